This is an optimization exercise on Yosys and OpenROAD, whose aim is a short achievable clock period and few clock cycles, not a production implementation.
RTL that was checked went through simulation tests only; none was proved equivalent to the original.
Runs are listed by start time; runs that overlapped did not see each other's results, and the first one shown may already differ from the original design.
Some runs may be left out. An edit can pass the tests and still lose a function that they never use.
Function not checked in run 2: the RTL went through the layout flow alone.
No activity file was given, so power comes from the tool's default toggle rates.

### config.mk
export PLATFORM = sky130hd
export DESIGN_NAME = mips_single_cycle
export DESIGN_NICKNAME = mips_single_cycle
export VERILOG_FILES = /design/flow/design.v
export SDC_FILE = /design/flow/constraint.sdc
export NUM_CORES = 4
export LEC_CHECK = 0
export CAP_MARGIN = 20
export CORE_MARGIN = 2
export CORE_UTILIZATION = 40
export SLEW_MARGIN = 20
### constraint.sdc
create_clock -name core_clock -period 11.0 [get_ports {clk}]
set_input_delay 2.2000 -clock core_clock [delete_from_list [all_inputs] [get_ports {clk}]]
set_output_delay 2.2000 -clock core_clock [all_outputs]
set_load 0.01 [all_outputs]
### design.v
module adder_32b (a , b, cin, cout, sum);
  input [31:0] a, b;
  input cin;
  output cout;
  output [31:0] sum;
  assign {cout, sum} = a + b + cin;
endmodule
module alu (a, b, ctrl, y, zero);
  input signed [31:0] a, b;
  input [2:0] ctrl;
  output [31:0] y;
  output zero;
  assign y =  (ctrl == 3'b000) ? (a & b) :
              (ctrl == 3'b001) ? (a | b) : 
              (ctrl == 3'b010) ? (a + b) :
              (ctrl == 3'b110) ? (a - b) : ((a<b) ? 32'd1: 32'd0);
  assign zero = (y == 32'd0) ? 1'b1 : 1'b0;
endmodule
module alu_controller (alu_op, func, operation);
  input [1:0] alu_op;
  input [5:0] func;
  output [2:0] operation;
  reg [2:0] operation;
  always @(alu_op, func)
  begin
    operation = 3'b000;
    if (alu_op == 2'b00)         
      operation = 3'b010;
    else if (alu_op == 2'b01)    
      operation = 3'b110;
    else if (alu_op == 2'b10)
      begin
        case (func)
          6'b100000: operation = 3'b010;   
          6'b100011: operation = 3'b110;   
          6'b100100: operation = 3'b000;   
          6'b100101: operation = 3'b001;   
          6'b101010: operation = 3'b111;   
          default:   operation = 3'b000;
        endcase
      end
      else 
          operation = 3'b111;  
  end
endmodule
module controller 
( opcode, func, zero, reg_dst, mem_to_reg,
 reg_write, alu_src, mem_read, mem_write, pc_src,
  operation, jSel, wRsel, jalSel, pcSel
                  );
    input [5:0] opcode;
    input [5:0] func;
    input zero;
    output  reg_dst, mem_to_reg, reg_write, alu_src, 
            mem_read, mem_write, pc_src ,jSel,wRsel,jalSel,pcSel ;
    reg     reg_dst, mem_to_reg, reg_write, 
            alu_src, mem_read, mem_write, jSel,
            wRsel, jalSel, pcSel, temp; 
    output [2:0] operation;
    reg [1:0] alu_op;     
    reg branch;   
    alu_controller ALU_CTRL(alu_op, func, operation);
    always @(opcode)
    begin
      {reg_dst, alu_src, mem_to_reg, reg_write, mem_read, mem_write, branch, alu_op,jSel,wRsel,jalSel,pcSel} = 13'b0;
      case (opcode)
        6'b000000 : {reg_dst, reg_write, alu_op ,jSel,wRsel} = 6'b111011;   
        6'b100011 : {alu_src, mem_to_reg, reg_write, mem_read,jSel,wRsel} = 6'b111111; 
        6'b101011 : {alu_src, mem_write,jSel} = 3'b111;                                 
        6'b000100 : {branch, alu_op,jSel} = 4'b1011; 
        6'b001001: {reg_write, alu_src,jSel,wRsel} = 4'b1111; 
        6'b000010:  ; 
        6'b000011: {reg_write,jalSel} = 2'b11 ; 
        6'b000110: {jSel,pcSel} = 2'b11 ; 
        6'b001010: {reg_write,wRsel,alu_src,alu_op,jSel} = 6'b111111; 
      endcase
    end
    assign pc_src = branch & zero;
endmodule
module mux2to1_32b (i0, i1, sel, y);
  input [31:0] i0, i1;
  input sel;
  output [31:0] y;
  assign y = (sel==1'b1) ? i1 : i0;
endmodule
module mux2to1_5b (i0, i1, sel, y);
  input [4:0] i0, i1;
  input sel;
  output [4:0] y;
  assign y = (sel==1'b1) ? i1 : i0;
endmodule
module reg_32b (d_in, sclr, ld, clk, d_out);
  input [31:0] d_in;
  input sclr, ld, clk;
  output [31:0] d_out;
  reg [31:0] d_out;
  always @(posedge clk)
  begin
    if (sclr==1'b1)
      d_out <= 32'd0;
    else if (ld)
      d_out <= d_in;
  end
endmodule
module reg_file (wr_data, rd_reg1, rd_reg2, wr_reg, reg_write, rst, clk, rd_data1, rd_data2);
  input [31:0] wr_data;
  input [4:0] rd_reg1, rd_reg2, wr_reg;
  input reg_write, rst, clk;
  output [31:0] rd_data1, rd_data2;
  reg [31:0] register_file [0:31];
  integer i;
  assign rd_data1 = (rd_reg1 == 5'b0) ? 32'd0 : register_file[rd_reg1];
  assign rd_data2 = (rd_reg2 == 5'b0) ? 32'd0 : register_file[rd_reg2];
  always @(posedge clk)
    if (rst == 1'b1)
      for (i=0; i<32 ; i=i+1 )
        register_file[i] <= 32'd0;
    else if (reg_write == 1'b1)
      if(wr_reg != 5'd0)
        register_file[wr_reg] <= wr_data;
endmodule
module shl2 (d_in, d_out);
  input [31:0] d_in;
  output [31:0] d_out;
  assign d_out = d_in << 2;
endmodule
module shl2_26bit (d_in, d_out);
  input [25:0] d_in;
  output [27:0] d_out;
  assign d_out = {d_in  , 2'b0};
endmodule
module sign_ext (d_in, d_out);
  input [15:0] d_in;
  output [31:0] d_out;
  assign d_out = {{16{d_in[15]}}, d_in};
endmodule
module datapath ( clk, rst, inst_adr, inst, data_adr,
data_out, data_in ,regDst, mem_to_reg, alu_src,
 pc_src, alu_ctrl, reg_write,zero, jalSel, wRsel, jSel, pcSel
                 );
  input  clk, rst;
  input jalSel,wRsel,jSel,pcSel;
  output [31:0] inst_adr;
  input  [31:0] inst;
  output [31:0] data_adr;
  output [31:0] data_out;
  input  [31:0] data_in;
  input  regDst, mem_to_reg, alu_src, pc_src, reg_write;
  input  [2:0] alu_ctrl;
  output zero;
  wire [31:0] pc_out;
  wire cout_pc_adder;
  wire [31:0] pc_plus4;
  wire cout_pc_adder2;
  wire [31:0] read_data1, read_data2;
  wire [31:0] sgn_ext_out;
  wire [31:0] mux2_out;
  wire [31:0] alu_out;
  wire [31:0] adder2_out;
  wire [31:0] shl2_out;
  wire [31:0] mux3_out;
  wire [31:0] mux4_out;
  wire [4:0]  mux1_out;
  wire [4:0] mux5_out;
  wire [31:0] mux6_out;
  wire [31:0] mux7_out;
  wire [31:0] mux8_out;
  wire [27:0] outShl ;
  wire [31:0] jAdr ;
  reg_32b PC(mux8_out, rst, 1'b1, clk, pc_out);
  adder_32b ADDER_PC (pc_out , 32'd4, 1'b0, cout_pc_adder, pc_plus4);
  adder_32b ADDER2_PC(pc_plus4, shl2_out, 1'b0, cout_pc_adder2, adder2_out);
  mux2to1_32b MUX_6(pc_plus4, adder2_out, pc_src, mux3_out);
  shl2 SHL2(sgn_ext_out, shl2_out);
  mux2to1_32b MUX_7(mux3_out,read_data1, pcSel , mux7_out);
  shl2_26bit SHL2_26to28(inst[25:0], outShl);
  mux2to1_32b MUX_8(jAdr,mux7_out, jSel , mux8_out);
  mux2to1_5b MUX_1(inst[20:16], inst[15:11], regDst, mux1_out);
  mux2to1_5b MUX_2(mux1_out, 5'd31 , jalSel, mux5_out);
  mux2to1_32b MUX_3(pc_plus4, mux4_out, wRsel, mux6_out);
  reg_file  RF(mux6_out, inst[25:21], inst[20:16], mux5_out, reg_write, rst, clk, read_data1, read_data2);
  sign_ext SGN_EXT(inst[15:0], sgn_ext_out);
  mux2to1_32b MUX_5(read_data2, sgn_ext_out, alu_src, mux2_out);
  alu ALU(read_data1, mux2_out, alu_ctrl, alu_out, zero);
  mux2to1_32b MUX_4(alu_out, data_in, mem_to_reg, mux4_out);
  assign inst_adr = pc_out;
  assign data_adr = alu_out;
  assign data_out = read_data2;
  assign jAdr = {pc_plus4[31:28],outShl};
endmodule
module mips_single_cycle 
(rst, clk, inst_adr, inst, data_adr, data_in,
 data_out, mem_read, mem_write);
  input rst, clk;
  output [31:0] inst_adr;
  input  [31:0] inst;
  output [31:0] data_adr;
  input  [31:0] data_in;
  output [31:0] data_out;
  output mem_read, mem_write;
  wire reg_dst, mem_to_reg, alu_src,
   pc_src, reg_write, zero,jalSel,wRsel,jSel,pcSel;
  wire [2:0] alu_ctrl;
  datapath DP(  
    clk, rst, inst_adr, inst, data_adr,
    data_out, data_in ,reg_dst, mem_to_reg, alu_src, 
    pc_src, alu_ctrl, reg_write,
    zero, jalSel, wRsel, jSel, pcSel
            );
  controller CU(  
    inst[31:26], inst[5:0], zero, reg_dst,
     mem_to_reg, reg_write, alu_src,
      mem_read, mem_write, pc_src, alu_ctrl,
       jSel, wRsel, jalSel, pcSel
                );
endmodule
### run.sh
#!/bin/bash
# synth_recipe.tcl (not shown) runs the flow's synth.tcl, then flattens the netlist and writes it again
# the make line also repeats each setting of config.mk as NAME=value (left out here)
make -C /OpenROAD-flow-scripts/flow DESIGN_CONFIG=/design/flow/config.mk WORK_HOME=/design/flow/orfs CLKGATE_MAP_FILE= SYNTH_SCRIPT=/design/flow/synth_recipe.tcl finish
==> results.cfg, run 1 <==
[status]
outcome = complete, no violations

[cts]
worstSkewPairLatency_ps = 750
cts.path.max_buffers = 3
hold_buffer_count_at_cts = 0
clk_transition_reported_paths_ps = 70
cts_inserted_buffers = 112
clk_root_buffer_cell = clkbuf_16
cts_sinks = 1056
cts_tree = done
ctsHtreeMaxLevel = 3

[synth]
synth_compound_area_share_pct = 7.05
synth.cell_area_um2 = 61500
area_share_of_xor_xnor_cells_in_the_synthesized_design_pct = 0.755
synth.distinct_cells = 91
synth.most_common_cell = nor2_1
netlist.top_cell.by_area = edfxtp_1
ys_ff_latch = 1056
yosys.area_share.adder_pct = 2.66
syn_avg_cell_area_um2 = 12.8
synthFlopType = edfxtp_1
ys.warnings.count = 4
synth_top_area_share_pct = 50.0
post_synth_and_or_nand_nor_area_fraction_pct = 10.9
synth_edf_count = 1024
post_synth_main_area_contributors = edfxtp_1 50%, mux4_2 21%, nor2_1 7.3%, ha_1 2.6%, mux2i_1 2.3%
async_sr_flop_fraction_pct = 0
synth_sequential_area_ratio_pct = 51.1
synth_cells = 4811
synth_top_family_by_area = multiplexers
post_synth_mux_area_share_pct = 23.9
ys_top_cells_by_count = 1,195 x nor2_1, 1,024 x edfxtp_1, 572 x mux4_2

[place]
place.port_buffers = 163
dp_hpwl_um = 147000
routability_congestion_estimate_from_global_placement = 0.965

[pwr]
vdd_drop_max_mv = 0.114
power-per-cell-area_nw_per_um2 = 157
power.leakage_nw = 24.5
finalPower_w = 0.0110

[critical_path]
crit_type = in -> out
timing.critical_path.from_type = input port
arrival_ps = 8460
cp_max_fo = 51
worstSetupEndpointType = output pin
cp.required_ps = 8800

[routing]
postRouteWirelength_um = 234000
wl_per_cell_um = 33.3
dr_vias_cell = 6.46
firstDrtPassIters = 6
dr.first_iter.drc_count = 7014
drc_violation_count_after_routing = 0
antenna_left = 0
vias = 45400

[grt]
grt-ovfl-total = 0
first_global_vias = 44700
grt_util_all_layers_pct = 29.5
grt_start_max_net_pins = 68
number_of_antenna_violations_at_the_first_check_in_global_routing = 8
global_route_wire_length_before_repair_um = 330000

[cells_and_area]
final_layout_size_suffix_gt1_share_pct = 23.2
seq_area_um2 = 31400
fillCellCount = 13500
nNetsFinal = 5094
area_of_the_multi_input_gates_um2 = 28400
syn_to_final_growth_pct = 14.1

[timing]
period_needed_ps = 10660
timing.max_slew.rel_slack_pct = 17.0
final_max_slew_viol_count = 0
final_hold_viol_count = 0
finalHoldWorstSlack_ps = 523
grt_setup_unrepaired = false
timing.clock.skew_ps = 47.5
tightestPinTransition_ps = 1230
fin_setup_tns_ps = 0
max_freq_mhz = 93.8
final_setup_viols = 0
finalCritPeriodShare_pct = 96.9

[min_path]
min_path_type = reg -> reg

[floorplanning]
core_um2 = 152000
effective_utilization_at_floorplan_pct = 40.4
dieArea_um2 = 157000
chipHeight_um = 396
io-pin-count = 164
die_width_um = 396
fp-row-count = 143

[flow_run]
maxcap_violations = 0
-- timing repair --
action                     in CTS  in global routing
setup buffers                   0                  0
setup endpoints to repair       0                  3
resized for setup               0                  1
hold endpoints to repair        0                  0
-- final cells by class --
class                           count  share of cell area [%]
Antenna cell                        1                 0.00357
Clock buffer                      141                    4.27
Clock inverter                     71                    1.01
Inverter                          117                   0.626
Multi-Input combinational cell   3212                    40.4
Sequential cell                  1056                    44.8
Tap cell                         2030                    3.62
Timing Repair Buffer              400                    5.28
-- report_power, final --
part / switching [W] / internal (W) / leakage, nW
Sequential: 0.0000851 / 0.00456 / 10.7
Combinational: 0.00151 / 0.000972 / 12.0
Clock: 0.00168 / 0.00221 / 1.80
-- per-layer routing --
metal  track usage, %  routed length (µm)  up-vias  part of all wire [%]
met3             5.96               27600      581                    12
met1             39.2               86100    23200                    37
met5                0                  64        -                 0.027
li1                 -                   -    18500                     -
met4             11.1                9480       10                   4.0
met2             48.0              111000     3060                    47
-- flip-flops by register name (all words and copies together), names as in the netlist, named ones only --
name	cells
DP.PC.d_out	30
DP.RF.register_file	1024
-- stage by stage --
stage | cells | setup WS, ps | area [µm²] | utilization [%]
finish | 7028 | 337 | 70100 | 46.1
global route | 7027 | 26.7 | 70100 | 46.1
CTS | 7026 | 171 | 70100 | 46.1
detailed placement | 6814 | 184 | 66400 | 43.6
global placement | 6813 | 304 | 66400 | 43.6
floorplan | 4842 | 937 | 61600 | -
-- path summary, 6_finish.rpt --
| check | from | to | slack (ps) | cells past startpoint |
|---|---|---|---|---|
| setup / recovery | inst[22] | data_adr[22] | 340 | 20 |
| hold / removal | flop | flop | 520 | 2 |
| setup reg to reg | DP.RF.register_file[12][0] | DP.PC.d_out[16] | 3500 | 20 |
| hold reg to reg | flop | flop | 520 | 2 |
-- cells by family after synthesis --
logic type,Yosys count
AO/OA/AOI/OAI,639
XOR/XNOR,53
adder cells (fa/ha/maj),129
buffers and inverters,574
flip-flops,1056
multiplexers,747
other,1
AND/OR/NAND/NOR,1612
-- worst max-delay path, cell delays in order --
cell and delay [ps]:
buf_8 250, buf_12 340, mux4_2 360, mux2_2 270
a221oi_1 550, o21ai_0 340, nand2b_1 460, inv_1 90
ha_1 250, fa_1 470, a21oi_1 270, o211ai_1 150
a21oi_1 310, a2111oi_2 180, buf_4 180, nor2_1 170
o31a_1 180, a221oi_1 80, o21ai_0 570, clkdlybuf4s50_1 660
-- placed cells by master (no fill, tap or decap), types with 32 or more instances in the layout --
cell type        netlist  routed
inv_1                117     117
nand2_1              148     116
mux2_2                34      34
clkbuf_16              0     114
nor2_1              1195    1193
edfxtp_1            1024    1024
mux2i_1              141     139
nand3_1               41      41
buf_4                  2     218
ha_1                 126     126
o211ai_1              33      33
mux4_2               572     572
o21ai_0              119      91
clkdlybuf4s50_1        0     152
dfxtp_1               32      32
nand2_2                1      33
a211oi_1              34      34
a21oi_1              147     146
nor3_1                38      36
o22ai_1               42      42
conb_1                 1      32
o21ai_2                3      32
Testbench counts, summed over its fixed seeds: cycles 259,282.
==> run 2, diff against run 1 <==
==> design.v (replaced) <==
module adder_32b (a , b, cin, cout, sum);
  input [31:0] a, b;
  input cin;
  output cout;
  output [31:0] sum;
  assign {cout, sum} = a + b + cin;
endmodule
module alu (a, b, op_add, op_sub, op_and, op_or, op_slt, y);
  input  [31:0] a, b;
  input  op_add, op_sub, op_and, op_or, op_slt;
  output [31:0] y;
  wire [31:0] sum  = a + b;
  wire [31:0] diff = a - b;
  wire lt = (a[31] ^ b[31]) ? a[31] : diff[31];
  assign y = ({32{op_add}} & sum)
           | ({32{op_sub}} & diff)
           | ({32{op_and}} & (a & b))
           | ({32{op_or}}  & (a | b))
           | {31'd0, op_slt & lt};
endmodule
module alu_controller (alu_op, func, operation);
  input [1:0] alu_op;
  input [5:0] func;
  output [2:0] operation;
  reg [2:0] operation;
  always @(alu_op, func)
  begin
    operation = 3'b000;
    if (alu_op == 2'b00)         
      operation = 3'b010;
    else if (alu_op == 2'b01)    
      operation = 3'b110;
    else if (alu_op == 2'b10)
      begin
        case (func)
          6'b100000: operation = 3'b010;   
          6'b100011: operation = 3'b110;   
          6'b100100: operation = 3'b000;   
          6'b100101: operation = 3'b001;   
          6'b101010: operation = 3'b111;   
          default:   operation = 3'b000;
        endcase
      end
      else 
          operation = 3'b111;  
  end
endmodule
module controller (inst, uses_rs, uses_rt, reg_write, dst_rd, dst_31,
                   alu_imm, is_load, is_store, is_beq, is_jr, is_jal,
                   op_add, op_sub, op_and, op_or, op_slt);
  input  [31:0] inst;
  output uses_rs, uses_rt, reg_write, dst_rd, dst_31, alu_imm,
         is_load, is_store, is_beq, is_jr, is_jal,
         op_add, op_sub, op_and, op_or, op_slt;
  wire [5:0] opcode = inst[31:26];
  wire [5:0] func   = inst[5:0];
  wire r_type = (opcode == 6'b000000);
  wire addi   = (opcode == 6'b001001);
  wire slti   = (opcode == 6'b001010);
  assign is_load  = (opcode == 6'b100011);
  assign is_store = (opcode == 6'b101011);
  assign is_beq   = (opcode == 6'b000100);
  assign is_jal   = (opcode == 6'b000011);
  assign is_jr    = (opcode == 6'b000110);
  wire f_add = (func == 6'b100000);
  wire f_sub = (func == 6'b100011);
  wire f_and = (func == 6'b100100);
  wire f_or  = (func == 6'b100101);
  wire f_slt = (func == 6'b101010);
  assign uses_rs   = r_type | addi | slti | is_load | is_store | is_beq | is_jr;
  assign uses_rt   = r_type | is_store | is_beq;
  assign reg_write = r_type | addi | slti | is_load | is_jal;
  assign dst_rd    = r_type;
  assign dst_31    = is_jal;
  assign alu_imm   = addi | slti | is_load | is_store;
  assign op_add = addi | is_load | is_store | is_jal | (r_type & f_add);
  assign op_sub = r_type & f_sub;
  assign op_and = r_type & (f_and | ~(f_add | f_sub | f_or | f_slt));
  assign op_or  = r_type & f_or;
  assign op_slt = slti | (r_type & f_slt);
endmodule
module mux2to1_32b (i0, i1, sel, y);
  input [31:0] i0, i1;
  input sel;
  output [31:0] y;
  assign y = (sel==1'b1) ? i1 : i0;
endmodule
module mux2to1_5b (i0, i1, sel, y);
  input [4:0] i0, i1;
  input sel;
  output [4:0] y;
  assign y = (sel==1'b1) ? i1 : i0;
endmodule
module reg_32b (d_in, sclr, ld, clk, d_out);
  input [31:0] d_in;
  input sclr, ld, clk;
  output [31:0] d_out;
  reg [31:0] d_out;
  always @(posedge clk)
  begin
    if (sclr==1'b1)
      d_out <= 32'd0;
    else if (ld)
      d_out <= d_in;
  end
endmodule
module reg_file (wr_data, rd_reg1, rd_reg2, wr_reg, reg_write, rst, clk, rd_data1, rd_data2);
  input [31:0] wr_data;
  input [4:0] rd_reg1, rd_reg2, wr_reg;
  input reg_write, rst, clk;
  output [31:0] rd_data1, rd_data2;
  reg [31:0] register_file [1:31];
  integer i;
  assign rd_data1 = (rd_reg1 == 5'b0) ? 32'd0 : register_file[rd_reg1];
  assign rd_data2 = (rd_reg2 == 5'b0) ? 32'd0 : register_file[rd_reg2];
  always @(posedge clk)
    if (rst == 1'b1)
      for (i = 1; i < 32; i = i + 1)
        register_file[i] <= 32'd0;
    else if (reg_write == 1'b1 && wr_reg != 5'd0)
      register_file[wr_reg] <= wr_data;
endmodule
module shl2 (d_in, d_out);
  input [31:0] d_in;
  output [31:0] d_out;
  assign d_out = d_in << 2;
endmodule
module shl2_26bit (d_in, d_out);
  input [25:0] d_in;
  output [27:0] d_out;
  assign d_out = {d_in  , 2'b0};
endmodule
module sign_ext (d_in, d_out);
  input [15:0] d_in;
  output [31:0] d_out;
  assign d_out = {{16{d_in[15]}}, d_in};
endmodule
module datapath (clk, rst, inst_adr, inst, data_adr, data_in, data_out,
                 mem_read, mem_write);
  input  clk, rst;
  output [31:0] inst_adr;
  input  [31:0] inst;
  output [31:0] data_adr;
  input  [31:0] data_in;
  output [31:0] data_out;
  output mem_read, mem_write;
  reg  [31:0] pc;
  reg         d_valid;
  reg  [31:0] d_ir;
  reg  [31:0] d_pc4;
  reg         d_fredir;      
  reg         e_valid;       
  reg  [31:0] e_a, e_b, e_sd;
  reg         e_add, e_sub, e_and, e_or, e_slt;
  reg         e_we, e_load, e_store, e_beqc;
  reg  [4:0]  e_wr;
  reg  [31:0] e_btarget;
  reg  [31:0] m_res, m_sd;
  reg         m_we, m_load, m_store;
  reg  [4:0]  m_wr;
  wire [31:0] pc4 = pc + 32'd4;
  wire [5:0]  f_op = inst[31:26];
  wire        f_j  = (f_op == 6'b000010) | (f_op == 6'b000011);
  wire        f_beq_u = (f_op == 6'b000100) & (inst[25:21] == inst[20:16]);
  wire [10:0] f_lo = {1'b0, pc4[11:2]} + {1'b0, inst[9:0]};
  wire        f_sgn = inst[15];
  wire        f_hi_ok = (inst[15:10] == {6{f_sgn}}) & (f_lo[10] == f_sgn);
  wire        f_bfast = f_beq_u & f_hi_ok;
  wire [31:0] f_jtarget = {pc4[31:28], inst[25:0], 2'b00};
  wire [31:0] f_btarget = {pc4[31:12], f_lo[9:0], pc4[1:0]};
  wire uses_rs, uses_rt, dec_we, dst_rd, dst_31, alu_imm,
       is_load, is_store, is_beq, is_jr, is_jal,
       op_add, op_sub, op_and, op_or, op_slt;
  controller CU(d_ir, uses_rs, uses_rt, dec_we, dst_rd, dst_31, alu_imm,
                is_load, is_store, is_beq, is_jr, is_jal,
                op_add, op_sub, op_and, op_or, op_slt);
  wire [4:0] rs = d_ir[25:21];
  wire [4:0] rt = d_ir[20:16];
  wire [4:0] wr = dst_31 ? 5'd31 : (dst_rd ? d_ir[15:11] : rt);
  wire [31:0] imm = {{16{d_ir[15]}}, d_ir[15:0]};
  wire [31:0] m_wdata = m_load ? data_in : m_res;
  wire [31:0] rf_a, rf_b;
  reg_file RF(m_wdata, rs, rt, m_wr, m_we, rst, clk, rf_a, rf_b);
  wire [31:0] e_res;
  alu ALU(e_a, e_b, e_add, e_sub, e_and, e_or, e_slt, e_res);
  wire fe_a = e_we & (e_wr == rs);
  wire fm_a = m_we & (m_wr == rs);
  wire fe_b = e_we & (e_wr == rt);
  wire fm_b = m_we & (m_wr == rt);
  wire [31:0] fwd_a = fe_a ? e_res : fm_a ? m_wdata : rf_a;
  wire [31:0] fwd_b = fe_b ? e_res : fm_b ? m_wdata : rf_b;
  wire rs_eq_rt = (rs == rt);
  wire stall = d_valid & e_load & ((uses_rs & fe_a) | (uses_rt & fe_b));
  wire e_redir = e_valid & e_beqc & (e_a == e_sd);
  wire [31:0] d_btarget = d_pc4 + {imm[29:0], 2'b00};
  wire d_redir = d_valid & ~stall & ~d_fredir & ((is_beq & rs_eq_rt) | is_jr);
  wire [31:0] d_target = is_jr ? fwd_a : d_btarget;
  wire d_go = d_valid & ~stall & ~e_redir;    
  always @(posedge clk) begin
    if (rst) begin
      pc <= 32'd0;
      d_valid <= 1'b0;
    end else if (e_redir) begin
      pc <= e_btarget;
      d_valid <= 1'b0;
    end else if (stall) begin
      pc <= pc;
    end else if (d_redir) begin
      pc <= d_target;
      d_valid <= 1'b0;
    end else begin
      pc <= f_j ? f_jtarget : (f_bfast ? f_btarget : pc4);
      d_valid <= 1'b1;
      d_ir <= inst;
      d_pc4 <= pc4;
      d_fredir <= f_j | f_bfast;
    end
  end
  always @(posedge clk) begin
    if (rst | ~d_go) begin
      e_valid <= 1'b0;
      e_we <= 1'b0; e_load <= 1'b0; e_store <= 1'b0; e_beqc <= 1'b0;
    end else begin
      e_valid <= 1'b1;
      e_we <= dec_we & (wr != 5'd0);
      e_load <= is_load;
      e_store <= is_store;
      e_beqc <= is_beq & ~rs_eq_rt;
    end
    e_a  <= is_jal ? d_pc4 : fwd_a;
    e_b  <= alu_imm ? imm : (is_jal ? 32'd0 : fwd_b);
    e_sd <= fwd_b;
    e_add <= op_add; e_sub <= op_sub; e_and <= op_and; e_or <= op_or; e_slt <= op_slt;
    e_wr <= wr;
    e_btarget <= d_btarget;
  end
  always @(posedge clk) begin
    if (rst) begin
      m_we <= 1'b0; m_load <= 1'b0; m_store <= 1'b0;
    end else begin
      m_we <= e_we; m_load <= e_load; m_store <= e_store;
    end
    m_res <= e_res;
    m_sd  <= e_sd;
    m_wr  <= e_wr;
  end
  assign inst_adr  = pc;
  assign data_adr  = m_res;
  assign data_out  = m_sd;
  assign mem_read  = m_load;
  assign mem_write = m_store;
endmodule
module mips_single_cycle
(rst, clk, inst_adr, inst, data_adr, data_in,
 data_out, mem_read, mem_write);
  input rst, clk;
  output [31:0] inst_adr;
  input  [31:0] inst;
  output [31:0] data_adr;
  input  [31:0] data_in;
  output [31:0] data_out;
  output mem_read, mem_write;
  datapath DP(clk, rst, inst_adr, inst, data_adr, data_in, data_out,
              mem_read, mem_write);
endmodule
--- a/config.mk
+++ b/config.mk
@@ -5,6 +5,7 @@
 export SDC_FILE = /design/flow/constraint.sdc
 export NUM_CORES = 4
 export LEC_CHECK = 0
+export ABC_CLOCK_PERIOD_IN_PS = 3000
 export CAP_MARGIN = 20
 export CORE_MARGIN = 2
 export CORE_UTILIZATION = 40
==> run 2 against run 1 <==
  * Still clean on timing, DRC and antenna
  * Die area rose by 17%
  * Count of clock-buffer cells in the layout rose by 54
  * Cell count rose by 15%
  * Utilization fell by 0.71 points
  * Clock power rose by 25%
  * Critical path depth fell by 10
  * Highest routed layer unchanged
==> results.cfg, run 2 <==
[grt]
first_global_vias = 49600
number_of_antenna_violations_at_the_first_check_in_global_routing = 11
grt_start_max_net_pins = 114
grt_util_all_layers_pct = 28.8
global_route_wire_length_before_repair_um = 373000
grt-ovfl-total = 0

[status]
outcome = complete, no violations

[cells_and_area]
layout.cells.most_common_list = 1,168 x nor2_1, 1,089 x edfxtp_1, 638 x mux4_2
max_ffs_per_register = 1024
syn_to_final_growth_pct = 12.7
nNetsFinal = 5808
largest_register_by_flop_count = DP.RF.register_file
mostFrequentLayoutCell = nor2_1
fillCellCount = 16000
post-route-cell-area_um2 = 80900
final_layout_size_suffix_gt1_share_pct = 19.9
final_util_pct = 45.3

[floorplanning]
die_width_um = 428
dieArea_um2 = 183000
core_um2 = 178000
fp-row-count = 155
effective_utilization_at_floorplan_pct = 40.2
chipHeight_um = 428
io-pin-count = 164

[synth]
ys_ff_latch = 1347
synth_cells = 5617
synth.cell_area_um2 = 71800
synth_top_area_share_pct = 45.5
synth.most_common_cell = nor2_1
netlist.top_cell.by_area = edfxtp_1
synth_edf_count = 1089
synth_sequential_area_ratio_pct = 52.7
synthFlopType = edfxtp_1
async_sr_flop_fraction_pct = 0
ys.warnings.count = 2
syn_avg_cell_area_um2 = 12.8
synth.distinct_cells = 93
ys_top_cells_by_count = 1,170 x nor2_1, 1,089 x edfxtp_1, 638 x mux4_2
post_synth_main_area_contributors = edfxtp_1 46%, mux4_2 20%, dfxtp_1 7.2%, nor2_1 6.1%, ha_1 2.4%

[critical_path]
path_buf_inv = 6
worstSetupPathDepth = 10
worstRegToRegCells = 17
cp.required_ps = 11700
regToRegEndpoint = DP.pc[31]
worst-r2r-setup-slack_ps = 5710
cp_max_fo = 63
critical_path.most_common_cell = buf_4
timing.critical_path.from_type = input port
worst_r2r_startpoint = DP.e_a[8]
worstSetupEndpointType = flop
arrival_ps = 6280
crit_type = in -> reg
worst_path_dominant_cell_family = buffers and inverters
timing.critical_path.cells = clkdlybuf4s50_1, buf_4, inv_2, buf_4, o211a_1, nand2_1, inv_2, buf_4, a221oi_1, o31ai_1
crit_path_max_incr_delay_ps = 770
critical-path-slowest-cell = buf_4

[cts]
cts.path.max_buffers = 3
cts_sinks = 1347
cts_tree = done
cts_inserted_buffers = 149
worstSkewPairLatency_ps = 820
clk_transition_reported_paths_ps = 60
hold_buffer_count_at_cts = 0
post-cts-setup-buffer-count = 0
ctsHtreeMaxLevel = 4
post_cts_resized = 0
clk_root_buffer_cell = clkbuf_16

[min_path]
worst_hold_path_cell_count = 0
min_to = DP.m_sd[25]
min_from = DP.e_sd[25]
min_path_type = reg -> reg

[routing]
vias = 51100
dr_vias_cell = 6.33
postRouteWirelength_um = 265000
antenna_left = 0
firstDrtPassIters = 6
wl_per_cell_um = 32.8
dr.first_iter.drc_count = 7211
drc_violation_count_after_routing = 0

[timing]
tightestPinTransition_ps = 1150
final_hold_viol_count = 0
grt_setup_unrepaired = false
timing.clock.skew_ps = 28.3
timing.max_slew.rel_slack_pct = 23.3
finalHoldWorstSlack_ps = 366
period_needed_ps = 5580
finalCritPeriodShare_pct = 50.8
final_max_slew_viol_count = 0
final_setup_viols = 0
max_freq_mhz = 179
fin_setup_tns_ps = 0

[flow_run]
maxcap_violations = 0

[place]
place.port_buffers = 163
post_dp_cell_area_um2 = 76300
dp_hpwl_um = 182000
routability_congestion_estimate_from_global_placement = 0.974

[pwr]
vdd_drop_max_mv = 0.157
power.leakage_nw = 28.4
power-per-cell-area_nw_per_um2 = 179
[run 2: cell types whose count changed after synthesis, sizes merged, moves of 49 or more]
| cell | before | now |
|---|---|---|
| dfxtp | 32 | 258 |
| nand2 | 149 | 327 |
| mux4 | 572 | 638 |
| edfxtp | 1024 | 1089 |
| inv | 117 | 166 |
| xor2 | 22 | 71 |
[run 2: where the power goes]
group,internal [W],total [W],switching [W]
sequential,0.00584,0.00618,0.000343
clock,0.00272,0.00488,0.00216
combinational,0.00123,0.00346,0.00223
total,0.00978,0.0145,0.00474
[run 2: metrics by stage]
stage / power (W) / worst slack [ps] / cells
after floorplan: 0.00812 / 5900 / 5648
after global placement: 0.00962 / 4750 / 7806
after detailed placement: 0.00964 / 4700 / 7806
after CTS: 0.0145 / 5550 / 8074
after global routing: 0.0149 / 5190 / 8074
final: 0.0145 / 5420 / 8076
[run 2: how the worst max path moves through the flow]
| stage | slack (ps) | start | endpoint |
|---|---|---|---|
| 2_1_floorplan | 5900 | rst | DP.d_fredir |
| 3_3_place_gp | 4750 | rst | DP.pc[30] |
| 3_5_place_dp | 4700 | rst | DP.pc[30] |
| 4_1_cts | 5550 | rst | DP.pc[30] |
| 5_1_grt | 5190 | rst | DP.pc[30] |
| 6_report | 5420 | rst | DP.pc[30] |
[run 2: layout make-up]
type	count	area (µm²)	share of cell area (%)
flip-flops and latches	1347	37900	46.8
multi-input cells	3647	32100	39.7
clock buffers	195	4090	5.05
well taps	2355	2950	3.64
repair buffers	288	2650	3.27
inverters	169	634	0.784
clock inverters	73	552	0.682
diodes	2	5.00	0.00619
[run 2: cells by family after synthesis]
| logic type | Yosys count | synth area share [%] |
|---|---|---|
| AOI/OAI and AO/OA | 736 | 7.12 |
| xor gates and xnor gates | 138 | 1.68 |
| adders and majority gates | 140 | 2.49 |
| buffers and inverters | 654 | 3.51 |
| DFF | 1347 | 52.7 |
| muxes | 749 | 21.6 |
| other | 1 | 0.00522 |
| and+or+nand+nor | 1852 | 10.9 |
[run 2: layer usage]
metal	wire, µm	track usage [%]
met3	29500	7.32
met5	131	0
met4	16300	15.3
met1	96600	37.0
met2	122000	45.1
==> run 3, diff against run 2 <==
--- a/design.v
+++ b/design.v
@@ -104,17 +104,27 @@
       d_out <= d_in;
   end
 endmodule
-module reg_file (wr_data, rd_reg1, rd_reg2, wr_reg, reg_write, rst, clk, rd_data1, rd_data2);
+module reg_file (wr_data, rd_sel1, rd_sel2, wr_reg, reg_write, clr, clk, rd_data1, rd_data2);
   input [31:0] wr_data;
-  input [4:0] rd_reg1, rd_reg2, wr_reg;
-  input reg_write, rst, clk;
+  input [31:0] rd_sel1, rd_sel2;
+  input [4:0] wr_reg;
+  input reg_write, clr, clk;
   output [31:0] rd_data1, rd_data2;
   reg [31:0] register_file [1:31];
   integer i;
-  assign rd_data1 = (rd_reg1 == 5'b0) ? 32'd0 : register_file[rd_reg1];
-  assign rd_data2 = (rd_reg2 == 5'b0) ? 32'd0 : register_file[rd_reg2];
+  reg [31:0] r1, r2;
+  always @* begin
+    r1 = 32'd0;
+    r2 = 32'd0;
+    for (i = 1; i < 32; i = i + 1) begin
+      r1 = r1 | ({32{rd_sel1[i]}} & register_file[i]);
+      r2 = r2 | ({32{rd_sel2[i]}} & register_file[i]);
+    end
+  end
+  assign rd_data1 = r1;
+  assign rd_data2 = r2;
   always @(posedge clk)
-    if (rst == 1'b1)
+    if (clr == 1'b1)
       for (i = 1; i < 32; i = i + 1)
         register_file[i] <= 32'd0;
     else if (reg_write == 1'b1 && wr_reg != 5'd0)
@@ -149,6 +159,10 @@
   reg  [31:0] d_ir;
   reg  [31:0] d_pc4;
   reg         d_fredir;      
+  reg  [31:0] d_rs_oh, d_rt_oh;  
+  reg         fe_a, fe_b;    
+  reg         fm_a, fm_b;    
+  reg         rst_q;         
   reg         e_valid;       
   reg  [31:0] e_a, e_b, e_sd;
   reg         e_add, e_sub, e_and, e_or, e_slt;
@@ -180,13 +194,24 @@
   wire [31:0] imm = {{16{d_ir[15]}}, d_ir[15:0]};
   wire [31:0] m_wdata = m_load ? data_in : m_res;
   wire [31:0] rf_a, rf_b;
-  reg_file RF(m_wdata, rs, rt, m_wr, m_we, rst, clk, rf_a, rf_b);
+  reg_file RF(m_wdata, d_rs_oh, d_rt_oh, m_wr, m_we, rst_q, clk, rf_a, rf_b);
   wire [31:0] e_res;
   alu ALU(e_a, e_b, e_add, e_sub, e_and, e_or, e_slt, e_res);
-  wire fe_a = e_we & (e_wr == rs);
-  wire fm_a = m_we & (m_wr == rs);
-  wire fe_b = e_we & (e_wr == rt);
-  wire fm_b = m_we & (m_wr == rt);
+  wire [4:0] f_rs = inst[25:21];
+  wire [4:0] f_rt = inst[20:16];
+  wire d_we = d_valid & dec_we & (wr != 5'd0);
+  wire n_fe_a = d_we & (wr == f_rs);
+  wire n_fe_b = d_we & (wr == f_rt);
+  wire n_fm_a = e_we & (e_wr == f_rs);
+  wire n_fm_b = e_we & (e_wr == f_rt);
+  reg [31:0] f_rs_oh, f_rt_oh;
+  integer k;
+  always @* begin
+    for (k = 0; k < 32; k = k + 1) begin
+      f_rs_oh[k] = (k != 0) && (f_rs == k);
+      f_rt_oh[k] = (k != 0) && (f_rt == k);
+    end
+  end
   wire [31:0] fwd_a = fe_a ? e_res : fm_a ? m_wdata : rf_a;
   wire [31:0] fwd_b = fe_b ? e_res : fm_b ? m_wdata : rf_b;
   wire rs_eq_rt = (rs == rt);
@@ -196,6 +221,7 @@
   wire d_redir = d_valid & ~stall & ~d_fredir & ((is_beq & rs_eq_rt) | is_jr);
   wire [31:0] d_target = is_jr ? fwd_a : d_btarget;
   wire d_go = d_valid & ~stall & ~e_redir;    
+  always @(posedge clk) rst_q <= rst;
   always @(posedge clk) begin
     if (rst) begin
       pc <= 32'd0;
@@ -205,6 +231,10 @@
       d_valid <= 1'b0;
     end else if (stall) begin
       pc <= pc;
+      fe_a <= 1'b0;
+      fe_b <= 1'b0;
+      fm_a <= fe_a;
+      fm_b <= fe_b;
     end else if (d_redir) begin
       pc <= d_target;
       d_valid <= 1'b0;
@@ -214,6 +244,12 @@
       d_ir <= inst;
       d_pc4 <= pc4;
       d_fredir <= f_j | f_bfast;
+      d_rs_oh <= f_rs_oh;
+      d_rt_oh <= f_rt_oh;
+      fe_a <= n_fe_a;
+      fe_b <= n_fe_b;
+      fm_a <= n_fm_a;
+      fm_b <= n_fm_b;
     end
   end
   always @(posedge clk) begin
@@ -222,7 +258,7 @@
       e_we <= 1'b0; e_load <= 1'b0; e_store <= 1'b0; e_beqc <= 1'b0;
     end else begin
       e_valid <= 1'b1;
-      e_we <= dec_we & (wr != 5'd0);
+      e_we <= d_we;
       e_load <= is_load;
       e_store <= is_store;
       e_beqc <= is_beq & ~rs_eq_rt;
==> flow/run.sh (new file) <==
#!/bin/bash
set -euo pipefail
export SETUP_SLACK_MARGIN=${SETUP_MARGIN_NS:-7.5}
bash standard.sh > standard.log 2>&1
==> standard.sh (new file) <==
#!/bin/bash
# synth_recipe.tcl (not shown) runs the flow's synth.tcl, then flattens the netlist and writes it again
# the make line also repeats each setting of config.mk as NAME=value (left out here)
make -C /OpenROAD-flow-scripts/flow DESIGN_CONFIG=/design/flow/config.mk WORK_HOME=/design/flow/orfs CLKGATE_MAP_FILE= SYNTH_SCRIPT=/design/flow/synth_recipe.tcl "${@:-finish}"
removed: run.sh
==> run 3 against run 2 <==
  * Critical endpoint is now DP.pc[9]
  * Worst hold slack got worse by 6.0 ps
  * Flip-flop and latch count rose by 25
  * Sequential share of layout area increased by 1.5 points
  * Worst setup slack better by 1300 ps
  * Utilization up 3.1 points
  * Cell area is 0.23% lower
  * First-iteration DRC count grew 100%
  * Global-route usage grew 15 points
==> results.cfg, run 3 <==
[synth]
synthFlopType = edfxtp_1
async_sr_flop_fraction_pct = 0
synth_cells = 6126
synth_top_area_share_pct = 50.4
post_synth_main_area_contributors = edfxtp_1 50%, dfxtp_1 7.4%, nor2_1 6.8%, a22o_1 4.4%, a221oi_1 4.1%
synth.most_common_cell = nor2_1
ys.warnings.count = 2
synth.cell_area_um2 = 66900
synth.distinct_cells = 81
syn_avg_cell_area_um2 = 10.9
synth_edf_count = 1123
ys_ff_latch = 1372
ys_top_cells_by_count = 1,207 x nor2_1, 1,123 x edfxtp_1, 462 x clkbuf_1
synth_sequential_area_ratio_pct = 57.8
netlist.top_cell.by_area = edfxtp_1

[timing]
timing.max_slew.rel_slack_pct = 8.24
final_max_slew_viol_count = 0
timing.clock.skew_ps = 45.5
final_hold_viol_count = 0
grt_setup_unrepaired = true
max_freq_mhz = 233
finalHoldWorstSlack_ps = 360
period_needed_ps = 4290
fin_setup_tns_ps = 0
tightestPinTransition_ps = 1370
finalCritPeriodShare_pct = 39.0
fin_ws_ps = 6710
final_setup_viols = 0

[floorplanning]
io-pin-count = 164
die_width_um = 413
core_um2 = 167000
chipHeight_um = 413
fp-row-count = 150
effective_utilization_at_floorplan_pct = 40.1
dieArea_um2 = 171000

[routing]
postRouteWirelength_um = 382000
dr_vias_cell = 7.54
firstDrtPassIters = 11
vias = 65800
drc_violation_count_after_routing = 0
dr.first_iter.drc_count = 14700
wl_per_cell_um = 43.7
antenna_left = 0

[status]
outcome = complete, no violations

[grt]
grt_util_all_layers_pct = 43.4
globalRouteMet3Util_pct = 23.9
grt_start_max_net_pins = 72
number_of_antenna_violations_at_the_first_check_in_global_routing = 25
global_route_wire_length_before_repair_um = 505000
met1_usage_pct = 49.0
first_global_vias = 60200
busiest_layer = met2
grt-ovfl-total = 0
met2_usage_pct = 58.5

[place]
place.port_buffers = 163
detailedPlace.worstSlack_ps = 5000
dp_hpwl_um = 213000
routability_congestion_estimate_from_global_placement = 1.00

[pwr]
vdd_drop_max_mv = 0.186
power-per-cell-area_nw_per_um2 = 170
power.leakage_nw = 28.6

[cells_and_area]
mostFrequentLayoutCell = nor2_1
fillCellCount = 14900
final_layout_size_suffix_gt1_share_pct = 19.5
final_util_pct = 48.4
max_ffs_per_register = 992
layout.cells.most_common_list = 1,203 x nor2_1, 1,123 x edfxtp_1, 413 x buf_4
syn_to_final_growth_pct = 20.6
nNetsFinal = 6590
largest_register_by_flop_count = DP.RF.register_file

[flow_run]
maxcap_violations = 0

[critical_path]
critical_path.most_common_cell = nor3b_4
critical-path-slowest-cell = or4_4
worst_r2r_startpoint = DP.e_a[16]
worstSetupEndpointType = flop
worst_path_dominant_cell_family = simple AND/OR/NAND/NOR gates
arrival_ps = 5010
regToRegEndpoint = DP.e_a[31]
crit_path_max_incr_delay_ps = 460
path_buf_inv = 4
timing.critical_path.cells = buf_8, ha_4, fa_2, a21oi_4, o211ai_1, or4_4, a41oi_4, nor3b_4, o21ai_4, buf_12, buf_16, buf_6, nor3b_4, a211oi_2, o22ai_1
crit_type = in -> reg
timing.critical_path.from_type = input port
worstRegToRegCells = 17
worst-r2r-setup-slack_ps = 6720
cp_max_fo = 5
cp.required_ps = 11720

[cts]
hold_buffer_count_at_cts = 0
clk_root_buffer_cell = clkbuf_16
cts.path.max_buffers = 3
cts_sinks = 1372
cts_tree = done
cts_inserted_buffers = 147
clk_transition_reported_paths_ps = 60
ctsHtreeMaxLevel = 4
worstSkewPairLatency_ps = 840

[min_path]
worst_hold_path_cell_count = 0
min_from = DP.e_sd[3]
min_to = DP.m_sd[3]
min_path_type = reg -> reg
run 3: changes by cell type after synthesis, sizes merged, moves of 46 or more:
cell	before	now
nand2	327	227
nand4	21	148
mux2i	104	58
a22oi	9	354
clkbuf	376	462
mux4	638	0
a22o	19	337
buf	109	61
a21oi	152	246
a221oi	21	313
nand3	53	116
run 3: what timing repair did:
action / CTS / global route
endpoints found under the setup margin: 685 / 274
gates resized for setup: 858 / 174
pin swaps: 74 / 84
gates cloned: 10 / 1
setup buffers: 139 / 88
run 3: per-stage QoR:
step	instances	area, µm²	power (W)
after global routing	8705	80700	0.0139
after detailed placement	8198	71800	0.00829
after CTS	8609	79200	0.0134
after global placement	8197	71800	0.00827
after floorplan	6126	67200	0.00728
final	8731	80700	0.0138
run 3: how the worst max path moves through the flow:
stage                          from          end  slack [ps]  cells after the start
after global routing      DP.e_b[1]   DP.e_a[31]        6610                     17
after global placement      inst[0]     DP.pc[2]        4940                     13
after floorplan                 rst  DP.d_fredir        5070                      3
final                       inst[0]     DP.pc[9]        6710                     15
after CTS                   inst[0]     DP.pc[9]        6750                     15
after detailed placement    inst[0]     DP.pc[3]        5000                     13
run 3: where the power goes:
part	internal [W]	leakage, nW	switching (W)
clock network	0.00277	2.28	0.00224
logic	0.000873	12.6	0.00176
registers	0.00587	13.7	0.000236
run 3: cell type report:
class                      count  area, µm²  share of cell area (%)
timing repair buffer         623       5440                    6.73
multi-input combinational   4110      28300                    35.1
clock buffer                 189       4010                    4.96
tap                         2204       2760                    3.42
inverter                     130        494                   0.612
clock inverter                73        642                   0.795
sequential                  1372      39000                    48.3
antenna                       30       75.1                  0.0930
run 3: layer usage:
metal  vias up  wire length (µm)
met3      2767             68500
met2      7782            147000
met4        30             45700
li1      23900                 -
met5         -               955
met1     31300            120000
run 3: cells by family after synthesis:
kind of cell	count (synthesis)	share of synthesized area, %
compound gates	1709	19.3
xor+xnor	147	1.92
fa+ha+maj	140	2.67
buf+inv	653	3.71
flops	1372	57.8
mux	73	1.13
simple gates	2032	13.4
Testbench counts for the RTL of run 3, summed over its fixed seeds: cycles 281,376.
==> run 4, diff against run 3 <==
--- a/design.v
+++ b/design.v
@@ -1,16 +1,67 @@
-module adder_32b (a , b, cin, cout, sum);
-  input [31:0] a, b;
-  input cin;
+module gp2 (gh, ph, gl, pl, g, p);
+  input gh, ph, gl, pl;
+  output g, p;
+  assign g = gh | (ph & gl);
+  assign p = ph & pl;
+endmodule
+module g1 (gh, ph, gl, g);
+  input gh, ph, gl;
+  output g;
+  assign g = gh | (ph & gl);
+endmodule
+module and_w #(parameter W = 32) (a, b, y);
+  input [W-1:0] a, b;
+  output [W-1:0] y;
+  assign y = a & b;
+endmodule
+module xor_w #(parameter W = 32) (a, b, y);
+  input [W-1:0] a, b;
+  output [W-1:0] y;
+  assign y = a ^ b;
+endmodule
+module adder_32b #(parameter W = 32) (a, b, cin, cout, sum);
+  input  [W-1:0] a, b;
+  input  cin;
   output cout;
-  output [31:0] sum;
-  assign {cout, sum} = a + b + cin;
+  output [W-1:0] sum;
+  localparam L = (W <= 2) ? 1 : (W <= 4) ? 2 : (W <= 8) ? 3 : (W <= 16) ? 4 : (W <= 32) ? 5 : 6;
+  wire [W-1:0] g [0:L];
+  wire [W-1:0] p [0:L];
+  wire [W-1:0] ab_g, ab_p;
+  and_w #(W) GEN(a, b, ab_g);
+  xor_w #(W) PRP(a, b, ab_p);
+  g1 G0(ab_g[0], ab_p[0], cin, g[0][0]);
+  assign g[0][W-1:1] = ab_g[W-1:1];
+  assign p[0] = ab_p;
+  genvar l, i;
+  generate
+    for (l = 0; l < L; l = l + 1) begin : lv
+      for (i = 0; i < W; i = i + 1) begin : bt
+        if (i >= (1 << l)) begin : c
+          if (i < (2 << l)) begin : go
+            g1 U(g[l][i], p[l][i], g[l][i-(1<<l)], g[l+1][i]);
+            assign p[l+1][i] = 1'b0;
+          end else begin : gp
+            gp2 U(g[l][i], p[l][i], g[l][i-(1<<l)], p[l][i-(1<<l)], g[l+1][i], p[l+1][i]);
+          end
+        end else begin : pass
+          assign g[l+1][i] = g[l][i];
+          assign p[l+1][i] = 1'b0;
+        end
+      end
+    end
+  endgenerate
+  xor_w #(W) SUM(ab_p, {g[L][W-2:0], cin}, sum);
+  assign cout = g[L][W-1];
 endmodule
 module alu (a, b, op_add, op_sub, op_and, op_or, op_slt, y);
   input  [31:0] a, b;
   input  op_add, op_sub, op_and, op_or, op_slt;
   output [31:0] y;
-  wire [31:0] sum  = a + b;
-  wire [31:0] diff = a - b;
+  wire [31:0] sum, diff;
+  wire co1, co2;
+  adder_32b #(32) ADD(a, b, 1'b0, co1, sum);
+  adder_32b #(32) SUB(a, ~b, 1'b1, co2, diff);
   wire lt = (a[31] ^ b[31]) ? a[31] : diff[31];
   assign y = ({32{op_add}} & sum)
            | ({32{op_sub}} & diff)
@@ -18,6 +69,21 @@
            | ({32{op_or}}  & (a | b))
            | {31'd0, op_slt & lt};
 endmodule
+module sum_eq (sp, x, cin, k, eq);
+  input  [31:0] sp;      
+  input  [31:0] x;
+  input  cin;
+  input  [31:0] k;
+  output eq;
+  wire [31:0] r = sp ^ k;
+  wire [31:0] g = (sp & ~k) | (~sp & x);
+  assign eq = (r[0] == cin) & (r[31:1] == g[30:0]);
+endmodule
+module eq32 (a, b, eq);
+  input [31:0] a, b;
+  output eq;
+  assign eq = (a == b);
+endmodule
 module alu_controller (alu_op, func, operation);
   input [1:0] alu_op;
   input [5:0] func;
@@ -85,6 +151,48 @@
   output [31:0] y;
   assign y = (sel==1'b1) ? i1 : i0;
 endmodule
+module aoi22 (a, b, c, d, y);
+  input a, b, c, d;
+  output y;
+  assign y = ~((a & b) | (c & d));
+endmodule
+module nand4m (a, b, c, d, y);
+  input a, b, c, d;
+  output y;
+  assign y = ~(a & b & c & d);
+endmodule
+module nor2m (a, b, y);
+  input a, b;
+  output y;
+  assign y = ~(a | b);
+endmodule
+module nand2m (a, b, y);
+  input a, b;
+  output y;
+  assign y = ~(a & b);
+endmodule
+module sel32 (d, sel, y);
+  input [32*32-1:0] d;
+  input [31:0] sel;
+  output [31:0] y;
+  genvar b, i;
+  generate
+    for (b = 0; b < 32; b = b + 1) begin : bit_
+      wire [15:0] l1;
+      wire [3:0] l2;
+      for (i = 0; i < 16; i = i + 1) begin : a
+        aoi22 U(sel[2*i], d[(2*i)*32+b], sel[2*i+1], d[(2*i+1)*32+b], l1[i]);
+      end
+      for (i = 0; i < 4; i = i + 1) begin : n
+        nand4m U(l1[4*i], l1[4*i+1], l1[4*i+2], l1[4*i+3], l2[i]);
+      end
+      wire [1:0] l3;
+      nor2m U0(l2[0], l2[1], l3[0]);
+      nor2m U1(l2[2], l2[3], l3[1]);
+      nand2m U2(l3[0], l3[1], y[b]);
+    end
+  endgenerate
+endmodule
 module mux2to1_5b (i0, i1, sel, y);
   input [4:0] i0, i1;
   input sel;
@@ -104,25 +212,27 @@
       d_out <= d_in;
   end
 endmodule
-module reg_file (wr_data, rd_sel1, rd_sel2, wr_reg, reg_write, clr, clk, rd_data1, rd_data2);
+module reg_file (wr_data, sel1, x1, sel2, x2, wr_reg, reg_write, clr, clk, rd1, rd2);
   input [31:0] wr_data;
-  input [31:0] rd_sel1, rd_sel2;
+  input [31:0] sel1, sel2;
+  input [31:0] x1, x2;
   input [4:0] wr_reg;
   input reg_write, clr, clk;
-  output [31:0] rd_data1, rd_data2;
+  output [31:0] rd1, rd2;
   reg [31:0] register_file [1:31];
   integer i;
-  reg [31:0] r1, r2;
-  always @* begin
-    r1 = 32'd0;
-    r2 = 32'd0;
-    for (i = 1; i < 32; i = i + 1) begin
-      r1 = r1 | ({32{rd_sel1[i]}} & register_file[i]);
-      r2 = r2 | ({32{rd_sel2[i]}} & register_file[i]);
+  wire [32*32-1:0] words1, words2;
+  assign words1[31:0] = x1;
+  assign words2[31:0] = x2;
+  genvar k;
+  generate
+    for (k = 1; k < 32; k = k + 1) begin : w
+      assign words1[k*32+31:k*32] = register_file[k];
+      assign words2[k*32+31:k*32] = register_file[k];
     end
-  end
-  assign rd_data1 = r1;
-  assign rd_data2 = r2;
+  endgenerate
+  sel32 R1(words1, sel1, rd1);
+  sel32 R2(words2, sel2, rd2);
   always @(posedge clk)
     if (clr == 1'b1)
       for (i = 1; i < 32; i = i + 1)
@@ -155,15 +265,17 @@
   output [31:0] data_out;
   output mem_read, mem_write;
   reg  [31:0] pc;
+  reg         rst_q;         
+  reg  [31:0] ra_pred;       
   reg         d_valid;
   reg  [31:0] d_ir;
   reg  [31:0] d_pc4;
+  reg  [31:0] d_pred;        
   reg         d_fredir;      
-  reg  [31:0] d_rs_oh, d_rt_oh;  
+  reg  [31:0] d_rfa, d_rfb;  
   reg         fe_a, fe_b;    
-  reg         fm_a, fm_b;    
-  reg         rst_q;         
-  reg         e_valid;       
+  reg         fl_a, fl_b;    
+  reg         e_valid;
   reg  [31:0] e_a, e_b, e_sd;
   reg         e_add, e_sub, e_and, e_or, e_slt;
   reg         e_we, e_load, e_store, e_beqc;
@@ -172,16 +284,27 @@
   reg  [31:0] m_res, m_sd;
   reg         m_we, m_load, m_store;
   reg  [4:0]  m_wr;
-  wire [31:0] pc4 = pc + 32'd4;
+  wire [31:0] pc4;
+  wire pc4_co;
+  adder_32b #(30) PCINC(pc[31:2], 30'd0, 1'b1, pc4_co, pc4[31:2]);
+  assign pc4[1:0] = pc[1:0];
   wire [5:0]  f_op = inst[31:26];
-  wire        f_j  = (f_op == 6'b000010) | (f_op == 6'b000011);
-  wire        f_beq_u = (f_op == 6'b000100) & (inst[25:21] == inst[20:16]);
-  wire [10:0] f_lo = {1'b0, pc4[11:2]} + {1'b0, inst[9:0]};
+  wire [4:0]  f_rs = inst[25:21];
+  wire [4:0]  f_rt = inst[20:16];
+  wire        f_j   = (f_op == 6'b000010) | (f_op == 6'b000011);
+  wire        f_jal = (f_op == 6'b000011);
+  wire        f_beq_u = (f_op == 6'b000100) & (f_rs == f_rt);
+  wire [10:0] f_lo;
+  adder_32b #(10) FADD(pc[11:2], inst[9:0], 1'b1, f_lo[10], f_lo[9:0]);
   wire        f_sgn = inst[15];
-  wire        f_hi_ok = (inst[15:10] == {6{f_sgn}}) & (f_lo[10] == f_sgn);
-  wire        f_bfast = f_beq_u & f_hi_ok;
+  wire        f_bfast = f_beq_u & (inst[15:10] == {6{f_sgn}});
+  wire [19:0] pc_hi_inc, pc_hi_dec;
+  wire        hi_co1, hi_co2;
+  adder_32b #(20) HINC(pc[31:12], 20'd0, 1'b1, hi_co1, pc_hi_inc);
+  adder_32b #(20) HDEC(pc[31:12], {20{1'b1}}, 1'b0, hi_co2, pc_hi_dec);
+  wire [19:0] f_bt_hi = (f_lo[10] == f_sgn) ? pc[31:12] : (f_lo[10] ? pc_hi_inc : pc_hi_dec);
   wire [31:0] f_jtarget = {pc4[31:28], inst[25:0], 2'b00};
-  wire [31:0] f_btarget = {pc4[31:12], f_lo[9:0], pc4[1:0]};
+  wire [31:0] f_btarget = {f_bt_hi, f_lo[9:0], pc[1:0]};
   wire uses_rs, uses_rt, dec_we, dst_rd, dst_31, alu_imm,
        is_load, is_store, is_beq, is_jr, is_jal,
        op_add, op_sub, op_and, op_or, op_slt;
@@ -192,64 +315,120 @@
   wire [4:0] rt = d_ir[20:16];
   wire [4:0] wr = dst_31 ? 5'd31 : (dst_rd ? d_ir[15:11] : rt);
   wire [31:0] imm = {{16{d_ir[15]}}, d_ir[15:0]};
+  wire d_we = d_valid & dec_we & (wr != 5'd0);
   wire [31:0] m_wdata = m_load ? data_in : m_res;
-  wire [31:0] rf_a, rf_b;
-  reg_file RF(m_wdata, d_rs_oh, d_rt_oh, m_wr, m_we, rst_q, clk, rf_a, rf_b);
   wire [31:0] e_res;
   alu ALU(e_a, e_b, e_add, e_sub, e_and, e_or, e_slt, e_res);
-  wire [4:0] f_rs = inst[25:21];
-  wire [4:0] f_rt = inst[20:16];
-  wire d_we = d_valid & dec_we & (wr != 5'd0);
   wire n_fe_a = d_we & (wr == f_rs);
   wire n_fe_b = d_we & (wr == f_rt);
   wire n_fm_a = e_we & (e_wr == f_rs);
   wire n_fm_b = e_we & (e_wr == f_rt);
-  reg [31:0] f_rs_oh, f_rt_oh;
+  wire n_fw_a = m_we & (m_wr == f_rs);
+  wire n_fw_b = m_we & (m_wr == f_rt);
+  wire x_a = (n_fm_a & ~e_load) | n_fw_a;
+  wire x_b = (n_fm_b & ~e_load) | n_fw_b;
+  wire xs_a = x_a | stall | rst_q;
+  wire xs_b = x_b | stall | rst_q;
+  wire [31:0] xv_a = rst_q ? 32'd0 : stall ? mr_a : (n_fm_a & ~e_load) ? e_res : m_wdata;
+  wire [31:0] xv_b = rst_q ? 32'd0 : stall ? mr_b : (n_fm_b & ~e_load) ? e_res : m_wdata;
+  reg [31:0] sel_a, sel_b;
   integer k;
   always @* begin
-    for (k = 0; k < 32; k = k + 1) begin
-      f_rs_oh[k] = (k != 0) && (f_rs == k);
-      f_rt_oh[k] = (k != 0) && (f_rt == k);
+    sel_a[0] = 1'b0;
+    sel_b[0] = 1'b0;
+    for (k = 1; k < 32; k = k + 1) begin
+      sel_a[k] = (f_rs == k);
+      sel_b[k] = (f_rt == k);
     end
   end
-  wire [31:0] fwd_a = fe_a ? e_res : fm_a ? m_wdata : rf_a;
-  wire [31:0] fwd_b = fe_b ? e_res : fm_b ? m_wdata : rf_b;
+  wire [31:0] rd_a, rd_b;
+  reg_file RF(m_wdata, sel_a, 32'd0, sel_b, 32'd0, m_wr, m_we, rst_q, clk, rd_a, rd_b);
+  wire [31:0] f_opa, f_opb;
+  mux2to1_32b OPA(rd_a, xv_a, xs_a, f_opa);
+  mux2to1_32b OPB(rd_b, xv_b, xs_b, f_opb);
+  wire [31:0] rdy_a = d_rfa;
+  wire [31:0] rdy_b = d_rfb;
+  wire [31:0] mr_a = fl_a ? data_in : d_rfa;
+  wire [31:0] mr_b = fl_b ? data_in : d_rfb;
+  wire [31:0] fwd_a = fe_a ? e_res : mr_a;
+  wire [31:0] a_other = is_jal ? d_pc4 : mr_a;
+  wire [31:0] b_other = alu_imm ? imm : (is_jal ? 32'd0 : mr_b);
   wire rs_eq_rt = (rs == rt);
   wire stall = d_valid & e_load & ((uses_rs & fe_a) | (uses_rt & fe_b));
-  wire e_redir = e_valid & e_beqc & (e_a == e_sd);
-  wire [31:0] d_btarget = d_pc4 + {imm[29:0], 2'b00};
-  wire d_redir = d_valid & ~stall & ~d_fredir & ((is_beq & rs_eq_rt) | is_jr);
-  wire [31:0] d_target = is_jr ? fwd_a : d_btarget;
+  wire f_jr31 = (f_op == 6'b000110) & (f_rs == 5'd31) & ~n_fe_a & ~(n_fm_a & e_load);
+  wire e_eq_sd;
+  eq32 EEQ(e_a, e_sd, e_eq_sd);
+  wire e_redir = e_valid & e_beqc & e_eq_sd;
+  wire [31:0] d_btarget;
+  wire d_bt_co;
+  adder_32b #(30) DADD(d_pc4[31:2], imm[29:0], 1'b0, d_bt_co, d_btarget[31:2]);
+  assign d_btarget[1:0] = d_pc4[1:0];
+  wire [31:0] kk = fe_a ? rdy_b : rdy_a;
+  wire [31:0] sy = e_sub ? ~e_b : e_b;
+  wire [31:0] sp;
+  xor_w #(32) SPX(e_a, sy, sp);
+  wire sum_eq_o, bit_eq_o, rdy_eq_o;
+  sum_eq SEQ(sp, e_a, e_sub, kk, sum_eq_o);
+  wire [31:0] bit_res = e_and ? (e_a & e_b) : (e_a | e_b);
+  eq32 BEQ(bit_res, kk, bit_eq_o);
+  eq32 REQ(rdy_a, rdy_b, rdy_eq_o);
+  wire e_eq = (e_add | e_sub) ? sum_eq_o : bit_eq_o;
+  wire e_fast = e_add | e_sub | e_and | e_or;
+  wire d_resolvable = ~(fl_a & ~fe_a) & ~(fl_b & ~fe_b)
+                      & (~(fe_a | fe_b) | e_fast);
+  wire d_eq = (fe_a | fe_b) ? e_eq : rdy_eq_o;
+  wire jr_ok;
+  eq32 JEQ(rdy_a, d_pred, jr_ok);
+  wire d_beqc = is_beq & ~rs_eq_rt;
+  wire d_taken = d_beqc & d_resolvable & d_eq;
+  wire d_act = d_valid & ~stall & ~e_redir;
+  wire d_jr  = d_act & is_jr & ~d_fredir;             
+  wire d_bu  = d_act & is_beq & rs_eq_rt & ~d_fredir;  
+  wire d_redir_o = d_valid & ~stall &
+                 ((~d_fredir & ((is_beq & rs_eq_rt) | is_jr)) |
+                  (d_fredir & is_jr & ~jr_ok));
+  wire d_taken_go = d_taken & d_valid & ~stall & ~e_redir & ~rst;
   wire d_go = d_valid & ~stall & ~e_redir;    
   always @(posedge clk) rst_q <= rst;
+  wire [31:0] f_next = f_j ? f_jtarget : f_jr31 ? ra_pred : (f_bfast ? f_btarget : pc4);
+  reg [31:0] pc_rest;
+  always @* begin
+    if (rst)
+      pc_rest = 32'd0;
+    else if (d_jr)
+      pc_rest = fwd_a;
+    else if (e_redir)
+      pc_rest = e_btarget;
+    else if (stall)
+      pc_rest = pc;
+    else if (d_redir_o)
+      pc_rest = (is_jr ? rdy_a : d_btarget);
+    else
+      pc_rest = f_next;
+  end
+  wire [31:0] pc_next;
+  mux2to1_32b PCM(pc_rest, d_btarget, d_taken_go, pc_next);
+  always @(posedge clk) pc <= pc_next;
+  always @(posedge clk)
+    d_valid <= ~rst & ~e_redir & (stall ? d_valid : ~(d_redir_o | (d_taken & d_valid)));
   always @(posedge clk) begin
-    if (rst) begin
-      pc <= 32'd0;
-      d_valid <= 1'b0;
-    end else if (e_redir) begin
-      pc <= e_btarget;
-      d_valid <= 1'b0;
-    end else if (stall) begin
-      pc <= pc;
+    if (f_jal) ra_pred <= pc4;
+    d_rfa <= f_opa;
+    d_rfb <= f_opb;
+    if (stall) begin
       fe_a <= 1'b0;
       fe_b <= 1'b0;
-      fm_a <= fe_a;
-      fm_b <= fe_b;
-    end else if (d_redir) begin
-      pc <= d_target;
-      d_valid <= 1'b0;
+      fl_a <= fe_a;
+      fl_b <= fe_b;
     end else begin
-      pc <= f_j ? f_jtarget : (f_bfast ? f_btarget : pc4);
-      d_valid <= 1'b1;
       d_ir <= inst;
       d_pc4 <= pc4;
-      d_fredir <= f_j | f_bfast;
-      d_rs_oh <= f_rs_oh;
-      d_rt_oh <= f_rt_oh;
+      d_pred <= ra_pred;
+      d_fredir <= f_j | f_bfast | f_jr31;
       fe_a <= n_fe_a;
       fe_b <= n_fe_b;
-      fm_a <= n_fm_a;
-      fm_b <= n_fm_b;
+      fl_a <= n_fm_a & e_load;
+      fl_b <= n_fm_b & e_load;
     end
   end
   always @(posedge clk) begin
@@ -261,11 +440,11 @@
       e_we <= d_we;
       e_load <= is_load;
       e_store <= is_store;
-      e_beqc <= is_beq & ~rs_eq_rt;
+      e_beqc <= d_beqc & ~d_resolvable;
     end
-    e_a  <= is_jal ? d_pc4 : fwd_a;
-    e_b  <= alu_imm ? imm : (is_jal ? 32'd0 : fwd_b);
-    e_sd <= fwd_b;
+    e_a  <= (fe_a & ~is_jal) ? e_res : a_other;
+    e_b  <= (fe_b & ~alu_imm & ~is_jal) ? e_res : b_other;
+    e_sd <= fe_b ? e_res : mr_b;
     e_add <= op_add; e_sub <= op_sub; e_and <= op_and; e_or <= op_or; e_slt <= op_slt;
     e_wr <= wr;
     e_btarget <= d_btarget;
--- a/config.mk
+++ b/config.mk
@@ -5,8 +5,8 @@
 export SDC_FILE = /design/flow/constraint.sdc
 export NUM_CORES = 4
 export LEC_CHECK = 0
-export ABC_CLOCK_PERIOD_IN_PS = 3000
 export CAP_MARGIN = 20
 export CORE_MARGIN = 2
-export CORE_UTILIZATION = 40
+export CORE_UTILIZATION = 55
 export SLEW_MARGIN = 20
+export SYNTH_HIERARCHICAL = 1
==> run 4 against run 3 <==
  * Global-route usage rose by 3.7 points
  * Wire length increased by 8.1%
  * Sequential share of layout area shrank 12 points
  * Synthesized area rose by 37%
  * Cell count rose by 28%
  * Register-to-register slack gained 20 ps
  * Flip-flop and latch count is 66 higher
  * Sequential power is 13% higher
  * Critical endpoint is now DP.pc[14]
  * Largest power group unchanged
  * Highest routed layer unchanged
==> results.cfg, run 4 <==
[place]
place.port_buffers = 163
dp_hpwl_um = 252000
routability_congestion_estimate_from_global_placement = 1.05

[critical_path]
critical_path.most_common_cell = mux2_4
crit_path_max_incr_delay_ps = 710
worst_path_dominant_cell_family = simple AND/OR/NAND/NOR gates
cp_max_fo = 6
cp.required_ps = 11730
timing.critical_path.cells = buf_6, or3_4, or3b_4, or4b_4, mux2_4, mux2_4, a221o_1, mux2_4
arrival_ps = 5110
critical-path-slowest-cell = or4b_4
worstSetupEndpointType = flop
path_buf_inv = 1
worst-r2r-setup-slack_ps = 6740
crit_type = in -> reg
timing.critical_path.from_type = input port

[grt]
global_route_wire_length_before_repair_um = 568000
first_global_vias = 75100
grt_util_all_layers_pct = 47.1
number_of_antenna_violations_at_the_first_check_in_global_routing = 14
grt_start_max_net_pins = 139
grt-ovfl-total = 0

[timing]
final_max_slew_viol_count = 0
timing.max_slew.rel_slack_pct = 21.0
period_needed_ps = 4380
final_setup_viols = 0
grt_setup_unrepaired = true
tightestPinTransition_ps = 1190
final_hold_viol_count = 0
timing.clock.skew_ps = 33.5
finalCritPeriodShare_pct = 39.8
fin_setup_tns_ps = 0
max_freq_mhz = 228

[routing]
drc_violation_count_after_routing = 0
dr.first_iter.drc_count = 12000
wl_per_cell_um = 36.8
vias = 79000
dr_vias_cell = 7.05
firstDrtPassIters = 7
antenna_left = 0
postRouteWirelength_um = 413000

[synth]
syn_avg_cell_area_um2 = 11.2
synth_cells = 8208
ys.warnings.count = 12
synth.cell_area_um2 = 91600

[flow_run]
maxcap_violations = 0

[pwr]
power.leakage_nw = 42.1
vdd_drop_max_mv = 0.214
power-per-cell-area_nw_per_um2 = 169

[cells_and_area]
layout.cells.most_common_list = 1,121 x edfxtp_1, 1,025 x a22oi_2, 638 x and2_1
mostFrequentLayoutCell = edfxtp_1
nNetsFinal = 8952
max_ffs_per_register = 992
largest_register_by_flop_count = DP.RF.register_file
final_util_pct = 66.9
final_layout_size_suffix_gt1_share_pct = 34.2
syn_to_final_growth_pct = 20.6
fillCellCount = 12700

[cts]
cts_tree = done
worstSkewPairLatency_ps = 870
ctsHtreeMaxLevel = 4
cts_inserted_buffers = 160
clk_root_buffer_cell = clkbuf_16
hold_buffer_count_at_cts = 0
cts.path.max_buffers = 3
clk_transition_reported_paths_ps = 60
cts_sinks = 1438

[floorplanning]
die_width_um = 412
effective_utilization_at_floorplan_pct = 55.4
io-pin-count = 164
fp-row-count = 149
core_um2 = 165000
dieArea_um2 = 170000
chipHeight_um = 412

[status]
outcome = complete, no violations

[min_path]
min_path_type = reg -> reg
run 4: routing by layer:
| layer | up-vias | share of wire, % | GRT usage (%) |
|---|---|---|---|
| met2 | 6189 | 42 | 68.5 |
| met3 | 1572 | 13 | 15.0 |
| li1 | 32700 | - | - |
| met1 | 38600 | 35 | 58.1 |
| met5 | - | 0.0092 | 0 |
| met4 | 6 | 10 | 35.9 |
run 4: worst paths after layout:
check	start	end	cells past startpoint
worst max-delay path	inst[30]	DP.pc[14]	8
worst max register to register	DP.d_rfa[13]	DP.pc[25]	12
worst min-delay path	DP.e_sd[21]	DP.m_sd[21]	0
worst min register to register	DP.e_sd[21]	DP.m_sd[21]	0
run 4: repair_timing:
item / 4_1_cts / 5_1_grt
endpoints found under the setup margin: 607 / 491
gates cloned: 57 / 14
pin swaps: 286 / 226
setup buffers: 194 / 59
resized for setup: 1371 / 230
run 4: through the flow:
step           instances  setup WS, ps  instance area, µm²  hold WS (ps)  power, W
6_report           11200          6620              110000           356    0.0186
5_1_grt            11200          6600              110000           362    0.0190
4_1_cts            11100          6680              109000           353    0.0182
3_5_place_dp       10600          4400               97400           355    0.0122
3_3_place_gp       10600          4480               97400           359    0.0122
2_1_floorplan       8483          6090               93500           349    0.0101
run 4: power by group:
part           internal, W  switching, W  leakage (nW)  total (W)
combinational      0.00239       0.00382          25.3    0.00621
sequential         0.00634      0.000542          14.3    0.00688
clock              0.00315       0.00240          2.57    0.00555
total               0.0119       0.00676          42.1     0.0186
run 4: cell type report:
type                       count  area (µm²)  area share [%]
clock buffer                 216        4440            4.02
antenna                        3        7.51         0.00680
multi-input combinational   6455       53000            48.0
sequential                  1438       40300            36.5
tap                         2189        2740            2.48
clock inverter                77         818           0.741
timing repair buffer         730        8740            7.91
inverter                      99         402           0.364
Testbench counts for the RTL of run 4, summed over its fixed seeds: cycles 272,817.
==> run 5, diff against run 4 <==
--- a/design.v
+++ b/design.v
@@ -193,6 +193,21 @@
     end
   endgenerate
 endmodule
+module sel8 (d, sel, y);
+  input [8*32-1:0] d;
+  input [7:0] sel;
+  output [31:0] y;
+  genvar b, i;
+  generate
+    for (b = 0; b < 32; b = b + 1) begin : bit_
+      wire [3:0] l1;
+      for (i = 0; i < 4; i = i + 1) begin : a
+        aoi22 U(sel[2*i], d[(2*i)*32+b], sel[2*i+1], d[(2*i+1)*32+b], l1[i]);
+      end
+      nand4m U(l1[0], l1[1], l1[2], l1[3], y[b]);
+    end
+  endgenerate
+endmodule
 module mux2to1_5b (i0, i1, sel, y);
   input [4:0] i0, i1;
   input sel;
@@ -390,24 +405,33 @@
   wire d_taken_go = d_taken & d_valid & ~stall & ~e_redir & ~rst;
   wire d_go = d_valid & ~stall & ~e_redir;    
   always @(posedge clk) rst_q <= rst;
-  wire [31:0] f_next = f_j ? f_jtarget : f_jr31 ? ra_pred : (f_bfast ? f_btarget : pc4);
+  wire d_jr_e = d_jr & fe_a;                   
+  wire d_rest = e_redir | stall | (d_redir_o & ~d_jr_e);
   reg [31:0] pc_rest;
   always @* begin
-    if (rst)
-      pc_rest = 32'd0;
-    else if (d_jr)
-      pc_rest = fwd_a;
-    else if (e_redir)
+    if (e_redir)
       pc_rest = e_btarget;
     else if (stall)
       pc_rest = pc;
-    else if (d_redir_o)
-      pc_rest = (is_jr ? rdy_a : d_btarget);
+    else if (d_jr)
+      pc_rest = mr_a;
     else
-      pc_rest = f_next;
+      pc_rest = is_jr ? rdy_a : d_btarget;
   end
-  wire [31:0] pc_next;
-  mux2to1_32b PCM(pc_rest, d_btarget, d_taken_go, pc_next);
+  wire s_f = ~rst & ~d_rest & ~d_jr_e;    
+  wire [7:0] pc_sel;
+  assign pc_sel[0] = 1'b0;
+  assign pc_sel[1] = d_jr_e & ~rst;
+  assign pc_sel[2] = d_rest & ~rst;
+  assign pc_sel[3] = s_f & f_j;
+  assign pc_sel[4] = s_f & f_jr31;
+  assign pc_sel[5] = s_f & f_bfast;
+  assign pc_sel[6] = s_f & ~f_j & ~f_jr31 & ~f_bfast;
+  assign pc_sel[7] = 1'b0;
+  wire [31:0] pc_sel_o, pc_next;
+  sel8 PCS({32'd0, pc4, f_btarget, ra_pred, f_jtarget, pc_rest, e_res, 32'd0},
+           pc_sel, pc_sel_o);
+  mux2to1_32b PCM(pc_sel_o, d_btarget, d_taken_go, pc_next);
   always @(posedge clk) pc <= pc_next;
   always @(posedge clk)
     d_valid <= ~rst & ~e_redir & (stall ? d_valid : ~(d_redir_o | (d_taken & d_valid)));
==> flow/run.sh (replaced) <==
#!/bin/bash
set -euo pipefail
export SETUP_SLACK_MARGIN=${SETUP_MARGIN_NS:-7.5}
export BUFFER_PORTS_ARGS="-buffer_cell sky130_fd_sc_hd__buf_8"
bash standard.sh > standard.log 2>&1
==> run 5 against run 4 <==
  * Synthesized area down 1.6%
  * Combinational power down 14%
  * Total power down 4.9%
  * Register-to-register slack better by 350 ps
  * Sequential share of layout area up 0.086 points
  * Critical path type is now reg -> reg
==> results.cfg, run 5 <==
[cts]
cts_tree = done
clk_root_buffer_cell = clkbuf_16
worstSkewPairLatency_ps = 860
ctsHtreeMaxLevel = 4
clk_transition_reported_paths_ps = 60
hold_buffer_count_at_cts = 0
cts.path.max_buffers = 3
cts_sinks = 1438
cts_inserted_buffers = 160

[synth]
syn_avg_cell_area_um2 = 11.2
ys.warnings.count = 12
synth_cells = 8020
synth.cell_area_um2 = 90100

[place]
routability_congestion_estimate_from_global_placement = 1.01
place.port_buffers = 163
dp_hpwl_um = 253000

[timing]
fin_setup_tns_ps = 0
grt_setup_unrepaired = true
period_needed_ps = 3910
timing.max_slew.rel_slack_pct = 12.9
finalHoldWorstSlack_ps = 366
max_freq_mhz = 256
final_max_slew_viol_count = 0
tightestPinTransition_ps = 1300
final_setup_viols = 0
timing.clock.skew_ps = 50.6
final_hold_viol_count = 0
finalCritPeriodShare_pct = 35.6

[floorplanning]
die_width_um = 409
fp-row-count = 148
chipHeight_um = 409
dieArea_um2 = 167000
effective_utilization_at_floorplan_pct = 55.4
core_um2 = 163000
io-pin-count = 164

[pwr]
power-per-cell-area_nw_per_um2 = 160
power.leakage_nw = 41.2
vdd_drop_max_mv = 0.191
finalPower_w = 0.0177

[critical_path]
timing.critical_path.from_type = flop
crit_type = reg -> reg
worstSetupEndpointType = flop
arrival_ps = 4670
worst-r2r-setup-slack_ps = 7090
cp_max_fo = 24
cp.required_ps = 11750

[cells_and_area]
max_ffs_per_register = 992
syn_to_final_growth_pct = 22.5
mostFrequentLayoutCell = a22oi_2
largest_register_by_flop_count = DP.RF.register_file
final_util_pct = 67.8
seq_area_um2 = 40400
final_layout_size_suffix_gt1_share_pct = 34.5
fillCellCount = 12300
layout.cells.most_common_list = 1,152 x a22oi_2, 1,121 x edfxtp_1, 740 x nor3_1
area_of_the_multi_input_gates_um2 = 52400
nNetsFinal = 8945

[flow_run]
maxcap_violations = 0

[grt]
first_global_vias = 72600
grt-ovfl-total = 0
number_of_antenna_violations_at_the_first_check_in_global_routing = 18
global_route_wire_length_before_repair_um = 547000
grt_util_all_layers_pct = 45.7
grt_start_max_net_pins = 142

[routing]
antenna_left = 0
postRouteWirelength_um = 408000
vias = 78200
wl_per_cell_um = 36.4
dr_vias_cell = 6.99
drc_violation_count_after_routing = 0
firstDrtPassIters = 7
dr.first_iter.drc_count = 12400

[status]
outcome = complete, no violations

[min_path]
min_path_type = reg -> reg
run 5: timing repair:
action,CTS,global route
gates resized for setup,679,382
setup buffers,113,172
pin swaps,98,264
endpoints found under the setup margin,607,506
gates cloned,29,34
run 5: final timing paths:
kind | endpoint | cells after the start | startpoint
max | DP.pc[17] | 12 | DP.d_rfa[10]
min | DP.m_sd[5] | 0 | DP.e_sd[5]
max reg2reg | DP.pc[17] | 12 | DP.d_rfa[10]
min reg2reg | DP.m_sd[5] | 0 | DP.e_sd[5]
run 5: layout make-up:
cell class / count / area share, %
multi-input combinational: 6459 / 47.4
clock inverter: 93 / 0.913
antenna: 7 / 0.0159
clock buffer: 204 / 3.87
timing repair buffer: 723 / 8.35
sequential: 1438 / 36.6
tap: 2175 / 2.46
inverter: 95 / 0.337
run 5: per-layer routing:
| metal | GRT usage, % | routed length (µm) | vias up | share of wire [%] |
|---|---|---|---|---|
| met5 | 0 | 354 | - | 0.087 |
| li1 | - | - | 32200 | - |
| met2 | 67.1 | 172000 | 6253 | 42 |
| met4 | 26.6 | 31800 | 22 | 7.8 |
| met1 | 59.1 | 145000 | 38300 | 36 |
| met3 | 14.8 | 57800 | 1428 | 14 |
run 5: critical path, cell delays in order, from the launching register on:
cell and delay (ps):
dfxtp_1 1050, xor2_1 290, nor4_1 400, nand4_1 140
nor2_1 260, a21o_1 170, and3_1 230, o21ai_4 150
nor4b_4 300, buf_6 400, a22oi_2 90, nand4_1 120
mux2_4 150
run 5: power by group:
part / switching [W] / internal [W]
logic: 0.00329 / 0.00205
registers: 0.000551 / 0.00630
clock network: 0.00244 / 0.00308
run 5: stage by stage:
stage / worst slack (ps) / instances / cell area (µm²)
after floorplan: 6300 / 8425 / 92300
after global placement: 5450 / 10500 / 97300
after detailed placement: 5290 / 10500 / 97300
after CTS: 7250 / 11000 / 107000
after global routing: 7120 / 11200 / 110000
final: 7090 / 11200 / 110000
Testbench counts for the RTL of run 5, summed over its fixed seeds: cycles 272,817.
==> run 6, diff against run 5 <==
--- a/design.v
+++ b/design.v
@@ -84,6 +84,11 @@
   output eq;
   assign eq = (a == b);
 endmodule
+module ao222 (a1, b1, a2, b2, a3, b3, y);
+  input a1, b1, a2, b2, a3, b3;
+  output y;
+  assign y = (a1 & b1) | (a2 & b2) | (a3 & b3);
+endmodule
 module alu_controller (alu_op, func, operation);
   input [1:0] alu_op;
   input [5:0] func;
@@ -227,6 +232,14 @@
       d_out <= d_in;
   end
 endmodule
+module reg_plain #(parameter W = 32) (d_in, clk, d_out);
+  input [W-1:0] d_in;
+  input clk;
+  output [W-1:0] d_out;
+  reg [W-1:0] d_out;
+  always @(posedge clk)
+    d_out <= d_in;
+endmodule
 module reg_file (wr_data, sel1, x1, sel2, x2, wr_reg, reg_write, clr, clk, rd1, rd2);
   input [31:0] wr_data;
   input [31:0] sel1, sel2;
@@ -402,7 +415,12 @@
   wire d_redir_o = d_valid & ~stall &
                  ((~d_fredir & ((is_beq & rs_eq_rt) | is_jr)) |
                   (d_fredir & is_jr & ~jr_ok));
-  wire d_taken_go = d_taken & d_valid & ~stall & ~e_redir & ~rst;
+  wire g_com = d_beqc & d_resolvable & d_valid & ~stall & ~e_redir & ~rst;
+  wire g_e   = g_com & (fe_a | fe_b);
+  wire d_taken_go;
+  ao222 DTG(g_e & (e_add | e_sub), sum_eq_o,
+            g_e & ~(e_add | e_sub), bit_eq_o,
+            g_com & ~(fe_a | fe_b), rdy_eq_o, d_taken_go);
   wire d_go = d_valid & ~stall & ~e_redir;    
   always @(posedge clk) rst_q <= rst;
   wire d_jr_e = d_jr & fe_a;                   
@@ -434,7 +452,7 @@
   mux2to1_32b PCM(pc_sel_o, d_btarget, d_taken_go, pc_next);
   always @(posedge clk) pc <= pc_next;
   always @(posedge clk)
-    d_valid <= ~rst & ~e_redir & (stall ? d_valid : ~(d_redir_o | (d_taken & d_valid)));
+    d_valid <= ~rst & ~e_redir & (stall ? d_valid : ~(d_redir_o | d_taken_go));
   always @(posedge clk) begin
     if (f_jal) ra_pred <= pc4;
     d_rfa <= f_opa;
@@ -483,10 +501,10 @@
     m_sd  <= e_sd;
     m_wr  <= e_wr;
   end
-  assign inst_adr  = pc;
-  assign data_adr  = m_res;
+  reg_plain #(32) PCO(pc_next, clk, inst_adr);
+  reg_plain #(32) DAO(e_res, clk, data_adr);
+  reg_plain #(1)  MRO(~rst & e_load, clk, mem_read);
   assign data_out  = m_sd;
-  assign mem_read  = m_load;
   assign mem_write = m_store;
 endmodule
 module mips_single_cycle
==> run 6 against run 5 <==
  * Count of clock-buffer cells in the layout increased by 11
  * Cell count grew 1.1%
  * Sequential power rose by 7.7%
  * Worst hold slack worse by 8.7 ps
==> results.cfg, run 6 <==
[pwr]
p_sw_share_pct = 36.6
share_clk_of_total_power_pct = 29.7
netSwitchingPower_w = 0.00715
power.leakage_nw = 42.5
seq_power_share_pct = 37.8
power-per-cell-area_nw_per_um2 = 171
comb_power_share_pct = 32.5
vdd_drop_max_mv = 0.192
internal_power_w = 0.0124
finalPower_w = 0.0195

[grt]
met1_usage_pct = 57.8
busiest_layer = met2
global_route_wire_length_before_repair_um = 554000
grt_util_all_layers_pct = 45.0
grt-ovfl-total = 0
first_global_vias = 73000
grt_start_max_net_pins = 137
met2_usage_pct = 65.4
globalRouteMet3Util_pct = 14.1
number_of_antenna_violations_at_the_first_check_in_global_routing = 15

[place]
routability_congestion_estimate_from_global_placement = 1.03
place.port_buffers = 163
post_dp_cell_area_um2 = 99600
dp.cells = 10600
dp_hpwl_um = 259000

[timing]
final_hold_viol_count = 0
finalCritPeriodShare_pct = 35.1
final_max_slew_viol_count = 0
timing.clock.skew_ps = 69.8
period_needed_ps = 3860
final_setup_viols = 0
timing.max_slew.rel_slack_pct = 10.1
tightestPinTransition_ps = 1340
max_freq_mhz = 259
grt_setup_unrepaired = true
fin_setup_tns_ps = 0

[routing]
postRouteWirelength_um = 417000
vias = 79200
wl_per_cell_um = 36.8
dr.first_iter.drc_count = 12300
dr_vias_cell = 7.00
firstDrtPassIters = 10
drc_violation_count_after_routing = 0
antenna_left = 0

[synth]
synth_cells = 8038
ys.warnings.count = 14
syn_avg_cell_area_um2 = 11.5
synth.cell_area_um2 = 92500

[cells_and_area]
layout.cells.non_filler = 11300
nNetsFinal = 9030
fillCellCount = 12300
layout.cells.most_common_list = 1,153 x a22oi_2, 1,121 x edfxtp_1, 633 x a21o_1
post-route-cell-area_um2 = 114000
final_layout_size_suffix_gt1_share_pct = 37.0
syn_to_final_growth_pct = 23.2
mostFrequentLayoutCell = a22oi_2
max_ffs_per_register = 992
largest_register_by_flop_count = DP.RF.register_file

[floorplanning]
fp-row-count = 150
core_um2 = 167000
chipHeight_um = 414
effective_utilization_at_floorplan_pct = 55.4
die_width_um = 414
dieArea_um2 = 171000
io-pin-count = 164

[critical_path]
cp_max_fo = 7
startpoint = DP.e_b[0]
regToRegEndpoint = DP.PCO.d_out[28]
worst-r2r-setup-slack_ps = 7140
worst_r2r_startpoint = DP.e_b[0]
timing.critical_path.from_type = flop
crit_type = reg -> reg
worstSetupEndpointType = flop
crit_end = DP.PCO.d_out[28]
arrival_ps = 4580
cp.required_ps = 11720
worstRegToRegCells = 14

[cts]
clk_transition_reported_paths_ps = 60
clk_root_buffer_cell = clkbuf_16
cts_sinks = 1503
hold_buffer_count_at_cts = 0
cts_inserted_buffers = 165
cts_tree = done
cts.path.max_buffers = 3
ctsHtreeMaxLevel = 4
worstSkewPairLatency_ps = 870

[status]
outcome = complete, no violations

[flow_run]
maxcap_violations = 0

[min_path]
min_path_type = reg -> reg
-- run 6: per-stage QoR --
step,worst slack (ps),util (%),hold WS (ps)
after floorplan,6340,-,349
after global placement,5370,59.6,357
after detailed placement,5270,59.6,355
after CTS,7270,65.2,355
after global routing,7120,68.2,366
final,7140,68.2,358
-- run 6: worst min path at each step --
stage	end	slack [ps]	from	cells after the start
2_1_floorplan	DP.m_sd[0]	350	DP.e_sd[0]	0
3_3_place_gp	DP.m_sd[29]	360	DP.e_sd[29]	0
3_5_place_dp	DP.m_sd[8]	360	DP.e_sd[8]	0
4_1_cts	DP.m_sd[8]	360	DP.e_sd[8]	0
5_1_grt	DP.m_sd[8]	370	DP.e_sd[8]	0
6_report	DP.m_sd[8]	360	DP.e_sd[8]	0
-- run 6: power by group through the flow --
stage | clock network [W] | logic [W] | registers, W
CTS | 0.00576 | 0.00568 | 0.00732
floorplan | 0 | 0.00352 | 0.00709
global placement | 0 | 0.00538 | 0.00740
finish | 0.00580 | 0.00635 | 0.00738
detailed placement | 0 | 0.00538 | 0.00741
global route | 0.00598 | 0.00659 | 0.00739
-- run 6: worst max-delay path: stages, from the launching register on --
cell      delay, ps
dfxtp_4         370
inv_4            50
xor2_2          170
a21o_2          280
a21o_4          250
a21o_4          230
a21o_1          200
a21o_1          270
xor2_1          190
a222oi_1        310
o21ai_1         140
buf_6           180
a22oi_2         600
nand4_1         160
mux2_4          320
-- run 6: final cells by class --
class	instances	area [µm²]	share of cell area, %
timing repair buffer	785	9880	8.67
clock buffer	215	4490	3.94
multi-input combinational	6407	53700	47.2
clock inverter	91	1040	0.917
antenna	7	17.5	0.0154
sequential	1503	41600	36.5
tap	2204	2760	2.42
inverter	100	405	0.356
-- run 6: timing repair --
action,4_1_cts,5_1_grt
buffers inserted,90,233
gates cloned,34,39
endpoints found under the setup margin,378,360
pin swaps,139,357
gates resized for setup,599,453
hold endpoints to repair,0,0
-- run 6: layer usage --
layer | vias to the layer above | wire (µm)
met1 | 38900 | 148000
met2 | 6287 | 175000
met3 | 1457 | 57200
met4 | 12 | 35800
met5 | - | 61
li1 | 32500 | -
Testbench counts for the RTL of run 6, summed over its fixed seeds: cycles 272,817.
==> run 7, diff against run 6 <==
--- a/design.v
+++ b/design.v
@@ -240,12 +240,12 @@
   always @(posedge clk)
     d_out <= d_in;
 endmodule
-module reg_file (wr_data, sel1, x1, sel2, x2, wr_reg, reg_write, clr, clk, rd1, rd2);
+module reg_file (wr_data, sel1, x1, sel2, x2, wr_en, clr, clk, rd1, rd2);
   input [31:0] wr_data;
   input [31:0] sel1, sel2;
   input [31:0] x1, x2;
-  input [4:0] wr_reg;
-  input reg_write, clr, clk;
+  input [31:0] wr_en;       
+  input clr, clk;
   output [31:0] rd1, rd2;
   reg [31:0] register_file [1:31];
   integer i;
@@ -262,11 +262,11 @@
   sel32 R1(words1, sel1, rd1);
   sel32 R2(words2, sel2, rd2);
   always @(posedge clk)
-    if (clr == 1'b1)
-      for (i = 1; i < 32; i = i + 1)
+    for (i = 1; i < 32; i = i + 1)
+      if (clr == 1'b1)
         register_file[i] <= 32'd0;
-    else if (reg_write == 1'b1 && wr_reg != 5'd0)
-      register_file[wr_reg] <= wr_data;
+      else if (wr_en[i] == 1'b1)
+        register_file[i] <= wr_data;
 endmodule
 module shl2 (d_in, d_out);
   input [31:0] d_in;
@@ -312,6 +312,7 @@
   reg  [31:0] m_res, m_sd;
   reg         m_we, m_load, m_store;
   reg  [4:0]  m_wr;
+  reg  [31:0] m_wen;         
   wire [31:0] pc4;
   wire pc4_co;
   adder_32b #(30) PCINC(pc[31:2], 30'd0, 1'b1, pc4_co, pc4[31:2]);
@@ -322,17 +323,17 @@
   wire        f_j   = (f_op == 6'b000010) | (f_op == 6'b000011);
   wire        f_jal = (f_op == 6'b000011);
   wire        f_beq_u = (f_op == 6'b000100) & (f_rs == f_rt);
-  wire [10:0] f_lo;
-  adder_32b #(10) FADD(pc[11:2], inst[9:0], 1'b1, f_lo[10], f_lo[9:0]);
+  wire [8:0] f_lo;
+  adder_32b #(8) FADD(pc[9:2], inst[7:0], 1'b1, f_lo[8], f_lo[7:0]);
   wire        f_sgn = inst[15];
-  wire        f_bfast = f_beq_u & (inst[15:10] == {6{f_sgn}});
-  wire [19:0] pc_hi_inc, pc_hi_dec;
+  wire        f_bfast = f_beq_u & (inst[15:8] == {8{f_sgn}});
+  wire [21:0] pc_hi_inc, pc_hi_dec;
   wire        hi_co1, hi_co2;
-  adder_32b #(20) HINC(pc[31:12], 20'd0, 1'b1, hi_co1, pc_hi_inc);
-  adder_32b #(20) HDEC(pc[31:12], {20{1'b1}}, 1'b0, hi_co2, pc_hi_dec);
-  wire [19:0] f_bt_hi = (f_lo[10] == f_sgn) ? pc[31:12] : (f_lo[10] ? pc_hi_inc : pc_hi_dec);
+  adder_32b #(22) HINC(pc[31:10], 22'd0, 1'b1, hi_co1, pc_hi_inc);
+  adder_32b #(22) HDEC(pc[31:10], {22{1'b1}}, 1'b0, hi_co2, pc_hi_dec);
+  wire [21:0] f_bt_hi = (f_lo[8] == f_sgn) ? pc[31:10] : (f_lo[8] ? pc_hi_inc : pc_hi_dec);
   wire [31:0] f_jtarget = {pc4[31:28], inst[25:0], 2'b00};
-  wire [31:0] f_btarget = {f_bt_hi, f_lo[9:0], pc[1:0]};
+  wire [31:0] f_btarget = {f_bt_hi, f_lo[7:0], pc[1:0]};
   wire uses_rs, uses_rt, dec_we, dst_rd, dst_31, alu_imm,
        is_load, is_store, is_beq, is_jr, is_jal,
        op_add, op_sub, op_and, op_or, op_slt;
@@ -370,7 +371,7 @@
     end
   end
   wire [31:0] rd_a, rd_b;
-  reg_file RF(m_wdata, sel_a, 32'd0, sel_b, 32'd0, m_wr, m_we, rst_q, clk, rd_a, rd_b);
+  reg_file RF(m_wdata, sel_a, 32'd0, sel_b, 32'd0, m_wen, rst_q, clk, rd_a, rd_b);
   wire [31:0] f_opa, f_opb;
   mux2to1_32b OPA(rd_a, xv_a, xs_a, f_opa);
   mux2to1_32b OPB(rd_b, xv_b, xs_b, f_opb);
@@ -500,6 +501,8 @@
     m_res <= e_res;
     m_sd  <= e_sd;
     m_wr  <= e_wr;
+    for (k = 0; k < 32; k = k + 1)
+      m_wen[k] <= ~rst & e_we & (e_wr == k) & (k != 0);
   end
   reg_plain #(32) PCO(pc_next, clk, inst_adr);
   reg_plain #(32) DAO(e_res, clk, data_adr);
==> run 7 against run 6 <==
  * Sequential power fell by 14%
  * Maximum frequency increased by 2.0%
  * Largest cell class unchanged
  * Synthesized area is 0.83% lower
  * Total power shrank 14%
  * Sequential share of layout area is 7.3 points lower
  * Non-clock buffer count shrank 116
  * Utilization fell by 1.1 points
==> results.cfg, run 7 <==
[grt]
global_route_wire_length_before_repair_um = 537000
grt-ovfl-total = 0
busiest_layer = met2
grt_start_max_net_pins = 220
first_global_vias = 74300
met1_usage_pct = 55.5
number_of_antenna_violations_at_the_first_check_in_global_routing = 12
met2_usage_pct = 64.9
grt_util_all_layers_pct = 43.5
globalRouteMet3Util_pct = 11.3

[cts]
clk_root_buffer_cell = clkbuf_16
ctsHtreeMaxLevel = 4
cts.path.max_buffers = 3
cts_sinks = 1534
worstSkewPairLatency_ps = 840
cts_inserted_buffers = 169
hold_buffer_count_at_cts = 0
clk_transition_reported_paths_ps = 60
cts_tree = done

[routing]
vias = 79200
wl_per_cell_um = 32.6
postRouteWirelength_um = 396000
firstDrtPassIters = 6
dr_vias_cell = 6.53
dr.first_iter.drc_count = 10500
drc_violation_count_after_routing = 0
antenna_left = 0

[critical_path]
worstSetupEndpointType = flop
path_buf_inv = 4
crit_type = reg -> reg
cp.required_ps = 11700
arrival_ps = 4490
crit_path_max_incr_delay_ps = 430
cp_max_fo = 15
worst_path_dominant_cell_family = simple AND/OR/NAND/NOR gates
critical-path-slowest-cell = mux2_2
timing.critical_path.from_type = flop
timing.critical_path.cells = buf_12, mux2_2, nand2b_1, a211o_1, and3_1, nor4_4, o2111ai_2, nor3_2, a222oi_1, inv_2, buf_6, buf_16, mux2_4

[synth]
synth.cell_area_um2 = 91700
ys.warnings.count = 15
syn_avg_cell_area_um2 = 10.2
synth_cells = 9033

[timing]
period_needed_ps = 3790
final_hold_viol_count = 0
fin_setup_tns_ps = 0
tightestPinTransition_ps = 1270
timing.max_slew.rel_slack_pct = 15.3
max_freq_mhz = 264
final_setup_viols = 0
finalCritPeriodShare_pct = 34.5
final_max_slew_viol_count = 0
timing.clock.skew_ps = 36.3
grt_setup_unrepaired = true

[floorplanning]
dieArea_um2 = 170000
die_width_um = 412
effective_utilization_at_floorplan_pct = 55.5
io-pin-count = 164
core_um2 = 165000
chipHeight_um = 412
fp-row-count = 149

[cells_and_area]
fillCellCount = 13000
syn_to_final_growth_pct = 21.0
mostFrequentLayoutCell = dfxtp_1
nNetsFinal = 9876
layout.cells.most_common_list = 1,219 x dfxtp_1, 1,153 x a22oi_2, 1,122 x mux2i_1
post-route-cell-area_um2 = 111000
largest_register_by_flop_count = DP.RF.register_file
final_layout_size_suffix_gt1_share_pct = 30.9
max_ffs_per_register = 992

[min_path]
min_path_type = reg -> reg

[pwr]
power-per-cell-area_nw_per_um2 = 151
power.leakage_nw = 42.3
vdd_drop_max_mv = 0.168

[place]
routability_congestion_estimate_from_global_placement = 1.03
dp_hpwl_um = 250000
post_dp_cell_area_um2 = 96800
place.port_buffers = 163

[status]
outcome = complete, no violations

[flow_run]
maxcap_violations = 0
run 7: cell type report:
| cell class | count | area, µm² | area share [%] |
|---|---|---|---|
| Multi-Input combinational cell | 7334 | 60600 | 54.6 |
| Sequential cell | 1534 | 32400 | 29.2 |
| Timing Repair Buffer | 669 | 9020 | 8.12 |
| Clock buffer | 239 | 4910 | 4.42 |
| Tap cell | 2189 | 2740 | 2.47 |
| Clock inverter | 67 | 927 | 0.835 |
| Inverter | 100 | 392 | 0.353 |
| Antenna cell | 7 | 17.5 | 0.0158 |
run 7: path summary, 6_finish.rpt:
check / start / to / slack, ps / depth (start not counted)
min reg2reg: DP.e_sd[28] / DP.m_sd[28] / 370 / 0
max reg2reg: DP.fe_a / DP.PCO.d_out[30] / 7210 / 13
min: DP.e_sd[28] / DP.m_sd[28] / 370 / 0
max: DP.fe_a / DP.PCO.d_out[30] / 7210 / 13
run 7: metal layers:
metal / vias to the layer above / share of wire (%)
li1: 34100 / -
met1: 38800 / 39
met2: 5016 / 43
met3: 1309 / 11
met4: 6 / 7.8
met5: - / 0.019
run 7: metrics by stage:
step	power [W]	cells	util, %	worst slack (ps)	hold WS, ps
after floorplan	0.00872	9446	-	6400	326
after global placement	0.0101	11500	58.5	5190	356
after detailed placement	0.0101	11500	58.5	5110	359
after CTS	0.0164	11900	64.8	7300	365
after global routing	0.0171	12100	67.1	7190	372
final	0.0167	12100	67.1	7210	367
run 7: timing repair:
| action | CTS | global route |
|---|---|---|
| pin swaps | 155 | 249 |
| endpoints found under the setup margin | 461 | 174 |
| setup buffers | 122 | 160 |
| cloned | 31 | 32 |
| resized for setup | 733 | 342 |
run 7: power breakdown:
group	switching [W]	total (W)	internal, W
sequential	0.000405	0.00633	0.00593
clock	0.00255	0.00606	0.00350
combinational	0.00263	0.00432	0.00169
total	0.00559	0.0167	0.0111
Testbench counts for the RTL of run 7, summed over its fixed seeds: cycles 272,817.
==> run 8, diff against run 7 <==
--- a/design.v
+++ b/design.v
@@ -307,6 +307,7 @@
   reg  [31:0] e_a, e_b, e_sd;
   reg         e_add, e_sub, e_and, e_or, e_slt;
   reg         e_we, e_load, e_store, e_beqc;
+  reg         e_jrchk;       
   reg  [4:0]  e_wr;
   reg  [31:0] e_btarget;
   reg  [31:0] m_res, m_sd;
@@ -387,7 +388,9 @@
   wire f_jr31 = (f_op == 6'b000110) & (f_rs == 5'd31) & ~n_fe_a & ~(n_fm_a & e_load);
   wire e_eq_sd;
   eq32 EEQ(e_a, e_sd, e_eq_sd);
-  wire e_redir = e_valid & e_beqc & e_eq_sd;
+  wire e_eq_bt;
+  eq32 JEQ(e_a, e_btarget, e_eq_bt);
+  wire e_redir = e_valid & ((e_beqc & e_eq_sd) | (e_jrchk & ~e_eq_bt));
   wire [31:0] d_btarget;
   wire d_bt_co;
   adder_32b #(30) DADD(d_pc4[31:2], imm[29:0], 1'b0, d_bt_co, d_btarget[31:2]);
@@ -406,16 +409,12 @@
   wire d_resolvable = ~(fl_a & ~fe_a) & ~(fl_b & ~fe_b)
                       & (~(fe_a | fe_b) | e_fast);
   wire d_eq = (fe_a | fe_b) ? e_eq : rdy_eq_o;
-  wire jr_ok;
-  eq32 JEQ(rdy_a, d_pred, jr_ok);
   wire d_beqc = is_beq & ~rs_eq_rt;
   wire d_taken = d_beqc & d_resolvable & d_eq;
   wire d_act = d_valid & ~stall & ~e_redir;
   wire d_jr  = d_act & is_jr & ~d_fredir;             
   wire d_bu  = d_act & is_beq & rs_eq_rt & ~d_fredir;  
-  wire d_redir_o = d_valid & ~stall &
-                 ((~d_fredir & ((is_beq & rs_eq_rt) | is_jr)) |
-                  (d_fredir & is_jr & ~jr_ok));
+  wire d_redir_o = d_valid & ~stall & ~d_fredir & ((is_beq & rs_eq_rt) | is_jr);
   wire g_com = d_beqc & d_resolvable & d_valid & ~stall & ~e_redir & ~rst;
   wire g_e   = g_com & (fe_a | fe_b);
   wire d_taken_go;
@@ -429,13 +428,13 @@
   reg [31:0] pc_rest;
   always @* begin
     if (e_redir)
-      pc_rest = e_btarget;
+      pc_rest = e_jrchk ? e_a : e_btarget;
     else if (stall)
       pc_rest = pc;
     else if (d_jr)
       pc_rest = mr_a;
     else
-      pc_rest = is_jr ? rdy_a : d_btarget;
+      pc_rest = d_btarget;
   end
   wire s_f = ~rst & ~d_rest & ~d_jr_e;    
   wire [7:0] pc_sel;
@@ -478,19 +477,21 @@
     if (rst | ~d_go) begin
       e_valid <= 1'b0;
       e_we <= 1'b0; e_load <= 1'b0; e_store <= 1'b0; e_beqc <= 1'b0;
+      e_jrchk <= 1'b0;
     end else begin
       e_valid <= 1'b1;
       e_we <= d_we;
       e_load <= is_load;
       e_store <= is_store;
       e_beqc <= d_beqc & ~d_resolvable;
+      e_jrchk <= is_jr & d_fredir;
     end
     e_a  <= (fe_a & ~is_jal) ? e_res : a_other;
     e_b  <= (fe_b & ~alu_imm & ~is_jal) ? e_res : b_other;
     e_sd <= fe_b ? e_res : mr_b;
     e_add <= op_add; e_sub <= op_sub; e_and <= op_and; e_or <= op_or; e_slt <= op_slt;
     e_wr <= wr;
-    e_btarget <= d_btarget;
+    e_btarget <= is_jr ? d_pred : d_btarget;
   end
   always @(posedge clk) begin
     if (rst) begin
==> run 8 against run 7 <==
  * Utilization down 1.4 points
  * Maximum frequency fell by 0.80%
  * Clock power down 2%
  * First-iteration DRC count rose by 12%
  * Combinational power rose by 13%
  * Total power up 3.1%
==> results.cfg, run 8 <==
[status]
outcome = complete, no violations

[grt]
grt-ovfl-total = 0
global_route_wire_length_before_repair_um = 561000
number_of_antenna_violations_at_the_first_check_in_global_routing = 25
grt_start_max_net_pins = 228
first_global_vias = 76000
grt_util_all_layers_pct = 45.9

[pwr]
p_sw_share_pct = 35.3
power-per-cell-area_nw_per_um2 = 157
vdd_drop_max_mv = 0.191
comb_power_share_pct = 28.5
seq_power_share_pct = 37.0
internal_power_w = 0.0111
power.leakage_nw = 41.7
share_clk_of_total_power_pct = 34.5
netSwitchingPower_w = 0.00609

[cts]
ctsHtreeMaxLevel = 4
clk_root_buffer_cell = clkbuf_16
cts_inserted_buffers = 167
worstSkewPairLatency_ps = 860
cts_tree = done
clk_transition_reported_paths_ps = 90
cts.path.max_buffers = 3
cts_sinks = 1535

[timing]
timing.max_slew.rel_slack_pct = 15.3
fin_setup_tns_ps = 0
period_needed_ps = 3820
final_setup_viols = 0
final_hold_viol_count = 0
timing.clock.skew_ps = 52.1
max_freq_mhz = 262
final_max_slew_viol_count = 0
finalCritPeriodShare_pct = 34.7
fin_ws_ps = 7180
tightestPinTransition_ps = 1270
grt_setup_unrepaired = true

[critical_path]
timing.critical_path.from_type = input port
worstRegToRegCells = 11
cp_max_fo = 8
crit_type = in -> reg
regToRegEndpoint = DP.PCO.d_out[14]
arrival_ps = 4540
worstSetupEndpointType = flop
cp.required_ps = 11720
worst_r2r_startpoint = DP.d_ir[11]
worst-r2r-setup-slack_ps = 7250

[floorplanning]
io-pin-count = 164
core_um2 = 166000
die_width_um = 413
chipHeight_um = 413
effective_utilization_at_floorplan_pct = 55.2
dieArea_um2 = 170000
fp-row-count = 150

[place]
place.port_buffers = 163
routability_congestion_estimate_from_global_placement = 1.05
detailedPlace.worstSlack_ps = 5390
dp_hpwl_um = 261000

[cells_and_area]
syn_to_final_growth_pct = 19.1
layout.cells.most_common_list = 1,221 x dfxtp_1, 1,153 x a22oi_2, 1,148 x mux2i_1
largest_register_by_flop_count = DP.RF.register_file
max_ffs_per_register = 992
final_layout_size_suffix_gt1_share_pct = 29.2
nNetsFinal = 9859
mostFrequentLayoutCell = dfxtp_1

[min_path]
min_path_type = reg -> reg
min_to = DP.m_sd[17]
min_from = DP.e_sd[17]
worst_hold_path_cell_count = 0

[routing]
drc_violation_count_after_routing = 0
antenna_left = 0
dr_vias_cell = 6.66
vias = 81000
wl_per_cell_um = 33.6
firstDrtPassIters = 8
dr.first_iter.drc_count = 11800
postRouteWirelength_um = 409000

[synth]
syn_avg_cell_area_um2 = 10.1
synth.cell_area_um2 = 91900
ys.warnings.count = 15
synth_cells = 9075

[flow_run]
maxcap_violations = 0
==> run 8: worst max path at each step <==
stage | slack [ps] | end | depth (start not counted) | from
detailed placement | 5390 | DP.PCO.d_out[22] | 13 | inst[0]
floorplan | 6720 | DP.d_rfb[0] | 9 | inst[18]
finish | 7180 | DP.pc[23] | 13 | inst[4]
CTS | 7250 | DP.PCO.d_out[18] | 13 | inst[0]
global route | 7090 | DP.PCO.d_out[23] | 14 | inst[0]
global placement | 5440 | DP.PCO.d_out[23] | 13 | inst[0]
==> run 8: power by group through the flow <==
stage	Combinational [W]	Sequential, W	Clock, W
6_report	0.00490	0.00637	0.00595
5_1_grt	0.00505	0.00637	0.00614
3_3_place_gp	0.00415	0.00644	0
2_1_floorplan	0.00264	0.00624	0
4_1_cts	0.00448	0.00634	0.00592
3_5_place_dp	0.00413	0.00644	0
==> run 8: layout make-up <==
type / count / area (µm²)
clock buffer: 240 / 4770
tap: 2204 / 2760
clock inverter: 65 / 930
fill: 13400 / 57000
inverter: 81 / 349
sequential: 1535 / 32500
antenna: 18 / 45.0
timing repair buffer: 617 / 7820
timing repair inverter: 2 / 17.5
multi-input combinational: 7387 / 60300
==> run 8: critical path, stage by stage <==
cell and delay [ps]:
buf_8 110, xor2_1 280, and2_1 210, and2_1 150, a21o_4 250, nand2b_4 100, buf_12 170, buf_12 150
o22ai_4 300, nor2_2 70, a22oi_2 120, nand4_1 120, mux2_4 300
==> run 8: per-layer routing <==
metal,share of wire [%],routed length (µm),global-route usage (%)
met1,40,162000,61.4
met2,40,163000,63.3
met3,14,58000,17.3
met4,6.3,25600,24.6
met5,0.022,89,0
==> run 8: timing repair <==
item	CTS	global route
gates cloned	38	4
pin swaps	109	123
hold buffers	0	0
endpoints found under the setup margin	450	303
gates resized for setup	655	284
buffers inserted	116	84
==> run 8: metrics by stage <==
step / hold slack [ps] / std cells / total power [W] / util (%) / instance area, µm²
floorplan: 326 / 9488 / 0.00888 / - / 94400
global placement: 357 / 11600 / 0.0106 / 58.5 / 97400
detailed placement: 354 / 11600 / 0.0106 / 58.5 / 97400
CTS: 322 / 12000 / 0.0167 / 64.5 / 107000
global route: 325 / 12100 / 0.0175 / 65.7 / 109000
finish: 313 / 12100 / 0.0172 / 65.8 / 109000
Testbench counts for the RTL of run 8, summed over its fixed seeds: cycles 272,817.
==> run 9, diff against run 8 <==
==> flow/run.sh (replaced) <==
#!/bin/bash
set -euo pipefail
export SETUP_SLACK_MARGIN=${SETUP_MARGIN_NS:-7.7}
export BUFFER_PORTS_ARGS="-buffer_cell sky130_fd_sc_hd__buf_8"
bash standard.sh > standard.log 2>&1
--- a/config.mk
+++ b/config.mk
@@ -7,6 +7,6 @@
 export LEC_CHECK = 0
 export CAP_MARGIN = 20
 export CORE_MARGIN = 2
-export CORE_UTILIZATION = 55
+export CORE_UTILIZATION = 65
 export SLEW_MARGIN = 20
 export SYNTH_HIERARCHICAL = 1
==> run 9 against run 8 <==
  * Flip-flop and latch count did not move
  * Worst hold slack improved by 33 ps
  * Wire length rose by 2.3%
  * Synthesized cell count did not move
  * Cell count fell by 1.8%
  * Total power fell by 1.5%
  * Maximum frequency fell by 5.5%
  * Worst setup slack got worse by 220 ps
  * Clock power fell by 1%
  * Clock skew rose by 21 ps
  * Critical path type is now reg -> reg
  * Largest cell class unchanged
  * Largest power group unchanged
  * Highest routed layer unchanged
==> results.cfg, run 9 <==
[floorplanning]
io-pin-count = 164
effective_utilization_at_floorplan_pct = 65.7
chipHeight_um = 380
fp-row-count = 137
dieArea_um2 = 144000
die_width_um = 380
core_um2 = 140000

[grt]
grt-ovfl-total = 0
number_of_antenna_violations_at_the_first_check_in_global_routing = 29
grt_util_all_layers_pct = 52.8
first_global_vias = 81200
global_route_wire_length_before_repair_um = 562000
grt_start_max_net_pins = 224

[pwr]
netSwitchingPower_w = 0.00598
internal_power_w = 0.0110
power-per-cell-area_nw_per_um2 = 153
finalPower_w = 0.0170
power.leakage_nw = 42.7
vdd_drop_max_mv = 0.147
comb_power_share_pct = 27.4
seq_power_share_pct = 38.0
p_sw_share_pct = 35.3
share_clk_of_total_power_pct = 34.7

[timing]
final_setup_viols = 0
finalHoldWorstSlack_ps = 346
finalCritPeriodShare_pct = 36.8
grt_setup_unrepaired = true
final_hold_viol_count = 0
final_max_slew_viol_count = 0
tightestPinTransition_ps = 1410
max_freq_mhz = 247
timing.max_slew.rel_slack_pct = 3.41
fin_setup_tns_ps = 0
timing.clock.skew_ps = 73.2
period_needed_ps = 4040

[place]
place.port_buffers = 163
dp_hpwl_um = 241000
routability_congestion_estimate_from_global_placement = 1.04
post_dp_cell_area_um2 = 96700

[flow_run]
maxcap_violations = 0

[cells_and_area]
mostFrequentLayoutCell = dfxtp_1
final_util_pct = 79.5
layout.cells.most_common_list = 1,207 x dfxtp_1, 1,154 x a22oi_2, 1,148 x mux2i_1
largest_register_by_flop_count = DP.RF.register_file
max_ffs_per_register = 992
syn_to_final_growth_pct = 21.0
nNetsFinal = 9975
post-route-cell-area_um2 = 111000
final_layout_size_suffix_gt1_share_pct = 30.3

[cts]
clk_transition_reported_paths_ps = 60
clk_root_buffer_cell = clkbuf_16
cts_sinks = 1535
cts_tree = done
worstSkewPairLatency_ps = 870
cts_inserted_buffers = 162
cts.path.max_buffers = 3
ctsHtreeMaxLevel = 4

[routing]
dr.first_iter.drc_count = 15200
vias = 86300
wl_per_cell_um = 35.0
firstDrtPassIters = 14
dr_vias_cell = 7.23
drc_violation_count_after_routing = 0
antenna_left = 0
postRouteWirelength_um = 418000

[synth]
synth.cell_area_um2 = 91900
synth_cells = 9075
ys.warnings.count = 15
syn_avg_cell_area_um2 = 10.1

[critical_path]
worstSetupEndpointType = flop
cp_max_fo = 30
arrival_ps = 4820
crit_type = reg -> reg
timing.critical_path.from_type = flop
cp.required_ps = 11780

[status]
outcome = complete, no violations

[min_path]
min_path_type = reg -> reg
run 9: cell count changes in the layout (fill, tap and decap cells not counted), sizes merged, moves of 2 or more:
cell	delta
buf	+105
bufbuf	-7
bufinv	-3
clkbuf	+11
clkinv	+2
nand2b	+2
run 9: cell type report:
cell class | count | area, µm²
Multi-Input combinational cell | 7393 | 60600
Sequential cell | 1535 | 32500
Fill cell | 8695 | 28700
Timing Repair Buffer | 733 | 9890
Clock buffer | 233 | 4670
Tap cell | 1876 | 2350
Clock inverter | 65 | 867
Inverter | 81 | 349
Antenna cell | 19 | 47.5
Timing Repair inverter | 1 | 7.51
run 9: per-stage QoR:
step	setup slack, ps	instances
final	6960	11900
after floorplan	6720	9488
after global placement	5320	11200
after CTS	7290	11700
after global routing	7010	11900
after detailed placement	5160	11200
run 9: final timing paths:
kind / slack (ps) / cells after the start / startpoint / to
worst min-delay path: 350 / 0 / DP.e_sd[1] / DP.m_sd[1]
worst min register to register: 350 / 0 / DP.e_sd[1] / DP.m_sd[1]
worst max register to register: 6960 / 14 / DP.e_a[28] / DP.PCO.d_out[23]
worst max-delay path: 6960 / 14 / DP.e_a[28] / DP.PCO.d_out[23]
run 9: worst max-delay path, cell delays in order (launching register included):
cell and delay [ps]:
dfxtp_4 620, xor2_1 230, nor4_1 350, nand4_1 160
nor2_2 230, o21ai_1 120, and2_4 190, buf_12 170
or4_4 610, buf_4 190, nor2_4 410, clkbuf_16 310
a22oi_2 100, nand4_1 120, mux2_4 170
run 9: power by group through the flow:
stage	Clock, W	Combinational [W]	Sequential, W
2_1_floorplan	0	0.00264	0.00624
3_3_place_gp	0	0.00385	0.00647
3_5_place_dp	0	0.00387	0.00647
4_1_cts	0.00571	0.00413	0.00636
5_1_grt	0.00600	0.00475	0.00642
6_report	0.00588	0.00465	0.00644
run 9: per-layer routing:
metal / wire length [µm] / track usage (%)
met5: 943 / 0
met4: 42300 / 40.6
met3: 72700 / 24.9
met2: 160000 / 71.7
met1: 142000 / 63.9
run 9: what timing repair did:
item                                    CTS  global route
cloned                                   49            24
gates resized for setup                 753           304
endpoints found under the setup margin  433           328
pin swaps                               175           273
hold buffers                              0             0
setup buffers                           166           158

what the ideal ports hide:
No port has a modelled driver above. Below, the same layouts with a new extraction and two added sets of constraints. Step 1 sets driving cells, clkbuf_16 on the clock port and buf_2 on the other inputs (assumed; they add their load-dependent delay and slew). Step 2 adds t to the input delays and takes it off the output delays; t is the mean of the earliest and latest rising clock arrival at the registers after step 1. Input paths then give back, and output paths get back, about the clock's delay inside the block. a / b / c = ideal ports / drivers / drivers and shift; a / b = the first two.
run | t (ns) | setup WS [ns] | slew at the worst register clock pin (ns)
run 1 | 0.811 | 0.337 / 0.171 / 0.171 | 0.07 / 0.07
run 2 | 0.883 | 5.417 / 5.465 / 4.582 | 0.07 / 0.07
run 3 | 0.903 | 6.710 / 6.724 / 5.850 | 0.07 / 0.07
run 4 | 0.949 | 6.622 / 6.682 / 5.733 | 0.07 / 0.07
run 5 | 0.930 | 7.088 / 6.982 / 6.051 | 0.07 / 0.07
run 6 | 0.931 | 7.135 / 7.071 / 6.140 | 0.07 / 0.07
run 7 | 0.911 | 7.209 / 7.193 / 6.282 | 0.08 / 0.08
run 8 | 0.928 | 7.179 / 7.149 / 6.221 | 0.09 / 0.09
run 9 | 0.926 | 6.957 / 6.804 / 5.878 | 0.08 / 0.08
After both steps setup and hold are still met in every run listed. The setup slack of run 9, which loses most, moves by -0.153 ns with the drivers and by -1.079 ns with both steps.
